What follows belongs to an exercise in optimizing a design on an open flow for small area and few clock cycles; a production flow would make more cautious choices. At most, simulation tests tie the RTL to the original design; equivalence was not proved. The runs stand in the order in which they began. Some may have run side by side, so a run need not build on the results above it, and the first need not be the original design. Some runs may be left out. An edit can pass the tests and still lose a function that they never use. Only the layout flow was run in runs 4 and 8 to 11; the RTL was not checked for function there. No activity file was given, so power comes from the tool's default toggle rates.

## flow/design.v

```verilog
module nic_output_port_lookup #(
    parameter int unsigned C_M_AXIS_DATA_WIDTH = 512,
    parameter int unsigned C_S_AXIS_DATA_WIDTH = 512,
    parameter int unsigned C_M_AXIS_TUSER_WIDTH = 128,
    parameter int unsigned C_S_AXIS_TUSER_WIDTH = 128,
    parameter int unsigned SRC_PORT_POS = 16,
    parameter int unsigned DST_PORT_POS = 24,
    parameter int unsigned        C_S_AXI_DATA_WIDTH = 32,
    parameter int unsigned        C_S_AXI_ADDR_WIDTH = 12,
    parameter bit          [31:0] C_BASEADDR         = 32'h00000000
) (
    input axis_aclk,
    input axis_resetn,
    output [        C_M_AXIS_DATA_WIDTH - 1:0] m_axis_tdata,
    output [((C_M_AXIS_DATA_WIDTH / 8)) - 1:0] m_axis_tkeep,
    output [         C_M_AXIS_TUSER_WIDTH-1:0] m_axis_tuser,
    output                                     m_axis_tvalid,
    input                                      m_axis_tready,
    output                                     m_axis_tlast,
    input  [        C_S_AXIS_DATA_WIDTH - 1:0] s_axis_tdata,
    input  [((C_S_AXIS_DATA_WIDTH / 8)) - 1:0] s_axis_tkeep,
    input  [         C_S_AXIS_TUSER_WIDTH-1:0] s_axis_tuser,
    input                                      s_axis_tvalid,
    output                                     s_axis_tready,
    input                                      s_axis_tlast,
    input  [  C_S_AXI_ADDR_WIDTH-1 : 0] S_AXI_AWADDR,
    input                               S_AXI_AWVALID,
    input  [  C_S_AXI_DATA_WIDTH-1 : 0] S_AXI_WDATA,
    input  [C_S_AXI_DATA_WIDTH/8-1 : 0] S_AXI_WSTRB,
    input                               S_AXI_WVALID,
    input                               S_AXI_BREADY,
    input  [  C_S_AXI_ADDR_WIDTH-1 : 0] S_AXI_ARADDR,
    input                               S_AXI_ARVALID,
    input                               S_AXI_RREADY,
    output                              S_AXI_ARREADY,
    output [  C_S_AXI_DATA_WIDTH-1 : 0] S_AXI_RDATA,
    output [                     1 : 0] S_AXI_RRESP,
    output                              S_AXI_RVALID,
    output                              S_AXI_WREADY,
    output [                     1 : 0] S_AXI_BRESP,
    output                              S_AXI_BVALID,
    output                              S_AXI_AWREADY
);
  localparam int unsigned DW = C_M_AXIS_DATA_WIDTH;
  localparam int unsigned KW = C_M_AXIS_DATA_WIDTH / 8;
  localparam int unsigned UW = C_M_AXIS_TUSER_WIDTH;
  localparam int unsigned W = DW + KW + UW + 1;
  wire rst = ~axis_resetn;
  reg  [W-1:0] out_q;   
  reg  [W-1:0] skid_q;   
  reg          out_v;
  reg          skid_v;
  reg          out_first;   
  wire [W-1:0] s_beat = {s_axis_tlast, s_axis_tuser, s_axis_tkeep, s_axis_tdata};
  wire         out_ld = ~out_v | m_axis_tready;
  always @(posedge axis_aclk) begin
    if (~skid_v) skid_q <= s_beat;
    if (out_ld) out_q <= skid_v ? skid_q : s_beat;
  end
  always @(posedge axis_aclk) begin
    if (rst) begin
      out_v     <= 1'b0;
      skid_v    <= 1'b0;
      out_first <= 1'b1;
    end else begin
      if (out_ld) begin
        out_v  <= skid_v | s_axis_tvalid;
        skid_v <= 1'b0;
      end else if (s_axis_tvalid) begin
        skid_v <= 1'b1;
      end
      if (out_v & m_axis_tready) out_first <= m_axis_tlast;
    end
  end
  assign s_axis_tready = ~skid_v;
  assign m_axis_tvalid = out_v;
  assign m_axis_tdata  = out_q[DW-1:0];
  assign m_axis_tkeep  = out_q[DW+:KW];
  assign m_axis_tlast  = out_q[W-1];
  wire [UW-1:0] out_user = out_q[DW+KW+:UW];
  wire [7:0] src_port = out_user[SRC_PORT_POS+:8];
  wire [7:0] dst_port = ~|src_port ? 8'h01
                      : (src_port[1] | src_port[3] | src_port[5] | src_port[7]) ? {1'b0, src_port[7:1]}
                      : {src_port[6:0], 1'b0};
  assign m_axis_tuser = out_first
      ? {out_user[UW-1:DST_PORT_POS+8], dst_port, out_user[DST_PORT_POS-1:0]} : out_user;
  wire s_fire = s_axis_tvalid & ~skid_v;
  wire m_fire = out_v & m_axis_tready;
  wire in_pkt_end = s_fire & s_axis_tlast;
  wire out_pkt_end = m_fire & m_axis_tlast;
  wire out_pkt_begin = m_fire & out_first;
  wire [7:0] ip_protocol = m_axis_tdata[184+:8];
  wire [31:0] ip_src = m_axis_tdata[208+:32];
  wire [31:0] ip_dst = m_axis_tdata[240+:32];
  wire [15:0] udp_sp = m_axis_tdata[272+:16];
  wire [15:0] udp_dp = m_axis_tdata[288+:16];
  reg [31:0] tgtip_q;
  reg [15:0] tgtport_q;
  wire is_icmp = out_pkt_begin & (ip_protocol == 8'h01);
  wire is_tgtip = out_pkt_begin & (ip_dst == tgtip_q);
  wire is_tgtudp = out_pkt_begin & (ip_protocol == 8'h11) & (ip_src == 32'hC0A80001)
                 & (ip_dst == 32'hC0A80101) & (udp_sp == 16'd12345) & (udp_dp == tgtport_q);
  reg        wr_rdy;   
  reg        bvalid;
  reg        ar_rdy;
  reg        rvalid;
  reg [31:0] rdata;
  wire       wr_go = S_AXI_AWVALID & S_AXI_WVALID & ~wr_rdy;
  wire       rd_go = S_AXI_ARVALID & ~ar_rdy & ~rvalid;
  wire [11:0] waddr = S_AXI_AWADDR ^ C_BASEADDR[11:0];
  wire [11:0] raddr = S_AXI_ARADDR ^ C_BASEADDR[11:0];
  always @(posedge axis_aclk) begin
    if (rst) begin
      wr_rdy <= 1'b0;
      bvalid <= 1'b0;
      ar_rdy <= 1'b0;
      rvalid <= 1'b0;
    end else begin
      wr_rdy <= wr_go;
      if (wr_rdy) bvalid <= 1'b1;
      else if (S_AXI_BREADY) bvalid <= 1'b0;
      ar_rdy <= rd_go;
      if (ar_rdy) rvalid <= 1'b1;
      else if (S_AXI_RREADY) rvalid <= 1'b0;
    end
  end
  assign S_AXI_AWREADY = wr_rdy;
  assign S_AXI_WREADY  = wr_rdy;
  assign S_AXI_BVALID  = bvalid;
  assign S_AXI_BRESP   = 2'b00;
  assign S_AXI_ARREADY = ar_rdy;
  assign S_AXI_RVALID  = rvalid;
  assign S_AXI_RRESP   = 2'b00;
  assign S_AXI_RDATA   = rdata;
  function automatic [31:0] merge(input [31:0] old, input [31:0] d, input [3:0] s);
    for (int i = 0; i < 4; i++) merge[i*8+:8] = s[i] ? d[i*8+:8] : old[i*8+:8];
  endfunction
  wire wr_reset = wr_go & (waddr == 32'h8);
  wire wr_flip = wr_go & (waddr == 32'hC);
  wire wr_debug = wr_go & (waddr == 32'h10);
  wire wr_tgtip = wr_go & (waddr == 32'h20);
  wire wr_tgtport = wr_go & (waddr == 32'h2C);
  wire clear_all = rst | (wr_reset & S_AXI_WSTRB[0] & (S_AXI_WDATA[0] | S_AXI_WDATA[4]));
  wire rd_pktin = rd_go & (raddr == 32'h14);
  wire rd_pktout = rd_go & (raddr == 32'h18);
  wire rd_icmp = rd_go & (raddr == 32'h1C);
  wire rd_tgtipout = rd_go & (raddr == 32'h24);
  reg  [31:0] flip_q;
  reg  [31:0] debug_q;
  reg  [31:0] pktin_q;
  reg  [31:0] pktout_q;
  reg  [31:0] icmp_q;
  reg  [31:0] tgtipout_q;
  reg  [31:0] tgtipoutlst_q;
  reg  [31:0] tgtudpcnt_q;
  wire [31:0] tgtip_new = merge(tgtip_q, S_AXI_WDATA, S_AXI_WSTRB);
  always @(posedge axis_aclk) begin
    if (rst) begin
      flip_q    <= 32'h0;
      debug_q   <= 32'h0;
      tgtip_q   <= 32'h0;
      tgtport_q <= 16'h0;
    end else begin
      if (wr_flip) flip_q <= merge(flip_q, S_AXI_WDATA, S_AXI_WSTRB);
      if (wr_debug) debug_q <= merge(debug_q, S_AXI_WDATA, S_AXI_WSTRB);
      if (wr_tgtip) tgtip_q <= tgtip_new;
      if (wr_tgtport) tgtport_q <= merge({16'h0, tgtport_q}, S_AXI_WDATA, S_AXI_WSTRB) & 32'hFFFF;
    end
  end
  function automatic [31:0] count(input [31:0] c, input inc);
    count = {c[31] | (&c[30:0] & inc), c[30:0] + {30'h0, inc}};
  endfunction
  always @(posedge axis_aclk) begin
    if (clear_all) begin
      pktin_q       <= 32'h0;
      pktout_q      <= 32'h0;
      icmp_q        <= 32'h0;
      tgtipout_q    <= 32'h0;
      tgtipoutlst_q <= 32'h0;
      tgtudpcnt_q   <= 32'h0;
    end else begin
      pktin_q     <= rd_pktin ? 32'h0 : count(pktin_q, in_pkt_end);
      pktout_q    <= rd_pktout ? 32'h0 : count(pktout_q, out_pkt_end);
      icmp_q      <= rd_icmp ? 32'h0 : count(icmp_q, is_icmp);
      tgtipout_q  <= rd_tgtipout ? 32'h0 : count(tgtipout_q, is_tgtip);
      tgtudpcnt_q <= tgtudpcnt_q + {31'h0, is_tgtudp};
      if (wr_tgtip & (tgtip_new != tgtip_q)) tgtipoutlst_q <= tgtipout_q;
    end
  end
  always @(posedge axis_aclk) begin
    if (rst) rdata <= 32'h0;
    else if (rd_go) begin
      case (raddr)
        32'h0:          rdata <= 32'h0000DA02;
        32'h4:     rdata <= 32'h1;
        32'hC:        rdata <= ~flip_q;
        32'h10:       rdata <= debug_q;
        32'h14:       rdata <= pktin_q;
        32'h18:      rdata <= pktout_q;
        32'h1C:     rdata <= icmp_q;
        32'h20:   rdata <= tgtip_q;
        32'h24:    rdata <= tgtipout_q;
        32'h28: rdata <= tgtipoutlst_q;
        32'h2C:  rdata <= {16'h0, tgtport_q};
        32'h2E:   rdata <= tgtudpcnt_q;
        default:               rdata <= 32'hFEE1DEAD;
      endcase
    end
  end
endmodule
```

## flow/run.sh

```bash
#!/bin/bash
# synth_recipe.tcl (not shown) runs the flow's synth.tcl, then flattens the netlist and writes it again
# the make line also repeats each setting of config.mk as NAME=value (left out here)
make -C /OpenROAD-flow-scripts/flow DESIGN_CONFIG=/design/flow/config.mk WORK_HOME=/design/flow/orfs CLKGATE_MAP_FILE= SYNTH_SCRIPT=/design/flow/synth_recipe.tcl finish
```

## flow/config.mk

```make
export PLATFORM = sky130hd
export DESIGN_NAME = nic_output_port_lookup
export DESIGN_NICKNAME = nic_output_port_lookup
export VERILOG_FILES = /design/flow/design.v
export SDC_FILE = /design/flow/constraint.sdc
export NUM_CORES = 4
export LEC_CHECK = 0
export CAP_MARGIN = 20
export CORE_AREA = 10 10 690 690
export DIE_AREA = 0 0 700 700
export SLEW_MARGIN = 20
```

## flow/constraint.sdc

```tcl
create_clock -name core_clock -period 4.0 [get_ports {axis_aclk}]
set_input_delay 0.8000 -clock core_clock [delete_from_list [all_inputs] [get_ports {axis_aclk}]]
set_output_delay 0.8000 -clock core_clock [all_outputs]
set_load 0.01 [all_outputs]
```

==> summary.md, run 1 <==
| Metric | Value |
|---|---|
| Final Critical Period | 3.78 ns |
| Clock skew | 0.0914 ns |
| Mapped Area | 67200 um2 |
| Fill cells | 49800 |
| Number of global-route vias before repair | 43000 |
| Unique masters post-synth | 73 |
| Worst-skew pair later-pin latency | 0.92 ns |
| Setup tns final | 0 ns |
| Pwr/cell area | about 480 nW/um2 |
| Worst setup margin | ~0.22 ns |
| Worst reg2reg path depth | 14 |
| Register bit total from synthesis | about 1800 |
| Syn Area/Cell | 13.2 um2 |
| Initial DRC count | 4578 |
| Die Footprint | about 490000 um2 |
| DRC | 0 |
| Crit-path slowest cell | dfxtp_1 |
| WP depth | 14 |
| # resized after CTS | 0 |
| Crit-path max FO | 3 |
| RSZ-0062 raised after global routing | no |
| Synthesis Warnings | 1 |
| GRT Residual Overflow | 0 |
| # rows | 249 |
| Synth cell count leaders | 1048 x dfxtp_1, 713 x mux2_2, 705 x edfxtp_1, 702 x buf_4, 249 x nand2_1 |
| Sequential share of the synthesized area | 62.7% |
| Critical Path Sink Type | flop |
| Fin crit share | 94.4% |
| Cells after Synth | 5113 |
| Die X | 700 um |
| Fraction of final layout cells sized beyond drive strength 1 | 20.4% |
| Leak pwr | 0.0323 uW |
| Starting density of the core | about 15% |
| Pre-antenna DRT Iters | 6 |
| CP max stage delay | between 0.5 and 0.6 ns |
| Area of the core | 460000 um2 |
| FFs w/ async S/R, synth | 0% |
| Yosys top cell area share | approximately a third |
| Post-layout net count | a little under 7000 |
| Worst slew pin tran | 0.956 ns |
| Status | finished clean |
| Worst min path class | primary input to flop |
| WL per Instance | about 30 um |
| First-pass GRT wire length | 468000 um |
| Crit path cell chain | xnor2_1 > nand4_1 > nor4_1 > buf_4 > nand2_1 > nor4_1 > ha_1 > ha_1 > nand4_1 > nor3b_1 > buf_4 > nor3b_1 > xnor2_1 > nor2_1 |
| Area Overhead vs Synth | 38.8% |
| CTS Buffer Depth | 4 |
| IO Count | 1522 |
| Critical Path RT | 4.73 ns |
| GRT Overall Usage | 14.4% |
| Hold-fix buffers, CTS | 0 |
| Number of flops mapped to enable cells by yosys | 705 |
| Maxcap violations | 0 |
| CTS tree | built |
| WHS | 0.256 ns |
| Root buf cell | clkbuf_16 |
| CP top delay family | simple AND/OR/NAND/NOR gates |
| H-tree Lvls | 4 |
| Final Hold Vio Count | 0 |
| Largest net degree at the start of global routing | 112 |
| Worst Setup Start Kind | flop |
| Most common cell in the netlist | dfxtp_1 |
| Antenna violations before repair | roughly 280 |
| Main synth FF type | dfxtp_1 |
| Slew margin rel. | 36.0% |
| Pre-CTS setup slack | -0.347 ns |
| CTS buffer count | 214 |
| RD Place Congestion | between 0.9 and 1 |
| IO buf count | 1517 |
| WL final | 372000 um |
| # clock sinks | between 1500 and 2000 |
| Fmax achieved | 265 MHz |
| Area of the multi-input gates | 18700 um2 |
| Final Max Slew Viols | 0 |
| Crit path kind | flop to flop |
| FF+latch area | 42200 um2 |
| CP arrival | 4.50 ns |
| VDD IR-drop max | 0.382 mV |
| Post-CTS Setup Repair Bufs | 0 |
| Post-DP HPWL | 309000 um |
| Die height | 700 um |
| Synth area leader | edfxtp_1 |
| Area contributors post-synth | edfxtp_1 31%, dfxtp_1 31%, mux2_2 12%, buf_4 7.8%, mux2i_1 1.6% |
| Final ANT Viol Nets | 0 |
| Clock-pin slew on the worst setup and hold paths | 0.06 ns |
| Hold Path Cell Cnt | 2 |
| DR vias | 45300 |
| Total Power | about 45000 uW |
| Via density | 3.62 |
| # setup viols final | 0 |
| Bufs and invs on worst path | 2 |
[sequential cells by signal, indices dropped and copies added (netlist names), 16 cells and up]
signal / flops
rdata: 32
tgtudpcnt_q: 32
tgtip_q: 32
tgtipoutlst_q: 32
pktout_q: 32
icmp_q: 32
debug_q: 32
out_q: 705
skid_q: 705
pktin_q: 32
tgtipout_q: 32
tgtport_q: 16
flip_q: 32
[metal layers]
metal	global-route usage (%)	part of all wire, %	up-vias
li1	-	-	19600
met1	17.6	40	22600
met2	23.9	46	2396
met3	6.05	11	635
met4	2.60	2.3	106
met5	0	0.19	-
[metrics by stage]
stage	instance area, um2	instances	util, %
after floorplan	67300	5116	-
after global placement	85800	12100	18.6
after detailed placement	85800	12100	18.6
after CTS	93200	12500	20.2
after global routing	93200	12500	20.2
final	93400	12500	20.3
[cell families (layout without fill, tap and decap cells)]
logic type / Yosys count / count (layout) / synth area share, %
other: 1 / 62 / 0.00558
adders and majority gates: 10 / 10 / 0.186
muxes: 823 / 823 / 13.7
and+or+nand+nor: 916 / 916 / 6.74
xor gates and xnor gates: 206 / 206 / 2.68
buffers and inverters: 987 / 2180 / 9.59
DFF: 1753 / 1753 / 62.7
AOI/OAI and AO/OA: 417 / 417 / 4.46
[area by class of cell]
type | count | area share [%]
Clock inverter | 90 | 1.11
Inverter | 65 | 0.261
Timing Repair Buffer | 1716 | 18.3
Clock buffer | 309 | 6.76
Antenna cell | 58 | 0.155
Multi-Input combinational cell | 2376 | 20.0
Sequential cell | 1753 | 45.1
Tap cell | 6149 | 8.24
[cell usage in the layout, fill, tap and decap left out, drive strengths merged, types with 24 or more instances in the layout]
| cell | count |
|---|---|
| nor3 | 31 |
| mux2i | 106 |
| a21oi | 48 |
| a21boi | 67 |
| nor4 | 31 |
| diode | 58 |
| inv | 79 |
| clkinv | 61 |
| mux2 | 713 |
| a2111oi | 33 |
| nand2 | 249 |
| a22oi | 52 |
| dfxtp | 1048 |
| and2 | 24 |
| edfxtp | 705 |
| nor2 | 221 |
| o21ai | 67 |
| xnor2 | 109 |
| clkbuf | 309 |
| nor2b | 73 |
| buf | 208 |
| xor2 | 97 |
| and3 | 65 |
| nand3 | 110 |
| a32oi | 38 |
| nand4 | 59 |
| clkdlybuf4s50 | 1508 |
[power by group]
group / switching (uW) / leakage [uW] / total, uW / internal (uW)
Sequential: 557 / 0.0160 / 20300 / 19700
Clock: 8510 / 0.00361 / 20300 / 11800
Combinational: 2290 / 0.0127 / 4490 / 2200
[worst paths after layout]
path | end | from | slack (ns)
max | tgtudpcnt_q[30] | tgtport_q[7] | 0.22
max reg2reg | tgtudpcnt_q[30] | tgtport_q[7] | 0.22
min | rdata[4] | axis_resetn | 0.26
min reg2reg | debug_q[29] | debug_q[29] | 0.46
[worst reg2reg max path, cell delays in order, from the launching register on]
cell	delay, ns
dfxtp_1	0.55
xnor2_1	0.17
nand4_1	0.40
nor4_1	0.46
buf_4	0.17
nand2_1	0.06
nor4_1	0.34
ha_1	0.27
ha_1	0.19
nand4_1	0.12
nor3b_1	0.24
buf_4	0.16
nor3b_1	0.26
xnor2_1	0.15
nor2_1	0.05
Testbench counts, summed over its fixed seeds: cycles 25,265.
==> run 2, diff against run 1 <==
==> flow/flow/run.sh (new file) <==
#!/bin/bash
# Standard ORFS layout; the port buffers use the smallest buffer cell, smaller clock tree.
set -euo pipefail
bash standard.sh BUFFER_PORTS_ARGS="-buffer_cell sky130_fd_sc_hd__buf_1" \
  CTS_BUF_LIST="sky130_fd_sc_hd__clkbuf_8 sky130_fd_sc_hd__clkbuf_4" CTS_CLUSTER_SIZE=24 \
  DIE_AREA="0 0 450 450" CORE_AREA="10 10 440 440" finish > standard.log 2>&1
==> flow/standard.sh (new file) <==
#!/bin/bash
# synth_recipe.tcl (not shown) runs the flow's synth.tcl, then flattens the netlist and writes it again
# the make line also repeats each setting of config.mk as NAME=value (left out here)
make -C /OpenROAD-flow-scripts/flow DESIGN_CONFIG=/design/flow/config.mk WORK_HOME=/design/flow/orfs CLKGATE_MAP_FILE= SYNTH_SCRIPT=/design/flow/synth_recipe.tcl "${@:-finish}"
removed: flow/run.sh
==> run 2 against run 1 <==
  * Clock skew decreased by 0.016 ns
  * Area after synthesis unchanged
  * Sequential share of layout area increased by 6.3 points
  * Routed wire length increased by 1.6%
  * Sequential power about the same
  * Sequential cell count unchanged
  * Setup slack got worse by 0.052 ns
  * First-iteration DRC count increased by 49%
  * Clock power decreased by 12%
  * Cell area decreased by 12%
  * Combinational power decreased by 12%
  * Global-route usage increased by 21 points
  * Critical path type is now flop to output port
  * Critical endpoint is now m_axis_tuser[29]
  * Largest power group unchanged
==> summary.md, run 2 <==
| Metric | Value |
|---|---|
| Status | finished clean |
| WL per Instance | 40.3 um (+36%) |
| Fill cells | 17400 (-65%) |
| Final Critical Period | 3.83 ns (+0.0516 ns) |
| Root buf cell | clkbuf_8 |
| Fin cells | 9381 (-25%) |
| Number of flops mapped to enable cells by yosys | 705 (unchanged) |
| DRC | 0 (unchanged) |
| Largest registers in the final layout | out_q (705), skid_q (705) |
| Final Hold Vio Count | 0 (unchanged) |
| Most frequent cells in the layout | 1514 x buf_1, 1047 x dfxtp_1, 713 x mux2_2, 705 x edfxtp_1, 387 x dlygate4sd3_1 |
| Worst Setup Start Kind | flop |
| Sequential share of the synthesized area | 62.7% (unchanged) |
| Clock skew | 0.0752 ns (-0.0162 ns) |
| Commonest non-fill, non-tap cell in the layout | buf_1 |
| IO Count | 1522 (unchanged) |
| Synthesis Warnings | 1 (unchanged) |
| Clock-pin slew on the worst setup and hold paths | 0.07 ns (about the same) |
| WP depth | 5 (-9) |
| Crit-path max FO | 5 (+2) |
| CP top delay family | compound AO/OA/AOI/OAI gates |
| Area contributors post-synth | edfxtp_1 31%, dfxtp_1 31%, mux2_2 12%, buf_4 7.8%, mux2i_1 1.6% |
| Total Power | 42100 uW (-6.8%) |
| CP max stage delay | 0.58 ns (+0.03 ns) |
| Die height | 450 um (-36%) |
| Slew margin rel. | 30.9% (-5.2 points) |
| Antenna violations before repair | 252 (-9.0%) |
| Maxcap violations | 0 (unchanged) |
| Worst-skew pair later-pin latency | 1.04 ns (+0.12 ns) |
| Largest net degree at the start of global routing | 126 (+13%) |
| Placed cells | 8313 (-31%) |
| Mapped Area | 67200 um2 (unchanged) |
| Crit path kind | flop to output port |
| Bufs and invs on worst path | 2 (unchanged) |
| CP arrival | 3.03 ns (-1.47 ns) |
| IO buf count | 1517 (unchanged) |
| Cells after Synth | 5113 (unchanged) |
| Crit-path slowest cell | a21oi_1 |
| # clock sinks | 1753 (unchanged) |
| Die X | 450 um (-36%) |
| Die Footprint | 203000 um2 (-59%) |
| WL final | 378000 um (+1.6%) |
| Post-DP HPWL | 312000 um (+1.0%) |
| First-pass GRT wire length | 477000 um (+2.0%) |
| Pwr/cell area | 514 nW/um2 (+6.2%) |
| RD Place Congestion | 1.12 (+17%) |
| FF-to-FF Start | out_q[260] |
| FF-to-FF setup slack | 0.26 ns (+0.04 ns) |
| Initial DRC count | 6829 (+49%) |
| CP endpoint | m_axis_tuser[29] |
| Unique masters post-synth | 73 (unchanged) |
| Pre-CTS setup slack | -0.251 ns (+0.0955 ns) |
| Yosys top cell area share | 31.5% (unchanged) |
| WHS | 0.0954 ns (-0.160 ns) |
| DR vias | 50100 (+11%) |
| Post-layout net count | 7346 (+6.3%) |
| CTS Buffer Depth | 4 (unchanged) |
| Register bit total from synthesis | 1753 (unchanged) |
| VDD IR-drop max | 0.387 mV (+1.2%) |
| Worst Setup SP | out_q[597] |
| Critical Path RT | 3.20 ns (-1.53 ns) |
| RSZ-0062 raised after global routing | no |
| Starting density of the core | 36.7% (+22 points) |
| Most common cell in the netlist | dfxtp_1 |
| R2r endpoint | tgtudpcnt_q[31] |
| FFs w/ async S/R, synth | 0% (unchanged) |
| Final Max Slew Viols | 0 (unchanged) |
| Worst setup margin | 0.171 ns (-0.0516 ns) |
| GRT Residual Overflow | 0 (unchanged) |
| CTS tree | built |
| CTS buffer count | 323 (+51%) |
| Synth area leader | edfxtp_1 |
| Area of the core | 183000 um2 (-60%) |
| Final ANT Viol Nets | 0 (unchanged) |
| Worst slew pin tran | 1.04 ns (+0.0808 ns) |
| Worst min path class | primary input to flop |
| # rows | 157 (-37%) |
| GRT Overall Usage | 35.6% (+21 points) |
| Crit path cell chain | nor4_1 > buf_4 > mux2i_1 > a21oi_1 > buf_1 |
| Main synth FF type | dfxtp_1 |
| Fraction of final layout cells sized beyond drive strength 1 | 20.9% (+0.49 points) |
| Pre-antenna DRT Iters | 6 (unchanged) |
| Area Overhead vs Synth | 21.8% |
| H-tree Lvls | 5 (+1) |
| Synth cell count leaders | 1048 x dfxtp_1, 713 x mux2_2, 705 x edfxtp_1, 702 x buf_4, 249 x nand2_1 |
| # setup viols final | 0 (unchanged) |
| Fin crit share | 95.7% (+1.3 points) |
| Syn Area/Cell | 13.2 um2 (unchanged) |
| Fmax achieved | 261 MHz (-1.3%) |
| Via density | 5.35 (+48%) |
| Worst reg2reg path depth | 14 (unchanged) |
| Setup tns final | 0 ns (unchanged) |
| Critical Path Sink Type | output port |
| Number of global-route vias before repair | 46500 (+8.1%) |
| Leak pwr | 0.0294 uW (-9.2%) |
## run 2: report_power, final
group	switching (uW)	internal, uW	leakage, uW
clock network	7970	9840	0.00349
registers	528	19700	0.0160
logic	2770	1200	0.00985
total	11300	30800	0.0294
## run 2: logic make-up (layout without fill, tap and decap cells)
logic type                 after synthesis  count (layout)  synth area share, %
buffers and inverters                  987            2677                 9.59
AOI/OAI and AO/OA                      417             417                 4.46
muxes                                  823             823                 13.7
DFF                                   1753            1753                 62.7
and+or+nand+nor                        916             916                 6.74
adders and majority gates               10              10                0.186
xor gates and xnor gates               206             206                 2.68
other                                    1             115              0.00558
## run 2: worst min-delay path by stage
stage,slack (ns),to,startpoint,cells past startpoint
finish,0.1,skid_q[253],s_axis_tdata[253],2
global route,0.03,skid_q[258],s_axis_tdata[258],2
CTS,0.0005,skid_q[219],s_axis_tdata[219],2
detailed placement,0.45,debug_q[21],debug_q[21],2
global placement,0.45,debug_q[21],debug_q[21],2
floorplan,0.43,debug_q[27],debug_q[27],2
## run 2: per-stage QoR
stage	instance area, um2	utilization [%]
after floorplan	67300	-
after global placement	71200	38.8
after detailed placement	71200	38.8
after CTS	81600	44.5
after global routing	81700	44.5
final	81900	44.6
## run 2: cell type report
| cell class | instances | area, um2 | share of cell area [%] |
|---|---|---|---|
| clock buffers | 497 | 6080 | 7.42 |
| flip-flops and latches | 1753 | 42200 | 51.5 |
| multi-input cells | 2376 | 18700 | 22.8 |
| well taps | 2464 | 3080 | 3.76 |
| diodes | 111 | 278 | 0.339 |
| clock inverters | 72 | 424 | 0.518 |
| inverters | 65 | 244 | 0.298 |
| repair buffers | 2043 | 10900 | 13.4 |
## run 2: timing repair
action                                  CTS  global route
hold buffers                            387             0
gates resized for setup                   0             3
hold endpoints to repair                569             0
setup buffers                             1             0
endpoints found under the setup margin    1             5
pin swaps                                 1             1
## run 2: worst register-to-register path: stages, from the launching register on
cell,delay (ns)
edfxtp_1,0.42
nor4b_1,0.44
nand4_1,0.38
nor4_1,0.35
buf_4,0.15
nand2_1,0.05
nor4_2,0.39
ha_1,0.27
buf_4,0.13
nand2_1,0.07
nor4_2,0.28
nand3_1,0.21
nor4_1,0.29
xnor2_1,0.17
nor2_1,0.05
## run 2: per-layer routing
layer,track usage [%],vias up,wire [um]
li1,-,20500,-
met1,47.0,25500,154000
met2,54.5,3393,167000
met3,14.6,676,46200
met4,7.93,74,9910
met5,0,-,512
==> run 3, diff against run 2 <==
==> flow/flow/run.sh (replaced) <==
#!/bin/bash
# Standard ORFS layout; the port buffers use the smallest buffer cell.
set -euo pipefail
bash standard.sh BUFFER_PORTS_ARGS="-buffer_cell sky130_fd_sc_hd__buf_1" finish > standard.log 2>&1
==> run 3 against run 2 <==
  * Still clean on timing, DRC and antenna
  * First-iteration DRC count is 30% lower
  * Combinational power decreased by 15%
  * Utilization down 26 points
  * Clock skew down 0.00094 ns
  * Clock power grew 13%
  * Critical endpoint is now tgtudpcnt_q[30]
  * Largest cell class unchanged
  * Largest power group unchanged
  * Highest routed layer unchanged
==> summary.md, run 3 <==
| Metric | Value |
|---|---|
| CTS tree | built |
| Worst slew pin tran | 1.04 ns (+0.00659 ns) |
| Post-DP HPWL | 308000 um (-1.4%) |
| Final Max Slew Viols | 0 (unchanged) |
| CP max stage delay | 0.39 ns (-0.19 ns) |
| Fill cells | 50800 (+190%) |
| Clock power frac | 45.9% (+3.5 points) |
| Crit path cell chain | nor4b_1 > nand4_1 > buf_4 > nor4_1 > buf_4 > nand2_1 > nor4_1 > ha_1 > ha_1 > nand4_1 > nor3b_1 > buf_4 > nor3b_1 > xnor2_1 > nor2_1 |
| RSZ-0062 raised after global routing | no |
| Hold Path Cell Cnt | 2 (unchanged) |
| Status | finished clean |
| # clock sinks | 1753 (unchanged) |
| Worst reg2reg path depth | 15 (+1) |
| Pre-antenna DRT Iters | 6 (unchanged) |
| Final ANT Viol Nets | 0 (unchanged) |
| FF-to-FF Start | out_q[260] |
| Register bit total from synthesis | 1753 (unchanged) |
| Cell repeated most along the worst path | buf_4 |
| # setup viols final | 0 (unchanged) |
| VDD IR-drop max | 0.396 mV (+2.3%) |
| Slew margin rel. | 30.4% (-0.44 points) |
| Fraction of final layout cells sized beyond drive strength 1 | 19.9% (-1.0 points) |
| Leak pwr | 0.0282 uW (-3.8%) |
| Fmax achieved | 267 MHz (+2.2%) |
| Critical Path Sink Type | flop |
| Crit path kind | flop to flop |
| Initial DRC count | 4776 (-30%) |
| Crit-path slowest cell | nor4b_1 |
| Starting density of the core | 14.6% (-22 points) |
| Sequential share of the synthesized area | 62.7% (unchanged) |
| Antenna violations before repair | 272 (+7.9%) |
| Most frequent cells in the layout | 1504 x buf_1, 1047 x dfxtp_1, 713 x mux2_2, 705 x edfxtp_1, 249 x nand2_1 |
| Int Power | 32200 uW (+4.7%) |
| H-tree Lvls | 4 (-1) |
| IO Count | 1522 (unchanged) |
| First-pass GRT wire length | 465000 um (-2.5%) |
| Area contributors post-synth | edfxtp_1 31%, dfxtp_1 31%, mux2_2 12%, buf_4 7.8%, mux2i_1 1.6% |
| Mapped Area | 67200 um2 (unchanged) |
| Main synth FF type | dfxtp_1 |
| GRT Overall Usage | 14.3% (-21 points) |
| Most common cell in the netlist | dfxtp_1 |
| Cells after Synth | 5113 (unchanged) |
| Yosys top cell area share | 31.5% (unchanged) |
| Pwr/cell area | 520 nW/um2 (+1.2%) |
| Hold path start | s_axis_tuser[64] |
| Final Critical Period | 3.74 ns (-0.0842 ns) |
| IO buf count | 1517 (unchanged) |
| Unique masters post-synth | 73 (unchanged) |
| Synth cell count leaders | 1048 x dfxtp_1, 713 x mux2_2, 705 x edfxtp_1, 702 x buf_4, 249 x nand2_1 |
| Commonest non-fill, non-tap cell in the layout | buf_1 |
| CP arrival | 4.45 ns (+1.42 ns) |
| WL final | 370000 um (-2.0%) |
| DR vias | 45700 (-8.8%) |
| WHS Endpoint | skid_q[640] |
| Switch Pwr | 11500 uW (+2.2%) |
| Area Overhead vs Synth | 25.2% |
| Placed cells | 12000 (+45%) |
| Number of global-route vias before repair | 43300 (-6.9%) |
| Die Footprint | 490000 um2 (+140%) |
| Area of the core | 460000 um2 (+150%) |
| Flop pwr share | 46.5% (-1.7 points) |
| Largest registers in the final layout | out_q (705), skid_q (705) |
| Root buf cell | clkbuf_16 |
| FF-to-FF setup slack | 0.26 ns (about the same) |
| Critical Path RT | 4.71 ns (+1.51 ns) |
| Fin crit share | 93.6% (-2.1 points) |
| FFs w/ async S/R, synth | 0% (unchanged) |
| Clock skew | 0.0742 ns (-0.000938 ns) |
| R2r endpoint | tgtudpcnt_q[30] |
| WL per Instance | 29.4 um (-27%) |
| GRT Residual Overflow | 0 (unchanged) |
| CTS buffer count | 214 (-34%) |
| Worst Setup Start Kind | flop |
| Clock-pin slew on the worst setup and hold paths | 0.06 ns (about the same) |
| Post-layout util | 18.3% (-26 points) |
| Switching part of the total | 26.3% (-0.47 points) |
| Via density | 3.64 (-32%) |
| Combinational fraction of design power | 7.7% (-1.7 points) |
| Final Hold Vio Count | 0 (unchanged) |
| DRC | 0 (unchanged) |
| Number of flops mapped to enable cells by yosys | 705 (unchanged) |
| Worst-skew pair later-pin latency | 0.91 ns (-0.13 ns) |
| Syn Area/Cell | 13.2 um2 (unchanged) |
| Synthesis Warnings | 1 (unchanged) |
| Largest net degree at the start of global routing | 128 (+1.6%) |
| Fin cells | 12600 (+34%) |
| Die X | 700 um (+56%) |
| Maxcap violations | 0 (unchanged) |
| Post-layout net count | 6954 (-5.3%) |
| CTS Buffer Depth | 4 (unchanged) |
| # rows | 249 (+59%) |
| RD Place Congestion | 0.971 (-13%) |
| Synth area leader | edfxtp_1 |
| Crit-path max FO | 4 (-1) |
| Die height | 700 um (+56%) |
| Worst min path class | primary input to flop |
## run 3: cell counts after synthesis
Identical to the previous run, type by type.
## run 3: cells by family (layout without fill, tap and decap cells)
kind of cell    count (synthesis)  in the layout  synth area share (%)
mux                           823            823                  13.7
xor+xnor                      206            206                  2.68
fa+ha+maj                      10             10                 0.186
other cells                     1             69               0.00558
buf+inv                       987           2227                  9.59
compound gates                417            417                  4.46
simple gates                  916            916                  6.74
flops                        1753           1753                  62.7
## run 3: power groups by stage
| stage | combinational, uW | sequential [uW] | clock [uW] |
|---|---|---|---|
| floorplan | 1980 | 20400 | 0 |
| global placement | 3400 | 20700 | 0 |
| detailed placement | 3390 | 20700 | 0 |
| CTS | 3470 | 20400 | 20700 |
| global route | 3600 | 20400 | 21300 |
| finish | 3360 | 20300 | 20100 |
## run 3: cell type report
| cell class | count | area, um2 | share of cell area (%) |
|---|---|---|---|
| antenna | 65 | 163 | 0.193 |
| clock buffer | 291 | 5970 | 7.09 |
| clock inverter | 111 | 1200 | 1.43 |
| inverter | 65 | 244 | 0.290 |
| multi-input combinational | 2376 | 18700 | 22.2 |
| sequential | 1753 | 42200 | 50.1 |
| tap | 6149 | 7690 | 9.14 |
| timing repair buffer | 1760 | 8040 | 9.56 |
## run 3: layer usage
| metal | GRT usage, % | vias to the layer above | share of wire, % |
|---|---|---|---|
| li1 | - | 19700 | - |
| met1 | 17.7 | 22900 | 40 |
| met2 | 23.4 | 2458 | 46 |
| met3 | 5.83 | 660 | 11 |
| met4 | 2.81 | 88 | 2.5 |
| met5 | 0 | - | 0.16 |
## run 3: what timing repair did
| item | 4_1_cts | 5_1_grt |
|---|---|---|
| resized for setup | 0 | 1 |
| hold buffers | 67 | 0 |
| setup endpoints to repair | 0 | 5 |
| buffers inserted | 0 | 0 |
| hold endpoints to repair | 67 | 0 |
## run 3: how the worst max path moves through the flow
stage,start,endpoint,slack [ns],cells after the start
after floorplan,m_axis_tready,out_v,-2.34,2
after global placement,m_axis_tready,tgtudpcnt_q[31],0.10,17
after detailed placement,m_axis_tready,tgtudpcnt_q[31],0.05,17
after CTS,out_q[597],m_axis_tuser[27],0.009,5
after global routing,out_q[185],tgtudpcnt_q[31],0.01,16
final,out_q[260],tgtudpcnt_q[30],0.26,15
## run 3: worst max-delay path, delay by kind of cell (launching register included)
kind | cells | cell delay (ns)
and+or+nand+nor | 9 | 2.03
buffers and inverters | 3 | 0.62
adders and majority gates | 2 | 0.40
DFF | 1 | 0.38
xor gates and xnor gates | 1 | 0.15
## run 3: stage by stage
step / hold WS [ns] / worst slack (ns) / power [uW] / TNS, ns / cell area (um2)
after global placement: 0.436 / 0.103 / 24100 / 0 / 76200
after detailed placement: 0.444 / 0.0516 / 24100 / 0 / 76200
final: 0.120 / 0.255 / 43800 / 0 / 84200
after CTS: 0.000731 / 0.00876 / 44500 / 0 / 84000
after floorplan: 0.430 / -2.34 / 22400 / -1550.89 / 67300
after global routing: 0.0407 / 0.0130 / 45300 / 0 / 84000
==> run 4, diff against run 3 <==
--- a/flow/design.v
+++ b/flow/design.v
@@ -156,17 +156,28 @@
   wire [31:0] tgtip_new = merge(tgtip_q, S_AXI_WDATA, S_AXI_WSTRB);
-  always @(posedge axis_aclk) begin
-    if (rst) begin
-      flip_q    <= 32'h0;
-      debug_q   <= 32'h0;
-      tgtip_q   <= 32'h0;
-      tgtport_q <= 16'h0;
-    end else begin
-      if (wr_flip) flip_q <= merge(flip_q, S_AXI_WDATA, S_AXI_WSTRB);
-      if (wr_debug) debug_q <= merge(debug_q, S_AXI_WDATA, S_AXI_WSTRB);
-      if (wr_tgtip) tgtip_q <= tgtip_new;
-      if (wr_tgtport) tgtport_q <= merge({16'h0, tgtport_q}, S_AXI_WDATA, S_AXI_WSTRB) & 32'hFFFF;
-    end
-  end
-  function automatic [31:0] count(input [31:0] c, input inc);
-    count = {c[31] | (&c[30:0] & inc), c[30:0] + {30'h0, inc}};
+  wire [31:0] wdata_rst = S_AXI_WDATA & {32{axis_resetn}};
+  always @(posedge axis_aclk) begin
+    for (int b = 0; b < 4; b++) begin
+      if (rst | (wr_flip & S_AXI_WSTRB[b])) flip_q[b*8+:8] <= wdata_rst[b*8+:8];
+      if (rst | (wr_debug & S_AXI_WSTRB[b])) debug_q[b*8+:8] <= wdata_rst[b*8+:8];
+      if (rst | (wr_tgtip & S_AXI_WSTRB[b])) tgtip_q[b*8+:8] <= wdata_rst[b*8+:8];
+    end
+    for (int b = 0; b < 2; b++)
+      if (rst | (wr_tgtport & S_AXI_WSTRB[b])) tgtport_q[b*8+:8] <= wdata_rst[b*8+:8];
+  end
+  function automatic [31:0] count(input [31:0] q, input inc);
+    logic c;
+    c = inc;
+    for (int i = 0; i < 31; i++) begin
+      count[i] = q[i] ^ c;
+      c = c & q[i];
+    end
+    count[31] = q[31] | c;
+  endfunction
+  function automatic [31:0] count32(input [31:0] q, input inc);
+    logic c;
+    c = inc;
+    for (int i = 0; i < 32; i++) begin
+      count32[i] = q[i] ^ c;
+      c = c & q[i];
+    end
   endfunction
@@ -185,3 +196,3 @@
       tgtipout_q  <= rd_tgtipout ? 32'h0 : count(tgtipout_q, is_tgtip);
-      tgtudpcnt_q <= tgtudpcnt_q + {31'h0, is_tgtudp};
+      tgtudpcnt_q <= count32(tgtudpcnt_q, is_tgtudp);
       if (wr_tgtip & (tgtip_new != tgtip_q)) tgtipoutlst_q <= tgtipout_q;
==> flow/flow/run.sh (replaced) <==
#!/bin/bash
set -euo pipefail
bash standard.sh BUFFER_PORTS_ARGS="-buffer_cell sky130_fd_sc_hd__buf_1" \
  CTS_ARGS="-sink_clustering_enable -repair_clock_nets -dont_use_dummy_load" finish > standard.log 2>&1
==> run 4 against run 3 <==
  * Now fails the layout checks on setup timing
  * Non-clock buffer count up 148
  * Sequential cell count unchanged
  * Worst hold slack better by 0.0085 ns
  * Clock power down 18%
  * Critical path type unchanged
  * Critical endpoint is now tgtipout_q[30]
==> summary.md, run 4 <==
| Metric | Value |
|---|---|
| WL per Instance | 31.2 um (+5.8%) |
| Largest registers in the final layout | out_q (705), skid_q (705) |
| DRC | 0 (unchanged) |
| WL final | 369000 um (-0.36%) |
| IO buf count | 1517 (unchanged) |
| Worst min path class | primary input to flop |
| # setup viols final | 76 (+76) |
| # rows | 249 (unchanged) |
| Total Power | 40800 uW (-6.7%) |
| GRT met3 Usage | 5.94% (+0.11 points) |
| Root buf cell | clkbuf_16 |
| # clock sinks | 1753 (unchanged) |
| GR met2 Demand/Resource | 24.8% (+1.4 points) |
| RD Place Congestion | 0.939 (-3.3%) |
| Area Overhead vs Synth | 28.9% |
| Area of the multi-input gates | 18200 um2 (-2.8%) |
| Clock-pin slew on the worst setup and hold paths | 0.06 ns (about the same) |
| Worst setup margin | -2.32 ns (-2.57 ns) |
| Starting density of the core | 14.1% (-0.48 points) |
| Final Critical Period | 6.32 ns (+2.57 ns) |
| CP max stage delay | 0.39 ns (about the same) |
| Clock skew | 0.139 ns (+0.0651 ns) |
| Bufs and invs on worst path | 2 (-1) |
| Synthesis Warnings | 1 (unchanged) |
| Worst Setup SP | out_q[261] |
| Critical Path RT | 4.81 ns (+0.10 ns) |
| Syn Area/Cell | 14.9 um2 (+13%) |
| GRT Max-Usage Layer | met2 |
| Yosys top cell area share | 37.7% (+6.2 points) |
| Number of flops mapped to enable cells by yosys | 817 (+16%) |
| Pre-antenna DRT Iters | 6 (unchanged) |
| Final Max Slew Viols | 0 (unchanged) |
| Via density | 3.47 (-4.5%) |
| Synth area leader | edfxtp_1 |
| Layout check faults | setup timing |
| Pwr/cell area | 487 nW/um2 (-6.3%) |
| Number of global-route vias before repair | 40100 (-7.3%) |
| CTS buffer count | 211 (-1.4%) |
| Die Footprint | 490000 um2 (unchanged) |
| Worst slew pin tran | 1.01 ns (-0.0350 ns) |
| Crit path kind | flop to flop |
| IO Count | 1522 (unchanged) |
| Worst reg2reg path depth | 39 (+24) |
| Critical Path Sink Type | flop |
| H-tree Lvls | 4 (unchanged) |
| Synth cell count leaders | 936 x dfxtp_1, 817 x edfxtp_1, 718 x mux2_2, 702 x buf_4, 166 x and2_1 |
| Leak pwr | 0.0285 uW (+0.75%) |
| Crit-path max FO | 2 (-2) |
| Final Instance Area | 83800 um2 (-0.40%) |
| Post-layout net count | 6557 (-5.7%) |
| Cell repeated most along the worst path | ha_4 |
| Final ANT Viol Nets | 0 (unchanged) |
| Most common cell in the netlist | dfxtp_1 |
| Area contributors post-synth | edfxtp_1 38%, dfxtp_1 29%, mux2_2 12%, buf_4 8.1%, ha_1 3.0% |
| Status | finished with violations |
| CP top delay family | adder cells |
| DR vias | 41100 (-10%) |
| Die X | 700 um (unchanged) |
| Mapped Area | 65100 um2 (-3.3%) |
| Hold path start | s_axis_tdata[358] |
| Routing usage on met1 | 16.4% (-1.3 points) |
| FFs w/ async S/R, synth | 0% (unchanged) |
| CP arrival | 7.13 ns (+2.68 ns) |
| Final Hold Vio Count | 0 (unchanged) |
| VDD IR-drop max | 0.308 mV (-22%) |
| Cells after Synth | 4365 (-15%) |
| Worst Setup Start Kind | flop |
| Die height | 700 um (unchanged) |
| Maxcap violations | 0 (unchanged) |
| Worst-skew pair later-pin latency | 0.94 ns (+0.03 ns) |
| CTS tree | built |
| Main synth FF type | dfxtp_1 |
| Fmax achieved | 158 MHz (-41%) |
| Fraction of final layout cells sized beyond drive strength 1 | 27.3% (+7.4 points) |
| Unique masters post-synth | 68 (-6.8%) |
| Crit-path slowest cell | edfxtp_1 |
| FF+latch area | 43300 um2 (+2.7%) |
| Dpl cell area | 77500 um2 (+1.7%) |
| Fin crit share | 158% (+64 points) |
| Antenna violations before repair | 272 (unchanged) |
| Commonest non-fill, non-tap cell in the layout | buf_1 |
| First-pass GRT wire length | 457000 um (-1.7%) |
| Largest net degree at the start of global routing | 127 (-0.78%) |
| CTS Buffer Depth | 4 (unchanged) |
| RSZ-0062 raised after global routing | yes |
| Area of the core | 460000 um2 (unchanged) |
| Initial DRC count | 4196 (-12%) |
| Slew margin rel. | 33.0% (+2.6 points) |
| Fill cells | 50400 (-0.77%) |
| Sequential share of the synthesized area | 66.5% (+3.8 points) |
| Most frequent cells in the layout | 1511 x buf_1, 933 x dfxtp_1, 817 x edfxtp_1, 718 x mux2_2, 303 x buf_4 |
| FF-to-FF Start | out_q[261] |
| Hold Path Cell Cnt | 2 (unchanged) |
| Post-DP HPWL | 312000 um (+1.1%) |
| Register bit total from synthesis | 1753 (unchanged) |
| GRT Overall Usage | 14.3% (about the same) |
| WP depth | 39 (+24) |
| GRT Residual Overflow | 0 (unchanged) |
-- run 4: final timing paths --
kind	end	slack [ns]
hold / removal	skid_q[358]	0.13
hold reg to reg	out_q[482]	0.42
setup reg to reg	tgtipout_q[30]	-2.32
setup / recovery	tgtipout_q[30]	-2.32
-- run 4: worst reg2reg max path, delay by kind of cell, from the launching register on --
kind / cells / cell delay [ns]
buffers and inverters: 2 / 0.28
xor gates and xnor gates: 1 / 0.12
and+or+nand+nor: 5 / 0.50
DFF: 1 / 0.39
adders and majority gates: 31 / 4.92
-- run 4: repair_timing --
item                                    4_1_cts  5_1_grt
hold buffers                                 47        0
gates resized for setup                      50       45
pin swaps                                    45       14
setup buffers                                 8        7
endpoints found under the hold margin        47        0
endpoints found under the setup margin      257       84
-- run 4: power breakdown --
| part | leakage, uW | switching (uW) | internal (uW) |
|---|---|---|---|
| registers | 0.0162 | 563 | 20000 |
| clock network | 0.00260 | 7380 | 9160 |
| logic | 0.00966 | 2510 | 1180 |
| total | 0.0285 | 10400 | 30400 |
-- run 4: metal layers --
layer	routed length, um	part of all wire (%)	vias up
met5	405	0.11	-
met4	11100	3.0	60
met3	39900	11	723
met2	178000	48	2284
met1	139000	38	20600
li1	-	-	17500
-- run 4: metrics by stage --
stage | hold WS (ns) | utilization [%] | setup WS [ns] | setup TNS, ns | instances
after floorplan | 0.435 | - | -2.34 | -1638.75 | 4368
after global placement | 0.451 | 16.8 | -3.11 | -181.20 | 11500
after detailed placement | 0.452 | 16.8 | -3.06 | -176.76 | 11500
after CTS | 0.0000215 | 18.1 | -2.41 | -91.27 | 11800
after global routing | 0.0478 | 18.2 | -2.45 | -92.04 | 11800
final | 0.128 | 18.2 | -2.32 | -82.62 | 11800
-- run 4: layout make-up --
type	instances	share of cell area (%)
Sequential cell	1753	51.6
Clock buffer	211	6.30
Antenna cell	61	0.182
Multi-Input combinational cell	1745	21.7
Inverter	9	0.0463
Tap cell	6149	9.18
Timing Repair Buffer	1908	11.0
-- run 4: cell families after synthesis --
kind of cell,after synthesis,synth area share [%]
other,1,0.00576
flip-flops,1753,66.5
XOR/XNOR,81,1.09
AND/OR/NAND/NOR,453,3.97
AO/OA/AOI/OAI,271,2.81
multiplexers,781,13.5
adder cells (fa/ha/maj),155,2.98
buffers and inverters,870,9.11
==> run 5, diff against run 4 <==
--- a/flow/design.v
+++ b/flow/design.v
@@ -166,18 +166,21 @@
   end
+  function automatic [31:0] ones_below(input [31:0] q);
+    logic g, r;
+    g = 1'b1;
+    for (int k = 0; k < 8; k++) begin
+      r = g;
+      for (int j = 0; j < 4; j++) begin
+        ones_below[4*k+j] = r;
+        r = r & q[4*k+j];
+      end
+      g = g & (&q[4*k+:4]);
+    end
+  endfunction
   function automatic [31:0] count(input [31:0] q, input inc);
-    logic c;
-    c = inc;
-    for (int i = 0; i < 31; i++) begin
-      count[i] = q[i] ^ c;
-      c = c & q[i];
-    end
-    count[31] = q[31] | c;
+    logic [31:0] t;
+    t = ones_below(q) & {32{inc}};
+    count = {q[31] | t[31], q[30:0] ^ t[30:0]};
   endfunction
   function automatic [31:0] count32(input [31:0] q, input inc);
-    logic c;
-    c = inc;
-    for (int i = 0; i < 32; i++) begin
-      count32[i] = q[i] ^ c;
-      c = c & q[i];
-    end
+    count32 = q ^ (ones_below(q) & {32{inc}});
   endfunction
==> flow/flow/run.sh (replaced) <==
#!/bin/bash
set -euo pipefail
bash standard.sh BUFFER_PORTS_ARGS="-buffer_cell sky130_fd_sc_hd__buf_1" \
  CTS_ARGS="-sink_clustering_enable -repair_clock_nets -dont_use_dummy_load" \
  DIE_AREA="0 0 450 450" CORE_AREA="10 10 440 440" finish > standard.log 2>&1
==> run 5 against run 4 <==
  * Now clean on timing, DRC and antenna
  * Area after synthesis up 0.73%
  * Non-clock buffer count shrank 298
  * Total power decreased by 4.5%
  * Largest power group unchanged
==> summary.md, run 5 <==
| Metric | Value |
|---|---|
| Final Max Slew Viols | 0 (unchanged) |
| Critical Path Sink Type | output port |
| GRT Overall Usage | 31.0% (+17 points) |
| Switch Pwr | 9740 uW (-6.8%) |
| Number of flops mapped to enable cells by yosys | 817 (unchanged) |
| Maxcap violations | 0 (unchanged) |
| First-pass GRT wire length | 417000 um (-8.9%) |
| DR vias | 43800 (+6.5%) |
| Area of the core | 183000 um2 (-60%) |
| Antenna violations before repair | 212 (-22%) |
| Critical Path RT | 3.20 ns (-1.61 ns) |
| Slew margin rel. | 22.1% (-11 points) |
| # clock sinks | 1753 (unchanged) |
| Sequential share of the synthesized area | 66.0% (-0.48 points) |
| Die height | 450 um (-36%) |
| Die X | 450 um (-36%) |
| Area contributors post-synth | edfxtp_1 37%, dfxtp_1 29%, mux2_2 12%, buf_4 8.1%, xnor2_1 1.6% |
| Via density | 5.39 (+55%) |
| Area Overhead vs Synth | 13.3% |
| Worst-skew pair later-pin latency | 0.82 ns (-0.12 ns) |
| Initial DRC count | 5983 (+43%) |
| CTS tree | built |
| CTS buffer count | 190 (-10%) |
| RSZ-0062 raised after global routing | no |
| Register bit total from synthesis | 1753 (unchanged) |
| Final ANT Viol Nets | 0 (unchanged) |
| Worst slew pin tran | 1.15 ns (+0.143 ns) |
| Clock-pin slew on the worst setup and hold paths | 0.06 ns (about the same) |
| Largest net degree at the start of global routing | 141 (+11%) |
| DRC | 0 (unchanged) |
| Number of global-route vias before repair | 40300 (+0.54%) |
| Pre-antenna DRT Iters | 9 (+3) |
| Worst min path class | primary input to flop |
| Cells after Synth | 4670 (+7.0%) |
| Syn Area/Cell | 14.0 um2 (-5.8%) |
| FF-to-FF setup slack | 0.90 ns (+3.22 ns) |
| Clock power frac | 38.6% (-1.9 points) |
| Most common cell in the netlist | dfxtp_1 |
| Synthesis Warnings | 1 (unchanged) |
| WL final | 330000 um (-11%) |
| Root buf cell | clkbuf_16 |
| Hold-fix buffers, CTS | 0 (-100%) |
| RD Place Congestion | 1.07 (+14%) |
| Leak pwr | 0.0253 uW (-11%) |
| Dpl cell area | 69300 um2 (-11%) |
| GRT Residual Overflow | 0 (unchanged) |
| Commonest non-fill, non-tap cell in the layout | buf_1 |
| H-tree Lvls | 4 (unchanged) |
| Starting density of the core | 35.7% (+22 points) |
| Switching part of the total | 25.0% (-0.60 points) |
| Post-layout net count | 6369 (-2.9%) |
| Worst setup margin | 0.255 ns (+2.57 ns) |
| FFs w/ async S/R, synth | 0% (unchanged) |
| Final Hold Vio Count | 0 (unchanged) |
| Int Power | 29200 uW (-3.7%) |
| Worst Setup Start Kind | flop |
| Mapped Area | 65500 um2 (+0.73%) |
| Clock skew | 0.0688 ns (-0.0705 ns) |
| Largest registers in the final layout | out_q (705), skid_q (705) |
| IO buf count | 1517 (unchanged) |
| Post-CTS Setup Repair Bufs | 0 (-8) |
| Synth cell count leaders | 936 x dfxtp_1, 817 x edfxtp_1, 709 x mux2_2, 706 x buf_4, 148 x clkbuf_1 |
| Final Instance Area | 74200 um2 (-11%) |
| Die Footprint | 203000 um2 (-59%) |
| Crit path kind | flop to output port |
| Unique masters post-synth | 74 (+8.8%) |
| CP arrival | 2.95 ns (-4.18 ns) |
| Yosys top cell area share | 37.4% (-0.27 points) |
| IO Count | 1522 (unchanged) |
| Final Critical Period | 3.75 ns (-2.57 ns) |
| VDD IR-drop max | 0.380 mV (+24%) |
| Status | finished clean |
| Post-DP HPWL | 273000 um (-12%) |
| Pre-CTS setup slack | 0.534 ns (+3.59 ns) |
| Combinational fraction of design power | 8.2% (-0.8 points) |
| Fraction of final layout cells sized beyond drive strength 1 | 18.4% (-8.9 points) |
| Main synth FF type | dfxtp_1 |
| # setup viols final | 0 (-100%) |
| Fin crit share | 93.6% (-64 points) |
| Most frequent cells in the layout | 1516 x buf_1, 935 x dfxtp_1, 817 x edfxtp_1, 709 x mux2_2, 190 x clkbuf_16 |
| # rows | 157 (-37%) |
| Crit-path max FO | 5 (+3) |
| Flop pwr share | 53.1% (+2.6 points) |
| Synth area leader | edfxtp_1 |
| CTS Buffer Depth | 3 (-1) |
| Fmax achieved | 267 MHz (+69%) |
| Pwr/cell area | 525 nW/um2 (+7.8%) |
| # resized after CTS | 0 (-100%) |
| WL per Instance | 40.6 um (+30%) |
[run 5: power by group through the flow]
stage | Sequential, uW | Clock [uW] | Combinational (uW)
6_report | 20700 | 15100 | 3210
3_3_place_gp | 21000 | 0 | 3200
5_1_grt | 20800 | 16000 | 3330
4_1_cts | 20700 | 15300 | 3220
3_5_place_dp | 21000 | 0 | 3200
2_1_floorplan | 20700 | 0 | 1970
[run 5: routing by layer]
layer | part of all wire (%) | track usage [%] | vias up
met5 | 0.16 | 0 | -
met4 | 2.9 | 8.48 | 86
met3 | 12 | 12.2 | 545
met2 | 42 | 44.4 | 2766
met1 | 43 | 43.3 | 22400
li1 | - | - | 18000
[run 5: area by class of cell]
cell class	count	area [um2]
diodes	69	173
clock buffers	190	4750
fillers	17700	109000
inverters	41	154
multi-input cells	1994	16200
flip-flops and latches	1753	43300
well taps	2464	3080
repair buffers	1610	6630
[run 5: final timing paths]
check,from,endpoint,cells after the start
min,s_axis_tdata[119],skid_q[119],2
min reg2reg,skid_q[193],skid_q[193],1
max,out_q[595],m_axis_tuser[29],4
max reg2reg,out_q[253],tgtudpcnt_q[28],7
[run 5: cell families after synthesis]
logic type,after synthesis,synth area share (%)
AO/OA/AOI/OAI,439,4.33
XOR/XNOR,158,2.11
adder cells (fa/ha/maj),5,0.0955
buffers and inverters,926,9.40
flip-flops,1753,66.0
multiplexers,720,12.4
other,1,0.00572
AND/OR/NAND/NOR,668,5.68
[run 5: through the flow]
| step | setup TNS, ns | utilization, % | hold WS (ns) | total power (uW) | std cells |
|---|---|---|---|---|---|
| after floorplan | -1551.27 | - | 0.425 | 22700 | 4673 |
| after global placement | 0 | 37.8 | 0.451 | 24200 | 7862 |
| after detailed placement | 0 | 37.8 | 0.455 | 24200 | 7862 |
| after CTS | 0 | 40.4 | 0.152 | 39200 | 8052 |
| after global routing | 0 | 40.4 | 0.176 | 40100 | 8069 |
| final | 0 | 40.5 | 0.214 | 39000 | 8121 |
[run 5: worst max-delay path, cell delays in order, from the launching register on]
cell and delay [ns]:
edfxtp_1 0.51, nor4_1 0.89, mux2i_1 0.16, a21oi_1 0.28, buf_1 0.28
Testbench counts for the RTL of run 5, summed over its fixed seeds: cycles 25,265.
==> run 6, diff against run 5 <==
==> flow/flow/run.sh (replaced) <==
#!/bin/bash
set -euo pipefail
bash standard.sh BUFFER_PORTS_ARGS="-buffer_cell sky130_fd_sc_hd__buf_1" \
  CTS_ARGS="-sink_clustering_enable -repair_clock_nets -dont_use_dummy_load" finish > standard.log 2>&1
==> run 6 against run 5 <==
  * Still clean on timing, DRC and antenna
  * Critical path depth increased by 1
  * Sequential share of layout area decreased by 4.0 points
  * Synthesized cell count unchanged
  * Via count fell by 4.4%
  * Worst hold slack got worse by 0.10 ns
  * Global-route usage decreased by 18 points
  * Total power increased by 3.0%
  * Final cell count grew 46%
  * Area after synthesis unchanged
  * Setup slack improved by 0.38 ns
  * Die area increased by 140%
==> summary.md, run 6 <==
| Metric | Value |
|---|---|
| Pre-antenna DRT Iters | 6 (-3) |
| Worst min path class | primary input to flop |
| Antenna violations before repair | 270 (+27%) |
| Area contributors post-synth | edfxtp_1 37%, dfxtp_1 29%, mux2_2 12%, buf_4 8.1%, xnor2_1 1.6% |
| IO Count | 1522 (unchanged) |
| Critical Path Sink Type | output port |
| Crit path cell chain | nor4_1 > buf_4 > mux2i_1 > a21oi_1 > buf_4 |
| Worst-skew pair later-pin latency | 0.94 ns (+0.12 ns) |
| FFs w/ async S/R, synth | 0% (unchanged) |
| Hold-fix buffers, CTS | 3 (+3) |
| Cells after Synth | 4670 (unchanged) |
| Synthesis Warnings | 1 (unchanged) |
| Unique masters post-synth | 74 (unchanged) |
| Status | finished clean |
| CP max stage delay | 0.45 ns (-0.44 ns) |
| Die X | 700 um (+56%) |
| Maxcap violations | 0 (unchanged) |
| GR met2 Demand/Resource | 22.5% (-22 points) |
| Sequential share of the synthesized area | 66.0% (unchanged) |
| Starting density of the core | 14.2% (-21 points) |
| Total Power | 40200 uW (+3.0%) |
| CTS tree | built |
| Synth cell count leaders | 936 x dfxtp_1, 817 x edfxtp_1, 709 x mux2_2, 706 x buf_4, 148 x clkbuf_1 |
| Crit-path max FO | 5 (unchanged) |
| WL final | 348000 um (+5.4%) |
| Via density | 3.53 (-35%) |
| Pre-CTS setup slack | 0.439 ns (-0.0955 ns) |
| Worst setup margin | 0.634 ns (+0.379 ns) |
| DRC | 0 (unchanged) |
| Die height | 700 um (+56%) |
| Placed cells | 11600 (+47%) |
| Most frequent cells in the layout | 1507 x buf_1, 935 x dfxtp_1, 817 x edfxtp_1, 709 x mux2_2, 209 x clkbuf_16 |
| Clock skew | 0.161 ns (+0.0927 ns) |
| # setup viols final | 0 (unchanged) |
| Post-layout net count | 6419 (+0.79%) |
| CTS buffer count | 209 (+10%) |
| Post-CTS Setup Repair Bufs | 0 (unchanged) |
| Worst slew pin tran | 1.03 ns (-0.122 ns) |
| Main synth FF type | dfxtp_1 |
| Final Critical Period | 3.37 ns (-0.379 ns) |
| WL per Instance | 29.3 um (-28%) |
| Cell repeated most along the worst path | buf_4 |
| Fin crit share | 84.2% (-9.5 points) |
| Register bit total from synthesis | 1753 (unchanged) |
| Largest registers in the final layout | out_q (705), skid_q (705) |
| DR vias | 41900 (-4.4%) |
| Synth area leader | edfxtp_1 |
| GRT Overall Usage | 13.5% (-18 points) |
| Final ANT Viol Nets | 0 (unchanged) |
| Fill cells | 50800 (+190%) |
| CP top delay family | buffers and inverters |
| Area Overhead vs Synth | 21.7% |
| VDD IR-drop max | 0.338 mV (-11%) |
| GRT Residual Overflow | 0 (unchanged) |
| Final Max Slew Viols | 0 (unchanged) |
| Crit path kind | flop to output port |
| GRT Max-Usage Layer | met2 |
| GRT met3 Usage | 5.67% (-6.5 points) |
| Root buf cell | clkbuf_16 |
| Syn Area/Cell | 14.0 um2 (unchanged) |
| Bufs and invs on worst path | 2 (+1) |
| CP arrival | 2.57 ns (-0.38 ns) |
| FF+latch area | 43300 um2 (unchanged) |
| Number of global-route vias before repair | 40600 (+0.59%) |
| Initial DRC count | 3997 (-33%) |
| Leak pwr | 0.0257 uW (+1.8%) |
| Yosys top cell area share | 37.4% (unchanged) |
| Largest net degree at the start of global routing | 140 (-0.71%) |
| Fmax achieved | 297 MHz (+11%) |
| Routing usage on met1 | 16.1% (-27 points) |
| IO buf count | 1517 (unchanged) |
| Critical Path RT | 3.20 ns (about the same) |
| Area of the multi-input gates | 16200 um2 (about the same) |
| Setup tns final | 0 ns (unchanged) |
| # resized after CTS | 0 (unchanged) |
| # clock sinks | 1753 (unchanged) |
| RD Place Congestion | 0.904 (-15%) |
| Crit-path slowest cell | edfxtp_1 |
| Fin cells | 11900 (+46%) |
| Commonest non-fill, non-tap cell in the layout | buf_1 |
| H-tree Lvls | 4 (unchanged) |
| Slew margin rel. | 31.7% (+9.5 points) |
| CTS Buffer Depth | 4 (+1) |
| Most common cell in the netlist | dfxtp_1 |
| # rows | 249 (+59%) |
| Worst Setup Start Kind | flop |
| Fraction of final layout cells sized beyond drive strength 1 | 19.3% (+0.88 points) |
| First-pass GRT wire length | 436000 um (+4.7%) |
| Clock-pin slew on the worst setup and hold paths | 0.06 ns (about the same) |
| Die Footprint | 490000 um2 (+140%) |
| Post-DP HPWL | 290000 um (+6.4%) |
| Number of flops mapped to enable cells by yosys | 817 (unchanged) |
| Area of the core | 460000 um2 (+150%) |
| Mapped Area | 65500 um2 (unchanged) |
| Final Hold Vio Count | 0 (unchanged) |
| RSZ-0062 raised after global routing | no |
| Pwr/cell area | 504 nW/um2 (-4.1%) |
-- run 6: cells by family (layout without fill, tap and decap cells) --
family | Yosys count | count (layout) | synth area share (%)
AOI/OAI and AO/OA | 439 | 439 | 4.33
xor gates and xnor gates | 158 | 158 | 2.11
adders and majority gates | 5 | 5 | 0.0955
buffers and inverters | 926 | 1891 | 9.40
DFF | 1753 | 1753 | 66.0
muxes | 720 | 720 | 12.4
other | 1 | 74 | 0.00572
and+or+nand+nor | 668 | 668 | 5.68
-- run 6: per-stage QoR --
step	instance area [um2]	utilization, %	hold slack (ns)
6_report	79700	17.3	0.112
5_1_grt	79600	17.3	0.0628
3_5_place_dp	74300	16.1	0.455
2_1_floorplan	65600	-	0.425
4_1_cts	79500	17.3	0.00576
3_3_place_gp	74300	16.1	0.451
-- run 6: routing by layer --
| metal | up-vias | wire [um] |
|---|---|---|
| met1 | 20900 | 137000 |
| met5 | - | 701 |
| met3 | 616 | 37600 |
| li1 | 18100 | - |
| met4 | 108 | 9220 |
| met2 | 2157 | 163000 |
-- run 6: path summary, 6_finish.rpt --
kind | startpoint | cells after the start | slack (ns) | to
worst max-delay path | out_q[595] | 5 | 0.63 | m_axis_tuser[25]
worst min-delay path | s_axis_tdata[186] | 2 | 0.11 | skid_q[186]
worst max register to register | wr_rdy | 8 | 0.81 | tgtipout_q[11]
worst min register to register | skid_q[19] | 1 | 0.47 | skid_q[19]
-- run 6: report_power, final --
group / switching [uW] / leakage (uW) / total [uW] / internal (uW)
Sequential: 703 / 0.0162 / 20700 / 20000
Combinational: 2090 / 0.00695 / 3080 / 985
Clock: 7270 / 0.00258 / 16300 / 9070
-- run 6: layout make-up --
cell class,count,area share [%]
inverters,41,0.193
repair buffers,1641,8.81
flip-flops and latches,1753,54.3
multi-input cells,1994,20.3
diodes,70,0.220
clock buffers,209,6.56
well taps,6149,9.65
-- run 6: worst register-to-register path, cell delays in order, from the launching register on --
cell and delay (ns):
dfxtp_1 0.76, and3b_1 0.27, buf_4 0.21, nand4b_1 0.36, nor2_1 0.14, nor2_1 0.49
nand2_1 0.44, buf_12 0.29, a21oi_1 0.14
==> run 7, diff against run 6 <==
==> flow/flow/run.sh (replaced) <==
#!/bin/bash
set -euo pipefail
bash standard.sh BUFFER_PORTS_ARGS="-buffer_cell sky130_fd_sc_hd__buf_1" \
  CTS_ARGS="-sink_clustering_enable -repair_clock_nets -dont_use_dummy_load -sink_clustering_size 20 -sink_clustering_max_diameter 60" \
  DIE_AREA="0 0 450 450" CORE_AREA="10 10 440 440" finish > standard.log 2>&1
==> run 7 against run 6 <==
  * Sequential cell count unchanged
  * Non-clock buffer count decreased by 31
  * Routed wire length decreased by 5.4%
  * Total power decreased by 7.9%
  * Largest power group unchanged
==> summary.md, run 7 <==
| Metric | Value |
|---|---|
| Status | finished clean |
| Maxcap violations | 0 (unchanged) |
| FF-to-FF Start | out_q[253] |
| Area contributors post-synth | edfxtp_1 37%, dfxtp_1 29%, mux2_2 12%, buf_4 8.1%, xnor2_1 1.6% |
| # resized after CTS | 0 (unchanged) |
| CTS buffer count | 151 (-28%) |
| H-tree Lvls | 4 (unchanged) |
| Initial DRC count | 6081 (+52%) |
| Pwr/cell area | 505 nW/um2 (+0.19%) |
| Commonest non-fill, non-tap cell in the layout | buf_1 |
| Worst-skew pair later-pin latency | 0.81 ns (-0.13 ns) |
| Leak pwr | 0.0248 uW (-3.7%) |
| Slew margin rel. | 26.2% (-5.5 points) |
| # clock sinks | 1753 (unchanged) |
| Flop pwr share | 56.0% (+4.4 points) |
| Clock skew | 0.0694 ns (-0.0921 ns) |
| Post-layout util | 39.9% (+23 points) |
| Cells after Synth | 4670 (unchanged) |
| Total Power | 37000 uW (-7.9%) |
| Mapped Area | 65500 um2 (unchanged) |
| Worst min path class | primary input to flop |
| Synth area leader | edfxtp_1 |
| Synth cell count leaders | 936 x dfxtp_1, 817 x edfxtp_1, 709 x mux2_2, 706 x buf_4, 148 x clkbuf_1 |
| Post-CTS Setup Repair Bufs | 0 (unchanged) |
| DR vias | 43500 (+4.0%) |
| Critical Path Sink Type | output port |
| Sequential share of the synthesized area | 66.0% (unchanged) |
| VDD IR-drop max | 0.369 mV (+9.3%) |
| Number of global-route vias before repair | 39900 (-1.7%) |
| Dpl cell area | 69300 um2 (-6.7%) |
| Yosys top cell area share | 37.4% (unchanged) |
| Worst Setup SP | out_q[595] |
| RSZ-0062 raised after global routing | no |
| Clock-pin slew on the worst setup and hold paths | 0.09 ns (+0.03 ns) |
| WL final | 329000 um (-5.4%) |
| Pre-CTS setup slack | 0.534 ns (+0.0955 ns) |
| RD Place Congestion | 1.07 (+18%) |
| CP arrival | 2.92 ns (+0.35 ns) |
| Most common cell in the netlist | dfxtp_1 |
| Die height | 450 um (-36%) |
| R2r endpoint | tgtudpcnt_q[28] |
| Syn Area/Cell | 14.0 um2 (unchanged) |
| Worst setup margin | 0.282 ns (-0.352 ns) |
| Post-DP HPWL | 273000 um (-6.1%) |
| CTS tree | built |
| Hold Path Cell Cnt | 2 (unchanged) |
| WHS | 0.213 ns (+0.100 ns) |
| Most frequent cells in the layout | 1516 x buf_1, 935 x dfxtp_1, 817 x edfxtp_1, 709 x mux2_2, 151 x clkbuf_16 |
| Final Hold Vio Count | 0 (unchanged) |
| Switch Pwr | 9390 uW (-6.7%) |
| Fmax achieved | 269 MHz (-9.5%) |
| IO buf count | 1517 (unchanged) |
| Hold path start | s_axis_tdata[60] |
| Switching part of the total | 25.4% (+0.33 points) |
| # rows | 157 (-37%) |
| Final Critical Period | 3.72 ns (+0.352 ns) |
| Number of flops mapped to enable cells by yosys | 817 (unchanged) |
| Antenna violations before repair | 206 (-24%) |
| First-pass GRT wire length | 415000 um (-4.8%) |
| Crit-path slowest cell | nor4_1 |
| Critical Path RT | 3.20 ns (about the same) |
| CTS Buffer Depth | 3 (-1) |
| Crit path kind | flop to output port |
| Starting density of the core | 35.7% (+21 points) |
| Final Max Slew Viols | 0 (unchanged) |
| Area Overhead vs Synth | 11.8% |
| Final ANT Viol Nets | 0 (unchanged) |
| Area of the core | 183000 um2 (-60%) |
| Synthesis Warnings | 1 (unchanged) |
| Crit path cell chain | nor4_1 > mux2i_1 > a21oi_1 > buf_1 |
| Root buf cell | clkbuf_16 |
| Die X | 450 um (-36%) |
| # setup viols final | 0 (unchanged) |
| DRC | 0 (unchanged) |
| GRT Overall Usage | 30.9% (+17 points) |
| Fin crit share | 93.0% (+8.8 points) |
| Register bit total from synthesis | 1753 (unchanged) |
| Fraction of final layout cells sized beyond drive strength 1 | 17.8% (-1.4 points) |
| Int Power | 27600 uW (-8.3%) |
| FF-to-FF setup slack | 0.89 ns (+0.08 ns) |
| IO Count | 1522 (unchanged) |
| CP max stage delay | 0.88 ns (+0.43 ns) |
| GRT Residual Overflow | 0 (unchanged) |
| Largest net degree at the start of global routing | 141 (+0.71%) |
| Hold-fix buffers, CTS | 0 (-3) |
| Pre-antenna DRT Iters | 7 (+1) |
| Worst Setup Start Kind | flop |
| Unique masters post-synth | 74 (unchanged) |
| Clock power frac | 35.4% (-5.3 points) |
| Post-layout net count | 6330 (-1.4%) |
| Largest registers in the final layout | out_q (705), skid_q (705) |
| Crit-path max FO | 5 (unchanged) |
| WL per Instance | 40.7 um (+39%) |
| Worst slew pin tran | 1.11 ns (+0.0778 ns) |
| Combinational fraction of design power | 8.7% (+1.0 points) |
| CP endpoint | m_axis_tuser[29] |
| Worst reg2reg path depth | 7 (-1) |
| Via density | 5.38 (+52%) |
| Die Footprint | 203000 um2 (-59%) |
| Main synth FF type | dfxtp_1 |
| Final Instance Area | 73300 um2 (-8.1%) |
| FFs w/ async S/R, synth | 0% (unchanged) |
run 7: cell types whose count changed in the layout (fill, tap and decap cells not counted), sizes merged:
cell	previous run	this run
clkbuf	212	152
dlygate4sd3	3	0
buf	1635	1609
run 7: power by group through the flow:
stage                     Combinational [uW]  Clock (uW)  Sequential, uW
after detailed placement                3200           0           21000
after global routing                    3330       13900           20800
after floorplan                         1970           0           20700
after CTS                               3220       13300           20700
final                                   3210       13100           20700
after global placement                  3200           0           21000
run 7: metal layers:
metal	wire (um)	GRT usage (%)	vias to the layer above
met2	138000	44.7	2696
met5	554	0	-
met3	38400	12.4	534
met1	143000	43.0	22300
li1	-	-	17900
met4	8940	7.36	90
run 7: cells by family (layout without fill, tap and decap cells):
logic type | count (synthesis) | after routing | share of synthesized area, %
flip-flops | 1753 | 1753 | 66.0
buffers and inverters | 926 | 1802 | 9.40
multiplexers | 720 | 720 | 12.4
AND/OR/NAND/NOR | 668 | 668 | 5.68
AO/OA/AOI/OAI | 439 | 439 | 4.33
XOR/XNOR | 158 | 158 | 2.11
adder cells (fa/ha/maj) | 5 | 5 | 0.0955
other | 1 | 74 | 0.00572
run 7: cell type report:
type                    count  area [um2]
flip-flops and latches   1753       43300
diodes                     70         175
well taps                2464        3080
inverters                  41         154
fillers                 17800      110000
repair buffers           1610        6630
clock buffers             151        3780
multi-input cells        1994       16200
run 7: how the worst min path moves through the flow:
stage                        end
finish                skid_q[60]
global route          skid_q[60]
CTS                   skid_q[60]
detailed placement   skid_q[640]
global placement     skid_q[518]
floorplan           pktout_q[31]
run 7: stage by stage:
step,TNS (ns),cells
after global placement,0,7862
after global routing,0,8025
final,0,8083
after floorplan,-1551.27,4673
after detailed placement,0,7862
after CTS,0,8013
run 7: critical path: cells and delay by family (launching register included):
kind            cells  cell delay (ns)
compound gates      1             0.28
mux                 1             0.16
buf+inv             1             0.27
simple gates        1             0.88
flops               1             0.52
==> run 8, diff against run 7 <==
--- a/flow/design.v
+++ b/flow/design.v
@@ -204,4 +204,3 @@
   always @(posedge axis_aclk) begin
-    if (rst) rdata <= 32'h0;
-    else if (rd_go) begin
+    if (rd_go) begin
       case (raddr)
==> flow/flow/run.sh (replaced) <==
#!/bin/bash
set -euo pipefail
bash standard.sh BUFFER_PORTS_ARGS="-buffer_cell sky130_fd_sc_hd__buf_1" \
  CTS_ARGS="-sink_clustering_enable -repair_clock_nets -dont_use_dummy_load -sink_clustering_size 30 -sink_clustering_max_diameter 60" \
  DIE_AREA="0 0 450 450" CORE_AREA="10 10 440 440" finish > standard.log 2>&1
==> run 8 against run 7 <==
  * Clock power about the same
  * Routed wire length down 5.3%
  * Utilization down 0.16 points
  * Combinational power down 3%
  * Still clean on timing, DRC and antenna
  * Area after synthesis down 0.44%
  * Critical path depth up 3
  * Worst hold slack worse by 0.027 ns
  * Non-clock buffer count up 6
  * Critical endpoint is now tgtudpcnt_q[12]
  * Die area unchanged
  * Maximum frequency up 2.1%
==> summary.md, run 8 <==
| Metric | Value |
|---|---|
| DR vias | 42100 (-3.2%) |
| Largest net degree at the start of global routing | 143 (+1.4%) |
| Fill cells | 17700 (-0.52%) |
| Most common cell in the netlist | dfxtp_1 |
| Unique masters post-synth | 64 (-14%) |
| RSZ-0062 raised after global routing | no |
| Cell repeated most along the worst path | or3_1 |
| Crit path kind | flop to flop |
| Placed cells | 7782 (-1.0%) |
| Post-DP HPWL | 259000 um (-5.2%) |
| Crit-path max FO | 16 (+11) |
| VDD IR-drop max | 0.396 mV (+7.4%) |
| Fraction of final layout cells sized beyond drive strength 1 | 18.0% (+0.18 points) |
| GRT Residual Overflow | 0 (unchanged) |
| Clock skew | 0.0852 ns (+0.0158 ns) |
| CP max stage delay | 0.68 ns (-0.20 ns) |
| Slew margin rel. | 23.3% (-2.9 points) |
| Final Max Slew Viols | 0 (unchanged) |
| Yosys top cell area share | 39.1% (+1.6 points) |
| IO Count | 1522 (unchanged) |
| Pre-antenna DRT Iters | 7 (unchanged) |
| Post-layout util | 39.8% (-0.16 points) |
| Area Overhead vs Synth | 11.8% (about the same) |
| Fmax achieved | 275 MHz (+2.1%) |
| Maxcap violations | 0 (unchanged) |
| Hold path start | s_axis_tdata[296] |
| Setup tns final | 0 ns (unchanged) |
| Status | finished clean |
| Mux share of post-synthesis cell area | 12.5% (+0.19 points) |
| Flop pwr share | 56.5% (+0.5 points) |
| # setup viols final | 0 (unchanged) |
| WL final | 312000 um (-5.3%) |
| First-pass GRT wire length | 396000 um (-4.7%) |
| Via density | 5.27 (-2.2%) |
| Worst slew pin tran | 1.15 ns (+0.0435 ns) |
| Register bit total from synthesis | 1753 (unchanged) |
| Combinational fraction of design power | 8.5% (-0.2 points) |
| Leak pwr | 0.0249 uW (+0.52%) |
| Bufs and invs on worst path | 1 (unchanged) |
| Int Power | 27400 uW (-0.55%) |
| Crit-path slowest cell | nor3_1 |
| Post-layout net count | 6246 (-1.3%) |
| Main synth FF type | dfxtp_1 |
| R2r endpoint | tgtudpcnt_q[12] |
| FF-to-FF Start | out_q[185] |
| FF-to-FF setup slack | 0.36 ns (-0.53 ns) |
| CTS Buffer Depth | 3 (unchanged) |
| Largest registers in the final layout | out_q (705), skid_q (705) |
| Worst setup margin | 0.360 ns (+0.0783 ns) |
| Mapped Area | 65200 um2 (-0.44%) |
| Pwr/cell area | 501 nW/um2 (-0.75%) |
| Hold Path Cell Cnt | 2 (unchanged) |
| Switch Pwr | 9120 uW (-2.9%) |
| Critical Path Sink Type | flop |
| FFs w/ async S/R, synth | 0% (unchanged) |
| Worst Setup Start Kind | flop |
| # clock sinks | 1753 (unchanged) |
| Clock-pin slew on the worst setup and hold paths | 0.11 ns (+0.02 ns) |
| Compound-cell area share of the yosys netlist | 3.57% (-0.76 points) |
| WHS Endpoint | skid_q[296] |
| Post-Synth Adder-Cell Area | 0.0959% (+0.00042 points) |
| # resized after CTS | 0 (unchanged) |
| CP top delay family | simple AND/OR/NAND/NOR gates |
| DRC | 0 (unchanged) |
| Crit path cell chain | or4_1 > or3_1 > nor3_1 > nand3_1 > buf_4 > or3_1 > a21oi_1 |
| Synth cell count leaders | 904 x dfxtp_1, 849 x edfxtp_1, 709 x mux2_2, 701 x buf_4, 145 x clkbuf_1 |
| CP arrival | 4.35 ns (+1.43 ns) |
| Number of flops mapped to enable cells by yosys | 849 (+3.9%) |
| Antenna violations before repair | 198 (-3.9%) |
| Fin cells | 8002 (-1.0%) |
| Post-synthesis simple-gate area fraction | 5.66% (-0.021 points) |
| Final ANT Viol Nets | 0 (unchanged) |
| Hold-fix buffers, CTS | 0 (unchanged) |
| Critical Path RT | 4.71 ns (+1.51 ns) |
| Pre-CTS setup slack | 0.340 ns (-0.194 ns) |
| Die Footprint | 203000 um2 (unchanged) |
| GRT Overall Usage | 29.4% (-1.6 points) |
| Area contributors post-synth | edfxtp_1 39%, dfxtp_1 28%, mux2_2 12%, buf_4 8.1%, xnor2_1 1.1% |
| IO buf count | 1517 (unchanged) |
| Final Hold Vio Count | 0 (unchanged) |
| Commonest non-fill, non-tap cell in the layout | buf_1 |
| Synth area leader | edfxtp_1 |
| Sequential share of the synthesized area | 66.8% (+0.78 points) |
| WHS | 0.186 ns (-0.0269 ns) |
| Initial DRC count | 5786 (-4.9%) |
| Die X | 450 um (unchanged) |
| Die height | 450 um (unchanged) |
| Clock power frac | 35.0% (-0.4 points) |
| CTS tree | built |
| Starting density of the core | 35.6% (-0.16 points) |
| Largest family of logic cells by synthesized area | multiplexers |
| Area of the core | 183000 um2 (unchanged) |
| Switching part of the total | 24.9% (-0.46 points) |
| Synthesis Warnings | 1 (unchanged) |
| Fin crit share | 91.0% (-2.0 points) |
| Xor and xnor area share after synthesis | 2.04% (-0.071 points) |
| Most frequent cells in the layout | 1516 x buf_1, 903 x dfxtp_1, 849 x edfxtp_1, 709 x mux2_2, 147 x clkbuf_16 |
| Worst-skew pair later-pin latency | 0.85 ns (+0.04 ns) |
| Post-CTS Setup Repair Bufs | 0 (unchanged) |
| Worst reg2reg path depth | 7 (unchanged) |
| Number of global-route vias before repair | 39100 (-1.8%) |
| RD Place Congestion | 1.07 (about the same) |
| Syn Area/Cell | 14.3 um2 (+1.7%) |
| H-tree Lvls | 4 (unchanged) |
| Cells after Synth | 4571 (-2.1%) |
| # rows | 157 (unchanged) |
| Root buf cell | clkbuf_16 |
| Worst min path class | primary input to flop |
| Final Critical Period | 3.64 ns (-0.0783 ns) |
| CTS buffer count | 147 (-2.6%) |
| WL per Instance | 38.9 um (-4.3%) |
run 8: cell types whose count changed after synthesis, moves of 32 or more:
cell	previous run	this run
nor2_1	147	110
xor2_1	38	72
xnor2_1	120	80
dfxtp_1	936	904
a21oi_1	138	97
edfxtp_1	817	849
run 8: logic make-up (layout without fill, tap and decap cells):
kind of cell | count (synthesis) | in the layout
XOR/XNOR | 152 | 152
AND/OR/NAND/NOR | 670 | 670
other | 1 | 77
flip-flops | 1753 | 1753
buffers and inverters | 902 | 1793
adder cells (fa/ha/maj) | 5 | 5
AO/OA/AOI/OAI | 359 | 359
multiplexers | 729 | 729
run 8: how the worst max path moves through the flow:
stage,endpoint,startpoint,slack [ns],cells after the start
after floorplan,out_v,m_axis_tready,-2.34,2
after global placement,tgtudpcnt_q[9],m_axis_tready,0.37,9
after detailed placement,tgtudpcnt_q[9],m_axis_tready,0.34,9
after CTS,m_axis_tuser[25],out_q[593],0.41,5
after global routing,tgtudpcnt_q[12],out_q[185],0.33,7
final,tgtudpcnt_q[12],out_q[185],0.36,7
run 8: layout make-up:
cell class	count	area, um2	share of cell area [%]
Clock buffer	147	3680	5.04
Sequential cell	1753	43600	59.8
Antenna cell	73	183	0.250
Inverter	30	113	0.154
Timing Repair Buffer	1616	6630	9.08
Multi-Input combinational cell	1919	15700	21.5
Tap cell	2464	3080	4.23
run 8: routing by layer:
metal / up-vias / share of wire [%] / global-route usage, %
met5: - / 0.21 / 0
met1: 21300 / 39 / 37.6
met2: 2659 / 44 / 45.0
li1: 17500 / - / -
met4: 70 / 3.4 / 8.48
met3: 557 / 13 / 12.6
run 8: worst register-to-register path: cells and delay by family (launching register included):
kind	cells	cell delay [ns]
and+or+nand+nor	5	2.66
DFF	1	0.37
buffers and inverters	1	0.36
AOI/OAI and AO/OA	1	0.15
run 8: stage by stage:
| step | cell area (um2) | power, uW |
|---|---|---|
| 2_1_floorplan | 65300 | 22700 |
| 3_3_place_gp | 69100 | 24100 |
| 3_5_place_dp | 69100 | 24100 |
| 4_1_cts | 72800 | 36800 |
| 5_1_grt | 72800 | 37600 |
| 6_report | 73000 | 36500 |
run 8: power groups by stage:
stage / sequential, uW / clock, uW / combinational (uW)
global route: 20700 / 13600 / 3230
floorplan: 20800 / 0 / 1940
detailed placement: 21000 / 0 / 3100
finish: 20700 / 12800 / 3110
global placement: 21000 / 0 / 3100
CTS: 20600 / 13000 / 3120
==> run 9, diff against run 8 <==
==> flow/flow/run.sh (replaced) <==
#!/bin/bash
set -euo pipefail
bash standard.sh BUFFER_PORTS_ARGS="-buffer_cell sky130_fd_sc_hd__buf_1" \
  CTS_ARGS="-sink_clustering_enable -repair_clock_nets -dont_use_dummy_load -sink_clustering_size 20 -sink_clustering_max_diameter 60" \
  DIE_AREA="0 0 400 400" CORE_AREA="10 10 390 390" SLEW_MARGIN=10 CAP_MARGIN=10 finish > standard.log 2>&1
==> run 9 against run 8 <==
  * The flow now stops in 3_2_place_iop
  * Area after synthesis did not move
  * Synthesized cell count did not move
==> summary.md, run 9 <==
| Metric | Value |
|---|---|
| Die height | 400 um (-11%) |
| Number of flops mapped to enable cells by yosys | 849 (unchanged) |
| Synthesis Warnings | 1 (unchanged) |
| Die X | 400 um (-11%) |
| Syn Area/Cell | 14.3 um2 (unchanged) |
| Failed at | 3_2_place_iop |
| Yosys top cell area share | 39.1% (unchanged) |
| Err | [ERROR PPL-0024] Number of IO pins (1522) exceeds maximum number of available positions (1446). Increase the die perimeter from 1600.00um to 2069.92um. |
| Main synth FF type | dfxtp_1 |
| Most common cell in the netlist | dfxtp_1 |
| Register bit total from synthesis | 1753 (unchanged) |
| FFs w/ async S/R, synth | 0% (unchanged) |
| Starting density of the core | 45.5% (+9.9 points) |
| Unique masters post-synth | 64 (unchanged) |
| Synth area leader | edfxtp_1 |
| Sequential share of the synthesized area | 66.8% (unchanged) |
| Mapped Area | 65200 um2 (unchanged) |
| # rows | 139 (-11%) |
| Cells after Synth | 4571 (unchanged) |
| Synth cell count leaders | 904 x dfxtp_1, 849 x edfxtp_1, 709 x mux2_2, 701 x buf_4, 145 x clkbuf_1 |
| Status | did not finish |
| Area contributors post-synth | edfxtp_1 39%, dfxtp_1 28%, mux2_2 12%, buf_4 8.1%, xnor2_1 1.1% |
[run 9: cells by family after synthesis]
logic type,share of synthesized area [%]
adder cells (fa/ha/maj),0.0959
flip-flops,66.8
buffers and inverters,9.27
multiplexers,12.5
AO/OA/AOI/OAI,3.57
XOR/XNOR,2.04
AND/OR/NAND/NOR,5.66
other,0.00575
==> run 10, diff against run 9 <==
==> flow/flow/run.sh (replaced) <==
#!/bin/bash
set -euo pipefail
bash standard.sh BUFFER_PORTS_ARGS="-buffer_cell sky130_fd_sc_hd__buf_1" \
  CTS_ARGS="-sink_clustering_enable -repair_clock_nets -dont_use_dummy_load -sink_clustering_size 20 -sink_clustering_max_diameter 60" \
  DIE_AREA="0 0 430 430" CORE_AREA="10 10 420 420" SLEW_MARGIN=10 CAP_MARGIN=10 finish > standard.log 2>&1
==> run 10 against run 9 <==
  * The run now finishes clean
  * Area after synthesis unchanged
  * Synthesized cell count unchanged
==> summary.md, run 10 <==
| Metric | Value |
|---|---|
| Status | finished clean |
| Die height | 430 um (+7.5%) |
| Fin cells | 7758 |
| Largest registers in the final layout | out_q (705), skid_q (705) |
| Total Power | between 30000 and 40000 uW |
| Leak pwr | 0.0250 uW |
| Antenna violations before repair | 199 |
| Area contributors post-synth | edfxtp_1 39%, dfxtp_1 28%, mux2_2 12%, buf_4 8.1%, xnor2_1 1.1% |
| Area of the multi-input gates | 15700 um2 |
| DR vias | around 43000 |
| Pre-antenna DRT Iters | 6 |
| Worst min path class | primary input to flop |
| IO buf count | 1517 |
| Fill cells | between 15000 and 20000 |
| Clock power frac | a little over a third |
| Final Hold Vio Count | 0 |
| CTS buffer count | 151 |
| Fmax achieved | 269 MHz |
| Worst Setup SP | out_q[255] |
| Crit-path max FO | 21 |
| Initial DRC count | 5831 |
| Starting density of the core | 39.0% (-6.5 points) |
| Flop pwr share | a little under three fifths |
| Clock skew | roughly 0.06 ns |
| Worst Setup Start Kind | flop |
| GRT Residual Overflow | 0 |
| Synth area leader | edfxtp_1 |
| Root buf cell | clkbuf_16 |
| # resized after CTS | 0 |
| GRT Overall Usage | 35.0% |
| Via density | 5.53 |
| Hold path start | s_axis_tdata[52] |
| VDD IR-drop max | 0.465 mV |
| H-tree Lvls | 4 |
| Switch Pwr | ~9400 uW |
| Main synth FF type | dfxtp_1 |
| CTS tree | built |
| DRC | 0 |
| Sequential share of the synthesized area | 66.8% (unchanged) |
| Crit path kind | flop to flop |
| Post-layout util | 43.6% |
| Post-layout net count | roughly 6300 |
| Area of the core | ~170000 um2 |
| Final Critical Period | between 3 and 4 ns |
| Worst-skew pair later-pin latency | slightly above 0.8 ns |
| Synthesis Warnings | 1 (unchanged) |
| Mapped Area | 65200 um2 (unchanged) |
| Pwr/cell area | about 510 nW/um2 |
| Placed cells | 7533 |
| Unique masters post-synth | 64 (unchanged) |
| Most common cell in the netlist | dfxtp_1 |
| FF-to-FF Start | out_q[255] |
| WL per Instance | 43.5 um |
| Synth cell count leaders | 904 x dfxtp_1, 849 x edfxtp_1, 709 x mux2_2, 701 x buf_4, 145 x clkbuf_1 |
| Critical Path Sink Type | flop |
| Fraction of final layout cells sized beyond drive strength 1 | 18.2% |
| Dpl cell area | 68900 um2 |
| Post-CTS Setup Repair Bufs | 0 |
| Switching part of the total | 25.4% |
| Final Instance Area | about 73000 um2 |
| Final ANT Viol Nets | 0 |
| Worst slew pin tran | 1.30 ns |
| Final Max Slew Viols | 0 |
| WL final | 338000 um |
| Die X | 430 um (+7.5%) |
| Fin crit share | between 90% and 100% |
| CTS Buffer Depth | 3 |
| Die Footprint | about 180000 um2 |
| IO Count | around 1500 |
| RD Place Congestion | around 1.0 |
| Post-DP HPWL | 283000 um |
| FF+latch area | about 44000 um2 |
| # rows | 150 (+7.9%) |
| Int Power | 27600 uW |
| CP arrival | 4.41 ns |
| Syn Area/Cell | 14.3 um2 (unchanged) |
| Slew margin rel. | 13.2% |
| FFs w/ async S/R, synth | 0% (unchanged) |
| FF-to-FF setup slack | 0.29 ns |
| Hold-fix buffers, CTS | 0 |
| Register bit total from synthesis | 1753 (unchanged) |
| Largest net degree at the start of global routing | 103 |
| RSZ-0062 raised after global routing | no |
| Area Overhead vs Synth | 11.7% |
| Most frequent cells in the layout | 1516 x buf_1, 903 x dfxtp_1, 849 x edfxtp_1, 709 x mux2_2, 151 x clkbuf_16 |
| Number of flops mapped to enable cells by yosys | 849 (unchanged) |
| Critical Path RT | 4.70 ns |
| Commonest non-fill, non-tap cell in the layout | buf_1 |
| Combinational fraction of design power | 9.1% |
| Number of global-route vias before repair | 39300 |
| Clock-pin slew on the worst setup and hold paths | 0.08 ns |
| Yosys top cell area share | 39.1% (unchanged) |
| # setup viols final | 0 |
| Cells after Synth | 4571 (unchanged) |
| Maxcap violations | 0 |
| # clock sinks | about 1800 |
| WHS | 0.220 ns |
| First-pass GRT wire length | roughly 420000 um |
[run 10: cell counts after synthesis]
Identical to the previous run, type by type.
[run 10: path summary, 6_finish.rpt]
path | depth (start not counted) | end
setup / recovery | 9 | tgtudpcnt_q[29]
setup reg to reg | 9 | tgtudpcnt_q[29]
hold / removal | 2 | skid_q[52]
hold reg to reg | 1 | skid_q[649]
[run 10: final cells by class]
type / count / share of cell area, %
antenna: 74 / 0.254
clock buffer: 151 / 5.18
inverter: 30 / 0.154
multi-input combinational: 1919 / 21.5
sequential: 1753 / 59.8
tap: 2204 / 3.78
timing repair buffer: 1627 / 9.31
[run 10: logic make-up (layout without fill, tap and decap cells)]
| logic type | Yosys count | in the layout | synth area share (%) |
|---|---|---|---|
| XOR/XNOR | 152 | 152 | 2.04 |
| multiplexers | 729 | 729 | 12.5 |
| adder cells (fa/ha/maj) | 5 | 5 | 0.0959 |
| flip-flops | 1753 | 1753 | 66.8 |
| AO/OA/AOI/OAI | 359 | 359 | 3.57 |
| buffers and inverters | 902 | 1808 | 9.27 |
| AND/OR/NAND/NOR | 670 | 670 | 5.66 |
| other | 1 | 78 | 0.00575 |
[run 10: critical path, stage by stage, from the launching register on]
cell and delay (ns):
edfxtp_1 0.54, buf_4 0.25, nor4_1 1.00, nand4_1 0.23
nor4_1 0.38, buf_4 0.21, nand4_1 0.09, buf_4 0.25
or4_1 0.53, a21oi_1 0.14
[run 10: stage by stage]
step,setup WS [ns],TNS [ns]
final,0.289,0
after detailed placement,0.497,0
after CTS,0.412,0
after global placement,-0.348,-24.82
after global routing,0.364,0
after floorplan,-2.34,-1550.87
[run 10: per-layer routing]
layer / wire [um] / track usage (%) / up-vias
met5: 568 / 0 / -
met4: 11200 / 9.85 / 94
met3: 45000 / 16.9 / 558
met2: 148000 / 53.1 / 2751
met1: 132000 / 44.2 / 22000
li1: - / - / 17600
[run 10: power by group through the flow]
stage                     combinational, uW  clock (uW)  sequential, uW
after floorplan                        1940           0           20800
after global placement                 3350           0           21000
after detailed placement               3350           0           21000
after CTS                              3370       13200           20600
after global routing                   3470       13800           20700
final                                  3360       13000           20600
==> run 11, diff against run 10 <==
==> flow/flow/run.sh (replaced) <==
#!/bin/bash
set -euo pipefail
bash standard.sh BUFFER_PORTS_ARGS="-buffer_cell sky130_fd_sc_hd__buf_1" \
  CTS_ARGS="-sink_clustering_enable -repair_clock_nets -dont_use_dummy_load -sink_clustering_size 30 -sink_clustering_max_diameter 80" \
  DIE_AREA="0 0 450 450" CORE_AREA="10 10 440 440" finish > standard.log 2>&1
==> run 11 against run 10 <==
  * Combinational power fell by 7.7%
  * Critical path depth fell by 2
  * Sequential power barely moved
  * Still clean
  * Worst hold slack improved by 0.029 ns
  * Critical path type unchanged
  * Sequential share of layout area increased by 0.87 points
  * Largest cell class unchanged
==> summary.md, run 11 <==
| Metric | Value |
|---|---|
| Status | finished clean |
| R2r endpoint | tgtudpcnt_q[12] |
| CP max stage delay | 0.70 ns (-0.30 ns) |
| Final Max Slew Viols | 0 (unchanged) |
| Critical Path RT | 4.70 ns (about the same) |
| Unique masters post-synth | 64 (unchanged) |
| Fraction of final layout cells sized beyond drive strength 1 | 17.4% (-0.87 points) |
| CP top delay family | simple AND/OR/NAND/NOR gates |
| CP arrival | 4.38 ns (-0.03 ns) |
| CTS tree | built |
| Post-layout net count | 6203 (-0.93%) |
| FF-to-FF Start | out_q[185] |
| Antenna violations before repair | 199 (unchanged) |
| DR vias | 41700 (-2.8%) |
| Largest net degree at the start of global routing | 143 (+39%) |
| Fill cells | 17800 (+13%) |
| Synth cell count leaders | 904 x dfxtp_1, 849 x edfxtp_1, 709 x mux2_2, 701 x buf_4, 145 x clkbuf_1 |
| Cells after Synth | 4571 (unchanged) |
| Pre-CTS setup slack | 0.340 ns (-0.157 ns) |
| GRT met3 Usage | 12.6% (-4.4 points) |
| Starting density of the core | 35.6% (-3.5 points) |
| Syn Area/Cell | 14.3 um2 (unchanged) |
| Most frequent cells in the layout | 1516 x buf_1, 903 x dfxtp_1, 849 x edfxtp_1, 709 x mux2_2, 110 x nand2_1 |
| Final ANT Viol Nets | 0 (unchanged) |
| Maxcap violations | 0 (unchanged) |
| Commonest non-fill, non-tap cell in the layout | buf_1 |
| Area of the multi-input gates | 15700 um2 (about the same) |
| WP depth | 7 (-2) |
| RD Place Congestion | 1.07 (+1.9%) |
| Fin crit share | 92.1% (-0.67 points) |
| Area contributors post-synth | edfxtp_1 39%, dfxtp_1 28%, mux2_2 12%, buf_4 8.1%, xnor2_1 1.1% |
| Main synth FF type | dfxtp_1 |
| Worst setup margin | 0.315 ns (+0.0268 ns) |
| Die Footprint | 203000 um2 (+9.5%) |
| WHS Endpoint | skid_q[478] |
| Initial DRC count | 5569 (-4.5%) |
| Worst slew pin tran | 1.07 ns (-0.231 ns) |
| CTS Buffer Depth | 3 (unchanged) |
| Hold-fix buffers, CTS | 0 (unchanged) |
| Bufs and invs on worst path | 1 (-2) |
| Routing usage on met1 | 37.6% (-6.6 points) |
| Setup tns final | 0 ns (unchanged) |
| GRT Residual Overflow | 0 (unchanged) |
| Final Hold Vio Count | 0 (unchanged) |
| # clock sinks | 1753 (unchanged) |
| Hold path start | s_axis_tdata[478] |
| Mapped Area | 65200 um2 (unchanged) |
| Clock-pin slew on the worst setup and hold paths | 0.11 ns (+0.03 ns) |
| Fmax achieved | 271 MHz (+0.73%) |
| GR met2 Demand/Resource | 45.0% (-8.1 points) |
| Post-CTS Setup Repair Bufs | 0 (unchanged) |
| Slew margin rel. | 28.6% (+15 points) |
| Register bit total from synthesis | 1753 (unchanged) |
| Hold Path Cell Cnt | 2 (unchanged) |
| Synth area leader | edfxtp_1 |
| Pwr/cell area | 476 nW/um2 (-6.1%) |
| GRT Max-Usage Layer | met2 |
| RSZ-0062 raised after global routing | no |
| CTS buffer count | 103 (-32%) |
| # setup viols final | 0 (unchanged) |
| Root buf cell | clkbuf_16 |
| Die X | 450 um (+4.7%) |
| Crit path cell chain | or4_1 > or3_1 > nor3_1 > nand3_1 > buf_4 > or3_1 > a21oi_1 |
| WL per Instance | 39.1 um (-10%) |
| FFs w/ async S/R, synth | 0% (unchanged) |
| Worst reg2reg path depth | 7 (-2) |
| # resized after CTS | 0 (unchanged) |
| Largest registers in the final layout | out_q (705), skid_q (705) |
| Final Critical Period | 3.68 ns (-0.0268 ns) |
| WL final | 311000 um (-8.0%) |
| H-tree Lvls | 3 (-1) |
| # rows | 157 (+4.7%) |
| Worst min path class | primary input to flop |
| Clock skew | 0.0629 ns (+0.00426 ns) |
| First-pass GRT wire length | 394000 um (-6.8%) |
| Synthesis Warnings | 1 (unchanged) |
| FF+latch area | 43600 um2 (unchanged) |
| Die height | 450 um (+4.7%) |
| Worst-skew pair later-pin latency | 0.78 ns (-0.03 ns) |
| Number of global-route vias before repair | 38700 (-1.6%) |
| FF-to-FF setup slack | 0.32 ns (+0.03 ns) |
| Post-DP HPWL | 259000 um (-8.8%) |
| Sequential share of the synthesized area | 66.8% (unchanged) |
| Yosys top cell area share | 39.1% (unchanged) |
| Worst Setup Start Kind | flop |
| DRC | 0 (unchanged) |
| Area of the core | 183000 um2 (+9.7%) |
| Crit path kind | flop to flop |
| IO buf count | 1517 (unchanged) |
| Pre-antenna DRT Iters | 7 (+1) |
| Leak pwr | 0.0244 uW (-2.6%) |
| Area Overhead vs Synth | 10.1% |
| Most common cell in the netlist | dfxtp_1 |
| Worst Setup SP | out_q[185] |
| GRT Overall Usage | 29.2% (-5.8 points) |
| Critical Path Sink Type | flop |
| Via density | 5.24 (-5.2%) |
| Number of flops mapped to enable cells by yosys | 849 (unchanged) |
| VDD IR-drop max | 0.350 mV (-25%) |
| Cell repeated most along the worst path | or3_1 |
| IO Count | 1522 (unchanged) |
| Crit-path slowest cell | nor3_1 |
| WHS | 0.249 ns (+0.0287 ns) |
| Crit-path max FO | 16 (-24%) |
## run 11: cell counts after synthesis
No cell type changed its count.
## run 11: worst max-delay path by stage
stage / to
floorplan: out_v
global placement: tgtudpcnt_q[9]
detailed placement: tgtudpcnt_q[9]
CTS: m_axis_tuser[25]
global route: tgtudpcnt_q[10]
finish: tgtudpcnt_q[12]
## run 11: power breakdown
part / internal (uW) / switching [uW] / total, uW
Sequential: 20000 / 609 / 20600
Combinational: 925 / 2180 / 3100
Clock: 4560 / 5930 / 10500
## run 11: final cells by class
type / instances / share of cell area, %
Tap cell: 2464 / 4.29
Timing Repair Buffer: 1617 / 9.24
Antenna cell: 67 / 0.233
Clock buffer: 103 / 3.59
Inverter: 30 / 0.157
Sequential cell: 1753 / 60.7
Multi-Input combinational cell: 1919 / 21.8
## run 11: cell families after synthesis
group	after synthesis	share of synthesized area, %
AND/OR/NAND/NOR	670	5.66
XOR/XNOR	152	2.04
other	1	0.00575
AO/OA/AOI/OAI	359	3.57
adder cells (fa/ha/maj)	5	0.0959
multiplexers	729	12.5
buffers and inverters	902	9.27
flip-flops	1753	66.8
## run 11: worst register-to-register path, stage by stage, from the launching register on
cell and delay, ns:
edfxtp_1 0.39, or4_1 0.67, or3_1 0.38, nor3_1 0.70
nand3_1 0.59, buf_4 0.37, or3_1 0.36, a21oi_1 0.15
## run 11: through the flow
step	cells	util, %	power, uW	cell area (um2)
final	7953	39.2	34200	71900
after CTS	7885	39.1	34500	71700
after floorplan	4574	-	22700	65300
after global routing	7906	39.1	35200	71700
after detailed placement	7782	37.7	24100	69100
after global placement	7782	37.7	24100	69100
## run 11: routing by layer
metal,vias up,wire length [um]
li1,17400,-
met1,21100,123000
met2,2618,139000
met3,474,38600
met4,72,9520
met5,-,442
==> run 12, diff against run 11 <==
--- a/flow/design.v
+++ b/flow/design.v
@@ -55,5 +55,7 @@
   wire         out_ld = ~out_v | m_axis_tready;
-  always @(posedge axis_aclk) begin
-    if (~skid_v) skid_q <= s_beat;
-    if (out_ld) out_q <= skid_v ? skid_q : s_beat;
+  reg skid_e;
+  wire [W-1:0] beat = (skid_q & {W{skid_v}}) | (s_beat & {W{skid_e}});
+  always @(posedge axis_aclk) begin
+    skid_q <= beat;
+    if (out_ld) out_q <= beat;
   end
@@ -63,2 +65,3 @@
       skid_v    <= 1'b0;
+      skid_e    <= 1'b1;
       out_first <= 1'b1;
@@ -68,4 +71,6 @@
         skid_v <= 1'b0;
+        skid_e <= 1'b1;
       end else if (s_axis_tvalid) begin
         skid_v <= 1'b1;
+        skid_e <= 1'b0;
       end
==> flow/flow/run.sh (replaced) <==
#!/bin/bash
set -euo pipefail
bash standard.sh BUFFER_PORTS_ARGS="-buffer_cell sky130_fd_sc_hd__buf_1" \
  CTS_ARGS="-sink_clustering_enable -repair_clock_nets -dont_use_dummy_load -sink_clustering_size 30 -sink_clustering_max_diameter 70" \
  DIE_AREA="0 0 450 450" CORE_AREA="10 10 440 440" finish > standard.log 2>&1
==> run 12 against run 11 <==
  * Sequential power grew 2%
  * Critical path type is now flop to output port
  * Sequential cell count is 1 higher
  * Cell area down 1.6%
  * Still clean
  * First-iteration DRC count is 41% higher
  * Critical endpoint is now m_axis_tuser[27]
  * Largest power group unchanged
  * Clock skew up 0.044 ns
==> summary.md, run 12 <==
| Metric | Value |
|---|---|
| Status | finished clean |
| Worst Setup Start Kind | flop |
| Placed cells | 7791 (+0.12%) |
| Fraction of final layout cells sized beyond drive strength 1 | 4.64% (-13 points) |
| Root buf cell | clkbuf_16 |
| Clock-pin slew on the worst setup and hold paths | 0.12 ns (about the same) |
| Pre-antenna DRT Iters | 10 (+3) |
| Crit-path max FO | 5 (-11) |
| Post-CTS Setup Repair Bufs | 0 (unchanged) |
| CTS tree | built |
| Die Footprint | 203000 um2 (unchanged) |
| Area of the core | 183000 um2 (unchanged) |
| IO buf count | 1517 (unchanged) |
| Synth area leader | edfxtp_1 |
| Number of global-route vias before repair | 41000 (+6.0%) |
| Final ANT Viol Nets | 0 (unchanged) |
| Die height | 450 um (unchanged) |
| VDD IR-drop max | 0.379 mV (+8.2%) |
| Slew margin rel. | 16.7% (-12 points) |
| Fin crit share | 97.2% (+5.1 points) |
| H-tree Lvls | 3 (unchanged) |
| Area Overhead vs Synth | 10.9% |
| Yosys top cell area share | 40.0% (+0.94 points) |
| GRT Residual Overflow | 0 (unchanged) |
| Initial DRC count | 7870 (+41%) |
| # rows | 157 (unchanged) |
| Largest net degree at the start of global routing | 191 (+34%) |
| Starting density of the core | 34.7% (-0.84 points) |
| WL final | 351000 um (+13%) |
| Fmax achieved | 257 MHz (-5.3%) |
| Commonest non-fill, non-tap cell in the layout | buf_1 |
| DR vias | 45700 (+9.5%) |
| CTS buffer count | 121 (+17%) |
| Sequential share of the synthesized area | 68.5% (+1.6 points) |
| Mapped Area | 63700 um2 (-2.4%) |
| Total Power | 35800 uW (+4.5%) |
| Post-layout net count | 6229 (+0.42%) |
| Post-DP HPWL | 289000 um (+12%) |
| DRC | 0 (unchanged) |
| Syn Area/Cell | 13.7 um2 (-4.2%) |
| Cells after Synth | 4657 (+1.9%) |
| Via density | 5.71 (+8.8%) |
| Clock skew | 0.107 ns (+0.0441 ns) |
| Largest registers in the final layout | out_q (705), skid_q (705) |
| Critical Path RT | 3.20 ns (-1.50 ns) |
| FFs w/ async S/R, synth | 0% (unchanged) |
| Crit path kind | flop to output port |
| Final Max Slew Viols | 0 (unchanged) |
| Hold-fix buffers, CTS | 0 (unchanged) |
| Setup tns final | 0 ns (unchanged) |
| Register bit total from synthesis | 1754 (+0.057%) |
| GRT Overall Usage | 33.0% (+3.8 points) |
| Fin cells | 8000 (+0.59%) |
| Area contributors post-synth | edfxtp_1 40%, dfxtp_1 28%, a22o_1 9.8%, buf_4 8.3%, xnor2_1 1.6% |
| Die X | 450 um (unchanged) |
| IO Count | 1522 (unchanged) |
| # setup viols final | 0 (unchanged) |
| Main synth FF type | dfxtp_1 |
| CP arrival | 3.09 ns (-1.29 ns) |
| Most common cell in the netlist | dfxtp_1 |
| Crit path cell chain | nor4_1 > buf_4 > mux2i_1 > a21oi_1 > buf_1 |
| Final Hold Vio Count | 0 (unchanged) |
| First-pass GRT wire length | 440000 um (+12%) |
| Worst-skew pair later-pin latency | 0.79 ns (about the same) |
| Final Instance Area | 70700 um2 (-1.6%) |
| Synthesis Warnings | 1 (unchanged) |
| Unique masters post-synth | 60 (-6.3%) |
| Number of flops mapped to enable cells by yosys | 849 (unchanged) |
| Antenna violations before repair | 246 (+24%) |
| Worst setup margin | 0.111 ns (-0.205 ns) |
| Worst slew pin tran | 1.25 ns (+0.179 ns) |
| Dpl cell area | 67400 um2 (-2.4%) |
| WL per Instance | 43.9 um (+12%) |
| CP max stage delay | 0.81 ns (+0.11 ns) |
| Pre-CTS setup slack | 0.305 ns (-0.0348 ns) |
| CTS Buffer Depth | 3 (unchanged) |
| RD Place Congestion | 1.05 (-2.2%) |
| Worst min path class | primary input to flop |
| RSZ-0062 raised after global routing | no |
| # clock sinks | 1754 (+0.057%) |
| Leak pwr | 0.0260 uW (+6.6%) |
| Pwr/cell area | 506 nW/um2 (+6.3%) |
| Synth cell count leaders | 905 x dfxtp_1, 849 x edfxtp_1, 712 x a22o_1, 701 x buf_4, 223 x clkbuf_1 |
| Maxcap violations | 0 (unchanged) |
| Critical Path Sink Type | output port |
| Most frequent cells in the layout | 1515 x buf_1, 903 x dfxtp_1, 849 x edfxtp_1, 712 x a22o_1, 146 x nor2_1 |
| # resized after CTS | 0 (unchanged) |
| Crit-path slowest cell | buf_1 |
| Final Critical Period | 3.89 ns (+0.205 ns) |
[run 12: changes by cell type after synthesis, moves of 17 or more]
| cell | change |
|---|---|
| a22o_1 | +699 |
| xnor2_1 | +40 |
| a222oi_1 | +24 |
| nand3_1 | -17 |
| nand4_1 | +44 |
| a22oi_1 | -41 |
| inv_1 | +22 |
| a21oi_1 | -17 |
| mux2_2 | -705 |
| xor2_1 | -31 |
| or3_1 | -19 |
| clkbuf_1 | +78 |
| nor2_1 | +36 |
[run 12: through the flow]
step,utilization [%],hold WS [ns]
global placement,36.7,0.445
CTS,38.4,0.158
finish,38.5,0.218
global route,38.4,0.184
detailed placement,36.7,0.448
floorplan,-,0.425
[run 12: power by group]
group	internal [uW]	switching, uW
Clock	5300	6130
Sequential	20100	921
Combinational	892	2440
[run 12: cell type report]
type	count	area, um2
timing repair buffer	1613	6750
sequential	1754	43600
antenna	88	220
clock buffer	121	3030
inverter	52	199
tap	2464	3080
multi-input combinational	1908	13800
fill	17800	113000
[run 12: critical path, delay by kind of cell (launching register included)]
kind,cells,cell delay (ns)
buffers and inverters,2,1.01
multiplexers,1,0.07
AND/OR/NAND/NOR,1,0.33
AO/OA/AOI/OAI,1,0.18
flip-flops,1,0.67
[run 12: per-layer routing]
metal	vias to the layer above	GRT usage [%]	wire [um]
met5	-	0	832
met4	84	10.2	14100
met3	671	18.5	59000
met2	3534	44.6	138000
met1	23100	44.3	139000
li1	18200	-	-
[run 12: path summary, 6_finish.rpt]
kind	startpoint	to	slack [ns]	cells after the start
min	s_axis_tkeep[41]	skid_q[553]	0.22	2
max	out_q[597]	m_axis_tuser[27]	0.11	5
min reg2reg	tgtipoutlst_q[8]	tgtipoutlst_q[8]	0.46	2
max reg2reg	out_q[268]	tgtudpcnt_q[31]	0.58	6
[run 12: cell families (layout without fill, tap and decap cells)]
family	Yosys count	in the layout	share of synthesized area, %
and+or+nand+nor	698	698	5.86
buffers and inverters	998	1786	10.0
adders and majority gates	5	5	0.0982
other	1	92	0.00589
xor gates and xnor gates	161	161	2.21
DFF	1754	1754	68.5
muxes	11	11	0.181
AOI/OAI and AO/OA	1029	1029	13.2
Testbench counts for the RTL of run 12, summed over its fixed seeds: cycles 25,265.
==> run 13, diff against run 12 <==
==> flow/flow/run.sh (replaced) <==
#!/bin/bash
set -euo pipefail
bash standard.sh BUFFER_PORTS_ARGS="-buffer_cell sky130_fd_sc_hd__buf_1" \
  CTS_ARGS="-sink_clustering_enable -repair_clock_nets -dont_use_dummy_load -sink_clustering_size 30 -sink_clustering_max_diameter 80" \
  DIE_AREA="0 0 450 450" CORE_AREA="10 10 440 440" finish > standard.log 2>&1
==> run 13 against run 12 <==
  * Total power shrank 2.8%
  * First-iteration DRC count shrank 0.86%
  * Setup slack better by 0.011 ns
  * Critical path type unchanged
  * Clock power down 9%
  * Register-to-register slack better by 0.16 ns
  * Sequential share of layout area rose by 0.46 points
  * Still clean
  * Critical path depth did not move
  * Largest power group unchanged
  * Clock-buffer cell count fell by 20
==> summary.md, run 13 <==
| Metric | Value |
|---|---|
| Area contributors post-synth | edfxtp_1 40%, dfxtp_1 28%, a22o_1 9.8%, buf_4 8.3%, xnor2_1 1.6% |
| CP top delay family | buffers and inverters |
| RSZ-0062 raised after global routing | no |
| Register bit total from synthesis | 1754 (unchanged) |
| Number of global-route vias before repair | 40900 (-0.40%) |
| Area of the multi-input gates | 13800 um2 (unchanged) |
| Compound-cell area share of the yosys netlist | 13.2% (unchanged) |
| Worst Setup Start Kind | flop |
| GRT Residual Overflow | 0 (unchanged) |
| Final Hold Vio Count | 0 (unchanged) |
| Synth area leader | edfxtp_1 |
| Maxcap violations | 0 (unchanged) |
| H-tree Lvls | 3 (unchanged) |
| Die X | 450 um (unchanged) |
| Most frequent cells in the layout | 1515 x buf_1, 903 x dfxtp_1, 849 x edfxtp_1, 712 x a22o_1, 146 x nor2_1 |
| Hold-fix buffers, CTS | 0 (unchanged) |
| WL final | 351000 um (about the same) |
| Die height | 450 um (unchanged) |
| Worst setup margin | 0.121 ns (+0.0107 ns) |
| Worst slew pin tran | 1.22 ns (-0.0286 ns) |
| Post-layout util | 38.2% (-0.29 points) |
| Mapped Area | 63700 um2 (unchanged) |
| Area of the core | 183000 um2 (unchanged) |
| Post-synthesis simple-gate area fraction | 5.86% (unchanged) |
| Status | finished clean |
| Area Overhead vs Synth | 10.1% |
| # resized after CTS | 0 (unchanged) |
| Worst-skew pair later-pin latency | 0.76 ns (-0.03 ns) |
| Setup tns final | 0 ns (unchanged) |
| CTS tree | built |
| Pre-CTS setup slack | 0.305 ns (unchanged) |
| Crit-path slowest cell | buf_1 |
| # setup viols final | 0 (unchanged) |
| Post-CTS Setup Repair Bufs | 0 (unchanged) |
| Antenna violations before repair | 244 (-0.81%) |
| Worst min path class | primary input to flop |
| RD Place Congestion | 1.05 (unchanged) |
| Yosys top cell area share | 40.0% (unchanged) |
| Syn Area/Cell | 13.7 um2 (unchanged) |
| Post-DP HPWL | 289000 um (unchanged) |
| Root buf cell | clkbuf_16 |
| FF+latch area | 43600 um2 (unchanged) |
| Synthesis Warnings | 1 (unchanged) |
| Pwr/cell area | 496 nW/um2 (-2.1%) |
| Main synth FF type | dfxtp_1 |
| Cells after Synth | 4657 (unchanged) |
| Fraction of final layout cells sized beyond drive strength 1 | 4.29% (-0.35 points) |
| WL per Instance | 44.1 um (+0.34%) |
| Clock-pin slew on the worst setup and hold paths | 0.11 ns (about the same) |
| Unique masters post-synth | 60 (unchanged) |
| IO buf count | 1517 (unchanged) |
| # clock sinks | 1754 (unchanged) |
| Die Footprint | 203000 um2 (unchanged) |
| Critical Path Sink Type | output port |
| Most common cell in the netlist | dfxtp_1 |
| Final Critical Period | 3.88 ns (-0.0107 ns) |
| Post-Synth Adder-Cell Area | 0.0982% (unchanged) |
| CP arrival | 3.08 ns (about the same) |
| Slew margin rel. | 18.6% (+1.9 points) |
| Bufs and invs on worst path | 2 (unchanged) |
| DRC | 0 (unchanged) |
| Sequential share of the synthesized area | 68.5% (unchanged) |
| Largest registers in the final layout | out_q (705), skid_q (705) |
| FFs w/ async S/R, synth | 0% (unchanged) |
| IO Count | 1522 (unchanged) |
| Mux share of post-synthesis cell area | 0.181% (unchanged) |
| GRT Overall Usage | 33.0% (-0.051 points) |
| Via density | 5.73 (+0.41%) |
| Commonest non-fill, non-tap cell in the layout | buf_1 |
| DR vias | 45700 (+0.033%) |
| Synth cell count leaders | 905 x dfxtp_1, 849 x edfxtp_1, 712 x a22o_1, 701 x buf_4, 223 x clkbuf_1 |
| Fmax achieved | 258 MHz (+0.27%) |
| VDD IR-drop max | 0.319 mV (-16%) |
| Critical Path RT | 3.20 ns (about the same) |
| Final Max Slew Viols | 0 (unchanged) |
| Crit-path max FO | 5 (unchanged) |
| Post-layout net count | 6209 (-0.32%) |
| Crit path cell chain | nor4_1 > buf_4 > mux2i_1 > a21oi_1 > buf_1 |
| Initial DRC count | 7802 (-0.86%) |
| Number of flops mapped to enable cells by yosys | 849 (unchanged) |
| Total Power | 34800 uW (-2.8%) |
| Crit path kind | flop to output port |
| Pre-antenna DRT Iters | 8 (-2) |
| Fill cells | 17800 (+0.24%) |
| Largest family of logic cells by synthesized area | compound AO/OA/AOI/OAI gates |
| CTS buffer count | 101 (-17%) |
| Starting density of the core | 34.7% (unchanged) |
| # rows | 157 (unchanged) |
| Leak pwr | 0.0257 uW (-0.95%) |
| First-pass GRT wire length | 439000 um (-0.21%) |
| Clock skew | 0.113 ns (+0.00630 ns) |
| CP max stage delay | 0.84 ns (+0.03 ns) |
| Fin crit share | 97.0% (-0.27 points) |
| CTS Buffer Depth | 3 (unchanged) |
| Xor and xnor area share after synthesis | 2.21% (unchanged) |
| Final ANT Viol Nets | 0 (unchanged) |
| Largest net degree at the start of global routing | 191 (unchanged) |
## run 13: cell counts after synthesis
No cell type changed its count.
## run 13: per-layer routing
metal / vias up / GRT usage, % / wire (um) / part of all wire, %
li1: 18200 / - / - / -
met5: - / 0 / 459 / 0.13
met4: 76 / 9.67 / 13400 / 3.8
met3: 661 / 18.0 / 58200 / 17
met2: 3566 / 44.8 / 139000 / 40
met1: 23200 / 44.5 / 140000 / 40
## run 13: kinds of logic after synthesis
family | after synthesis
other | 1
DFF | 1754
muxes | 11
buffers and inverters | 998
adders and majority gates | 5
and+or+nand+nor | 698
AOI/OAI and AO/OA | 1029
xor gates and xnor gates | 161
## run 13: final timing paths
kind                                   startpoint          endpoint  slack, ns  cells past startpoint
worst max-delay path                   out_q[597]  m_axis_tuser[27]       0.12                      5
worst min-delay path            s_axis_tdata[208]       skid_q[208]       0.25                      2
worst max register to register         out_q[211]   tgtudpcnt_q[31]       0.74                      6
worst min register to register   tgtipoutlst_q[8]  tgtipoutlst_q[8]       0.46                      2
## run 13: power by group
group	total, uW	internal (uW)	switching [uW]
logic	3330	892	2440
clock network	10400	4470	5950
registers	21000	20100	920
total	34800	25500	9310
## run 13: metrics by stage
step           hold WS, ns  instances  cell area [um2]
2_1_floorplan        0.425       4660            63700
3_3_place_gp         0.445       7791            67400
3_5_place_dp         0.448       7791            67400
4_1_cts              0.186       7892            70000
5_1_grt              0.220       7904            70000
6_report             0.251       7970            70100
## run 13: layout make-up
class                      count  area share, %
antenna                       78          0.278
clock buffer                 101           3.60
inverter                      52          0.284
multi-input combinational   1908           19.6
tap                         2464           4.39
timing repair buffer        1613           9.62
sequential                  1754           62.2
==> run 14, diff against run 13 <==
==> flow/flow/run.sh (replaced) <==
#!/bin/bash
set -euo pipefail
bash standard.sh BUFFER_PORTS_ARGS="-buffer_cell sky130_fd_sc_hd__buf_1" \
  CTS_ARGS="-sink_clustering_enable -repair_clock_nets -dont_use_dummy_load -sink_clustering_size 30 -sink_clustering_max_diameter 80" \
  PLACE_DENSITY=0.8 DIE_AREA="0 0 450 450" CORE_AREA="10 10 440 440" finish > standard.log 2>&1
==> run 14 against run 13 <==
  * Still clean on timing, DRC and antenna
  * Total power increased by 1.0%
  * Die area unchanged
  * Combinational power increased by 6.9%
  * Critical path type unchanged
  * Highest routed layer unchanged
==> summary.md, run 14 <==
| Metric | Value |
|---|---|
| FFs w/ async S/R, synth | 0% (unchanged) |
| Critical Path Sink Type | output port |
| H-tree Lvls | 3 (unchanged) |
| Leak pwr | 0.0258 uW (+0.43%) |
| Worst Setup Start Kind | flop |
| First-pass GRT wire length | 447000 um (+1.7%) |
| Final Hold Vio Count | 0 (unchanged) |
| Post-layout net count | 6225 (+0.26%) |
| Root buf cell | clkbuf_16 |
| CTS buffer count | 107 (+5.9%) |
| GRT Residual Overflow | 0 (unchanged) |
| Total Power | 35100 uW (+1.0%) |
| Most frequent cells in the layout | 1516 x buf_1, 903 x dfxtp_1, 849 x edfxtp_1, 712 x a22o_1, 146 x nor2_1 |
| RSZ-0062 raised after global routing | no |
| Worst slew pin tran | 1.07 ns (-0.147 ns) |
| CTS Buffer Depth | 3 (unchanged) |
| # resized after CTS | 0 (unchanged) |
| IO Count | 1522 (unchanged) |
| Die X | 450 um (unchanged) |
| Final Instance Area | 70300 um2 (+0.24%) |
| Via density | 5.75 (+0.43%) |
| Bufs and invs on worst path | 2 (unchanged) |
| IO buf count | 1517 (unchanged) |
| Crit path cell chain | nor4_2 > mux2i_1 > a21oi_1 > buf_4 > buf_1 |
| Fin crit share | 91.0% (-6.0 points) |
| Status | finished clean |
| Final Max Slew Viols | 0 (unchanged) |
| Dpl cell area | 67400 um2 (about the same) |
| Sequential share of the synthesized area | 68.5% (unchanged) |
| Main synth FF type | dfxtp_1 |
| DR vias | 45900 (+0.59%) |
| Starting density of the core | 34.7% (unchanged) |
| Crit path kind | flop to output port |
| Syn Area/Cell | 13.7 um2 (unchanged) |
| Cells after Synth | 4657 (unchanged) |
| Hold-fix buffers, CTS | 0 (unchanged) |
| Area contributors post-synth | edfxtp_1 40%, dfxtp_1 28%, a22o_1 9.8%, buf_4 8.3%, xnor2_1 1.6% |
| Die height | 450 um (unchanged) |
| RD Place Congestion | 1.08 (+3.6%) |
| GRT Overall Usage | 33.5% (+0.59 points) |
| Most common cell in the netlist | dfxtp_1 |
| FF-to-FF setup slack | 0.79 ns (+0.05 ns) |
| Pwr/cell area | 500 nW/um2 (+0.78%) |
| Register bit total from synthesis | 1754 (unchanged) |
| Commonest non-fill, non-tap cell in the layout | buf_1 |
| Synthesis Warnings | 1 (unchanged) |
| WL final | 358000 um (+1.8%) |
| CP top delay family | simple AND/OR/NAND/NOR gates |
| Area Overhead vs Synth | 10.4% |
| Yosys top cell area share | 40.0% (unchanged) |
| Post-DP HPWL | 296000 um (+2.5%) |
| Post-layout util | 38.3% (+0.093 points) |
| Synth area leader | edfxtp_1 |
| Critical Path RT | 3.20 ns (about the same) |
| CP arrival | 2.84 ns (-0.24 ns) |
| Area of the core | 183000 um2 (unchanged) |
| Antenna violations before repair | 223 (-8.6%) |
| Clock-pin slew on the worst setup and hold paths | 0.11 ns (about the same) |
| Mapped Area | 63700 um2 (unchanged) |
| CP max stage delay | 0.74 ns (-0.10 ns) |
| Crit-path slowest cell | nor4_2 |
| Largest net degree at the start of global routing | 182 (-4.7%) |
| # clock sinks | 1754 (unchanged) |
| Crit-path max FO | 5 (unchanged) |
| Final Critical Period | 3.64 ns (-0.240 ns) |
| # setup viols final | 0 (unchanged) |
| Fmax achieved | 275 MHz (+6.6%) |
| Die Footprint | 203000 um2 (unchanged) |
| Unique masters post-synth | 60 (unchanged) |
| Final ANT Viol Nets | 0 (unchanged) |
| Pre-antenna DRT Iters | 9 (+1) |
| Maxcap violations | 0 (unchanged) |
| Worst-skew pair later-pin latency | 0.78 ns (+0.02 ns) |
| Initial DRC count | 7161 (-8.2%) |
| WHS | 0.210 ns (-0.0409 ns) |
| Post-CTS Setup Repair Bufs | 0 (unchanged) |
| DRC | 0 (unchanged) |
| Worst min path class | primary input to flop |
| # rows | 157 (unchanged) |
| Synth cell count leaders | 905 x dfxtp_1, 849 x edfxtp_1, 712 x a22o_1, 701 x buf_4, 223 x clkbuf_1 |
| CTS tree | built |
| Number of global-route vias before repair | 41300 (+1.1%) |
| WL per Instance | 44.8 um (+1.7%) |
| VDD IR-drop max | 0.381 mV (+20%) |
| Clock skew | 0.114 ns (+0.000771 ns) |
| Fraction of final layout cells sized beyond drive strength 1 | 4.57% (+0.28 points) |
| Largest registers in the final layout | out_q (705), skid_q (705) |
| Slew margin rel. | 28.4% (+9.8 points) |
| Number of flops mapped to enable cells by yosys | 849 (unchanged) |
## run 14: routing by layer
layer	routed length, um	track usage, %	share of wire [%]	up-vias
met5	483	0	0.14	-
met4	16200	12.0	4.5	76
met3	46700	13.9	13	615
met2	150000	48.3	42	3409
met1	145000	45.0	40	23600
li1	-	-	-	18200
## run 14: worst paths after layout
kind                           end  cells past startpoint         startpoint
hold / removal         skid_q[504]                      2  s_axis_tdata[504]
hold reg to reg   tgtipoutlst_q[0]                      2   tgtipoutlst_q[0]
setup / recovery  m_axis_tuser[27]                      5         out_q[593]
setup reg to reg   tgtudpcnt_q[23]                      6         out_q[219]
## run 14: final cells by class
class | instances | area (um2)
multi-input cells | 1908 | 13800
flip-flops and latches | 1754 | 43600
fillers | 17800 | 113000
well taps | 2464 | 3080
diodes | 75 | 188
repair buffers | 1623 | 6770
inverters | 52 | 199
clock buffers | 107 | 2680
## run 14: report_power, final
group | switching, uW | internal, uW
registers | 751 | 20100
clock network | 6000 | 4720
logic | 2670 | 896
total | 9420 | 25700
## run 14: logic make-up after synthesis
kind of cell               share of synthesized area [%]
muxes                                              0.181
AOI/OAI and AO/OA                                   13.2
xor gates and xnor gates                            2.21
other                                            0.00589
DFF                                                 68.5
adders and majority gates                         0.0982
buffers and inverters                               10.0
and+or+nand+nor                                     5.86
## run 14: metrics by stage
stage | TNS (ns) | worst slack (ns) | cells
6_report | 0 | 0.361 | 7983
5_1_grt | 0 | 0.262 | 7921
4_1_cts | 0 | 0.102 | 7908
3_5_place_dp | 0 | 0.492 | 7801
3_3_place_gp | 0 | 0.491 | 7801
2_1_floorplan | -5603.24 | -7.93 | 4660
==> run 15, diff against run 14 <==
==> flow/flow/run.sh (replaced) <==
#!/bin/bash
set -euo pipefail
bash standard.sh BUFFER_PORTS_ARGS="-buffer_cell sky130_fd_sc_hd__buf_1" \
  CTS_ARGS="-sink_clustering_enable -repair_clock_nets -dont_use_dummy_load -sink_clustering_size 30 -sink_clustering_max_diameter 90" \
  DIE_AREA="0 0 450 450" CORE_AREA="10 10 440 440" finish > standard.log 2>&1
==> run 15 against run 14 <==
  * Sequential share of layout area is 0.45 points higher
  * Largest cell class unchanged
  * Total power is 3.0% lower
  * Final cell count is 0.29% lower
  * Still clean on timing, DRC and antenna
  * Highest routed layer unchanged
  * Via count is 1.4% lower
  * Routed wire length is 1.8% lower
  * Register-to-register slack worse by 0.10 ns
  * Largest power group unchanged
  * Critical path type unchanged
  * Cell area is 0.73% lower
  * Maximum frequency is 4.4% lower
  * Sequential power hardly changed
  * Worst hold slack better by 0.041 ns
  * Clock power is 9% lower
==> summary.md, run 15 <==
| Metric | Value |
|---|---|
| Pre-antenna DRT Iters | 10 (+1) |
| GRT Overall Usage | 32.9% (-0.61 points) |
| # clock sinks | 1754 (unchanged) |
| Fmax achieved | 263 MHz (-4.4%) |
| IO Count | 1522 (unchanged) |
| Main synth FF type | dfxtp_1 |
| Status | finished clean |
| Worst Setup Start Kind | flop |
| Yosys top cell area share | 40.0% (unchanged) |
| Clock-pin slew on the worst setup and hold paths | 0.12 ns (about the same) |
| GR met2 Demand/Resource | 44.6% (-3.7 points) |
| Hold-fix buffers, CTS | 0 (unchanged) |
| GRT Residual Overflow | 0 (unchanged) |
| DRC | 0 (unchanged) |
| Most frequent cells in the layout | 1515 x buf_1, 903 x dfxtp_1, 849 x edfxtp_1, 712 x a22o_1, 146 x nor2_1 |
| Number of global-route vias before repair | 40700 (-1.4%) |
| Synth cell count leaders | 905 x dfxtp_1, 849 x edfxtp_1, 712 x a22o_1, 701 x buf_4, 223 x clkbuf_1 |
| Maxcap violations | 0 (unchanged) |
| Root buf cell | clkbuf_16 |
| Worst min path class | primary input to flop |
| Initial DRC count | 7672 (+7.1%) |
| Area contributors post-synth | edfxtp_1 40%, dfxtp_1 28%, a22o_1 9.8%, buf_4 8.3%, xnor2_1 1.6% |
| Post-layout util | 38.0% (-0.28 points) |
| # setup viols final | 0 (unchanged) |
| Setup tns final | 0 ns (unchanged) |
| Critical Path Sink Type | output port |
| Sequential share of the synthesized area | 68.5% (unchanged) |
| Largest registers in the final layout | out_q (705), skid_q (705) |
| Clock skew | 0.0910 ns (-0.0231 ns) |
| Fraction of final layout cells sized beyond drive strength 1 | 4.05% (-0.53 points) |
| WL final | 351000 um (-1.8%) |
| Worst-skew pair later-pin latency | 0.79 ns (about the same) |
| Crit-path max FO | 5 (unchanged) |
| Mapped Area | 63700 um2 (unchanged) |
| Area of the core | 183000 um2 (unchanged) |
| Synthesis Warnings | 1 (unchanged) |
| Starting density of the core | 34.7% (unchanged) |
| First-pass GRT wire length | 438000 um (-1.8%) |
| Number of flops mapped to enable cells by yosys | 849 (unchanged) |
| Most common cell in the netlist | dfxtp_1 |
| Final Hold Vio Count | 0 (unchanged) |
| Final Max Slew Viols | 0 (unchanged) |
| Die Footprint | 203000 um2 (unchanged) |
| Largest net degree at the start of global routing | 191 (+4.9%) |
| Pwr/cell area | 488 nW/um2 (-2.3%) |
| Fin crit share | 95.1% (+4.1 points) |
| RSZ-0062 raised after global routing | no |
| Area Overhead vs Synth | 9.58% |
| Post-layout net count | 6195 (-0.48%) |
| Post-DP HPWL | 289000 um (-2.4%) |
| WL per Instance | 44.1 um (-1.5%) |
| Final ANT Viol Nets | 0 (unchanged) |
| CTS Buffer Depth | 3 (unchanged) |
| Leak pwr | 0.0256 uW (-1.1%) |
| DR vias | 45300 (-1.4%) |
| Worst slew pin tran | 1.25 ns (+0.179 ns) |
| Register bit total from synthesis | 1754 (unchanged) |
| Syn Area/Cell | 13.7 um2 (unchanged) |
| CP max stage delay | 0.79 ns (+0.05 ns) |
| Critical Path RT | 3.20 ns (about the same) |
| GRT met3 Usage | 19.5% (+5.7 points) |
| H-tree Lvls | 3 (unchanged) |
| Cells after Synth | 4657 (unchanged) |
| Synth area leader | edfxtp_1 |
| FFs w/ async S/R, synth | 0% (unchanged) |
| Antenna violations before repair | 251 (+13%) |
| CTS tree | built |
| Commonest non-fill, non-tap cell in the layout | buf_1 |
| # resized after CTS | 0 (unchanged) |
| Crit path cell chain | nor4_1 > buf_4 > mux2i_1 > a21oi_1 > buf_1 |
| VDD IR-drop max | 0.344 mV (-9.7%) |
| CP arrival | 3.00 ns (+0.16 ns) |
| Unique masters post-synth | 60 (unchanged) |
| Routing usage on met1 | 43.5% (-1.5 points) |
| Via density | 5.69 (-1.1%) |
| IO buf count | 1517 (unchanged) |
| Crit-path slowest cell | buf_1 |
| Die height | 450 um (unchanged) |
| Die X | 450 um (unchanged) |
| # rows | 157 (unchanged) |
| Slew margin rel. | 16.8% (-12 points) |
| Final Critical Period | 3.80 ns (+0.166 ns) |
| RD Place Congestion | 1.05 (-3.5%) |
| Crit path kind | flop to output port |
| Post-CTS Setup Repair Bufs | 0 (unchanged) |
| GRT Max-Usage Layer | met2 |
| CTS buffer count | 87 (-19%) |
[run 15: cell count changes in the layout (fill, tap and decap cells not counted), sizes merged]
cell	delta
diode	+7
clkbuf	-20
buf	-10
[run 15: path summary, 6_finish.rpt]
| kind | from | slack, ns | to | depth (start not counted) |
|---|---|---|---|---|
| setup / recovery | out_q[597] | 0.20 | m_axis_tuser[27] | 5 |
| hold / removal | s_axis_tdata[88] | 0.25 | skid_q[88] | 2 |
| setup reg to reg | out_q[268] | 0.69 | tgtudpcnt_q[30] | 6 |
| hold reg to reg | icmp_q[31] | 0.46 | icmp_q[31] | 2 |
[run 15: final cells by class]
| type | instances | area (um2) |
|---|---|---|
| fill | 17900 | 114000 |
| antenna | 82 | 205 |
| sequential | 1754 | 43600 |
| clock buffer | 87 | 2180 |
| timing repair buffer | 1613 | 6750 |
| inverter | 52 | 199 |
| multi-input combinational | 1908 | 13800 |
| tap | 2464 | 3080 |
[run 15: power breakdown]
group	switching [uW]	internal, uW	leakage [uW]	total [uW]
clock	5810	3890	0.00107	9710
sequential	926	20100	0.0162	21000
combinational	2440	892	0.00828	3340
total	9180	24900	0.0256	34100
[run 15: cells by family (layout without fill, tap and decap cells)]
| logic type | count (synthesis) | count (layout) | share of synthesized area, % |
|---|---|---|---|
| compound gates | 1029 | 1029 | 13.2 |
| mux | 11 | 11 | 0.181 |
| fa+ha+maj | 5 | 5 | 0.0982 |
| simple gates | 698 | 698 | 5.86 |
| other cells | 1 | 86 | 0.00589 |
| xor+xnor | 161 | 161 | 2.21 |
| buf+inv | 998 | 1752 | 10.0 |
| flops | 1754 | 1754 | 68.5 |
[run 15: stage by stage]
| stage | setup slack [ns] | hold WS, ns | std cells | instance area (um2) | power [uW] |
|---|---|---|---|---|---|
| after CTS | 0.265 | 0.188 | 7878 | 69600 | 34100 |
| after floorplan | -7.93 | 0.425 | 4660 | 63700 | 22900 |
| after global placement | 0.339 | 0.445 | 7791 | 67400 | 24600 |
| after global routing | 0.0416 | 0.221 | 7891 | 69600 | 34900 |
| final | 0.195 | 0.251 | 7960 | 69800 | 34100 |
| after detailed placement | 0.305 | 0.448 | 7791 | 67400 | 24600 |
[run 15: layer usage]
metal  vias to the layer above  share of wire, %
met5                         -              0.16
met4                        94               3.8
met3                       641                17
met2                      3418                39
met1                     23000                40
li1                      18100                 -
[run 15: critical path: cells and delay by family (launching register included)]
kind / cells / cell delay (ns)
and+or+nand+nor: 1 / 0.33
buffers and inverters: 2 / 0.99
AOI/OAI and AO/OA: 1 / 0.18
muxes: 1 / 0.07
DFF: 1 / 0.65

==> port drivers added, routing unchanged <==
No port has a modelled driver above. Below, the same layouts with a new extraction and two added sets of constraints.
Step 1, drivers: a clkbuf_16 drives axis_aclk and a buf_2 each remaining input, both assumed.
Step 2, shift: input delay + t, output delay - t, t = (earliest + latest rising clock arrival at the registers) / 2. This alone moves slack from input paths to output paths.
Slacks: ideal / step 1 / step 2; pairs: ideal / step 1.
| run | shift t [ns] | slack for setup (ns) | clock arrival spread, ns | worst slew at a driven data input, ns |
|---|---|---|---|---|
| run 1 | 0.980 | 0.223 / 0.151 / -0.460 | 0.106 / 0.106 | 0.47 |
| run 2 | 1.093 | 0.171 / 0.077 / -0.056 | 0.086 / 0.086 | 0.31 |
| run 3 | 0.982 | 0.255 / 0.156 / -0.018 | 0.107 / 0.107 | 0.55 |
| run 4 | 0.952 | -2.317 / -2.317 / -2.904 | 0.160 / 0.159 | 0.38 |
| run 5 | 0.879 | 0.255 / 0.163 / 0.441 | 0.072 / 0.071 | 0.34 |
| run 6 | 0.950 | 0.634 / 0.543 / 0.269 | 0.169 / 0.169 | 0.38 |
| run 7 | 0.867 | 0.282 / 0.191 / 0.427 | 0.089 / 0.088 | 0.32 |
| run 8 | 0.882 | 0.360 / 0.352 / -0.037 | 0.126 / 0.127 | 0.43 |
| run 10 | 0.860 | 0.289 / 0.289 / 0.289 | 0.066 / 0.066 | 0.44 |
| run 11 | 0.844 | 0.315 / 0.298 / -0.040 | 0.075 / 0.075 | 0.39 |
| run 12 | 0.840 | 0.111 / 0.023 / 0.178 | 0.144 / 0.144 | 0.44 |
| run 13 | 0.799 | 0.121 / 0.036 / 0.182 | 0.131 / 0.132 | 0.43 |
| run 14 | 0.838 | 0.361 / 0.268 / 0.327 | 0.153 / 0.153 | 0.37 |
| run 15 | 0.816 | 0.195 / 0.109 / 0.099 | 0.120 / 0.119 | 0.47 |
With both steps, setup timing fails in 5 of these runs, where it was met with ideal ports. For run 1, which loses most, drivers alone change the setup slack by -0.072 ns; drivers and shift together by -0.683 ns.
